This design comes from an exercise in tuning for small area, a short achievable clock period and few clock cycles per item on the open sky130 flow, not from production work.
The RTL was checked by simulation tests, not by an equivalence proof against the original design.
Runs are listed by start time; runs that overlapped did not see each other's results, and the first one shown may already differ from the original design.
Some runs may be left out. An edit can pass the tests and still lose a function that they never use.
Power figures rest on the tool's default switching activity, not on a simulated workload.

File: design/flow/design.v
module mult_dsp (
    input  wire        CLK,
    input  wire [31:0] A,
    input  wire [31:0] B,
    output reg  [63:0] P
);
    reg [31:0] a_reg, b_reg;
    always @(posedge CLK) begin
        a_reg <= A;
        b_reg <= B;
        P     <= a_reg * b_reg;
    end
endmodule
module priority_encoder_4bits (
    input wire [3:0] data,
    output reg [1:0] result,
    output wire zero
);
    assign zero = (data == 4'b0000);
    always @(*)
        case (data)
            0, 1: result = 2'b00;
            2, 3: result = 2'b01;
            4, 5, 6, 7: result = 2'b10;
            default: result = 2'b11;
        endcase
endmodule
module priority_encoder_16bits (
    input wire [15:0] data,
    output wire [3:0] result,
    output wire zero
);
    wire [3:0] reduction = {(|data[15:12]), (|data[11:8]), (|data[7:4]), (|data[3:0])};
    wire [1:0] level1_result;
    wire level1_zero;
    priority_encoder_4bits level1 (
        .data  (reduction),
        .result(level1_result),
        .zero  (level1_zero)
    );
    wire [1:0] level2_result[3:0];
    wire [3:0] level2_zero;
    genvar i;
    generate
        for (i = 0; i < 4; i = i + 1) begin
            priority_encoder_4bits level2 (
                .data  (data[4*i+:4]),
                .result(level2_result[i]),
                .zero  (level2_zero[i])
            );
        end
    endgenerate
    wire [1:0] level2_result_summary = level2_result[level1_result];
    wire level2_zero_summary = level2_zero[level1_result];
    assign result = {level1_result, level2_result_summary};
    assign zero   = level2_zero_summary;
endmodule
module base4_divider (
    input wire clk,
    input wire rst,
    input wire [31:0] dividend,
    input wire [31:0] divisor,
    input wire input_valid,
    output wire [31:0] quotient,
    output wire [31:0] remainder,
    output wire output_valid
);
    localparam STATE_IDLE = 0;
    localparam STATE_PREPROCESS = 1;
    localparam STATE_SHIFT = 2;
    localparam STATE_DIVIDE = 3;
    localparam STATE_CACHED = 4;
    reg [4:0] cycle_counter;
    reg [2:0] state;
    reg [31:0] dividend_reg, divisor_reg;
    reg [15:0] interleaved_dividend_reg;
    reg [33:0] divisor_1, divisor_2, divisor_3;
    reg [65:0] dividend_shift;
    reg [31:0] quotient_shift;
    reg [31:0] last_dividend, last_divisor, last_quotient, last_remainder;   
    wire [15:0] interleaved_dividend_result = {
        dividend[31] | dividend[30],
        dividend[29] | dividend[28],
        dividend[27] | dividend[26],
        dividend[25] | dividend[24],
        dividend[23] | dividend[22],
        dividend[21] | dividend[20],
        dividend[19] | dividend[18],
        dividend[17] | dividend[16],
        dividend[15] | dividend[14],
        dividend[13] | dividend[12],
        dividend[11] | dividend[10],
        dividend[9] | dividend[8],
        dividend[7] | dividend[6],
        dividend[5] | dividend[4],
        dividend[3] | dividend[2],
        dividend[1] | dividend[0]
    };
    wire [3:0] counter_value;
    wire counter_zero;
    priority_encoder_16bits counter (
        .data  (interleaved_dividend_result),
        .result(counter_value),
        .zero  (counter_zero)
    );
    wire [4:0] counter_init = {!counter_zero, counter_value};
    wire counter_end = !cycle_counter[4];
    wire cache_hit = last_dividend == dividend_reg && last_divisor == divisor_reg;
    wire [33:0] divisor_1_gen = divisor_reg;
    wire [33:0] divisor_2_gen = {divisor_reg, 1'b0};
    wire [33:0] divisor_3_gen = divisor_2_gen + divisor_1_gen;
    wire [33:0] dividend_target = dividend_shift[65:32];
    wire lt1 = dividend_target < divisor_1;   
    wire lt2 = dividend_target < divisor_2;   
    wire lt3 = dividend_target < divisor_3;   
    reg [1:0] gen_res;
    always @(*)
        case ({
            lt1, lt2, lt3
        })
            3'b111, 3'b110, 3'b101, 3'b100: gen_res = 0;   
            3'b011, 3'b010: gen_res = 1;   
            3'b001: gen_res = 2;   
            3'b000: gen_res = 3;   
        endcase
    reg [33:0] sel_sub;
    always @(*)
        case (gen_res)
            0: sel_sub = 0;   
            1: sel_sub = divisor_1_gen;   
            2: sel_sub = divisor_2_gen;   
            3: sel_sub = divisor_3_gen;   
        endcase
    wire [33:0] dividend_sub = dividend_target - sel_sub;
    always @(posedge clk)
        if (rst) begin
            cycle_counter            <= 0;
            state                    <= STATE_IDLE;
            dividend_reg             <= 0;
            divisor_reg              <= 0;
            interleaved_dividend_reg <= 0;
            divisor_1                <= 0;
            divisor_2                <= 0;
            divisor_3                <= 0;
            dividend_shift           <= 0;
            quotient_shift           <= 0;
            last_dividend            <= 0;
            last_divisor             <= 0;
            last_quotient            <= 0;
            last_remainder           <= 0;
        end else
            case (state)
                STATE_IDLE: begin
                    if (input_valid) begin
                        state                    <= STATE_PREPROCESS;
                        dividend_reg             <= dividend;
                        divisor_reg              <= divisor;
                        interleaved_dividend_reg <= interleaved_dividend_result;
                    end
                end
                STATE_PREPROCESS: begin
                    if (cache_hit) state <= STATE_CACHED;
                    else state <= STATE_SHIFT;
                    quotient_shift <= 0;
                    dividend_shift <= {34'b0, dividend_reg};
                    divisor_1      <= divisor_1_gen;
                    divisor_2      <= divisor_2_gen;
                    divisor_3      <= divisor_3_gen;
                    cycle_counter  <= counter_init;
                end
                STATE_SHIFT: begin
                    state <= STATE_DIVIDE;
                    dividend_shift <= dividend_shift << {16 - cycle_counter[3:0], 1'b0};   
                end
                STATE_DIVIDE: begin
                    if (counter_end) begin
                        state          <= STATE_IDLE;
                        last_dividend  <= dividend_reg;
                        last_divisor   <= divisor_reg;
                        last_quotient  <= quotient;
                        last_remainder <= remainder;
                    end else begin
                        cycle_counter  <= cycle_counter - 1;
                        quotient_shift <= {quotient_shift[29:0], gen_res};
                    end
                    if (cycle_counter != 5'b10000)
                        dividend_shift <= {dividend_sub[31:0], dividend_shift[31:0], 2'b00};
                    else dividend_shift <= {2'b00, dividend_sub[31:0], 32'b00};
                end
                STATE_CACHED: state <= STATE_IDLE;
                default: state <= STATE_IDLE;
            endcase
    assign output_valid = state == STATE_DIVIDE && counter_end || state == STATE_CACHED;
    assign quotient     = state == STATE_CACHED ? last_quotient : quotient_shift;
    assign remainder    = state == STATE_CACHED ? last_remainder : dividend_shift[63:32];
endmodule
module alu_integer (
    input  wire [ 3:0] op,
    input  wire [31:0] num1,
    input  wire [31:0] num2,
    output reg  [31:0] result,
    output wire [31:0] add
);
    assign add = num1 + num2;
    always @(*)
        case (op)
            4'b0000:  result = add;
            4'b1000:  result = num1 - num2;
            4'b0001:  result = num1 << num2[4:0];
            4'b0010:  result = $signed(num1) < $signed(num2);
            4'b0011: result = num1 < num2;
            4'b0100:  result = num1 ^ num2;
            4'b0101:  result = num1 >> num2[4:0];
            4'b1101:  result = $signed(num1) >>> num2[4:0];
            4'b0110:   result = num1 | num2;
            4'b0111:  result = num1 & num2;
            default:  result = 0;
        endcase
endmodule
module alu_muldiv (
    input wire clk,
    input wire rst,
    input wire [2:0] op,
    input wire input_valid,
    input wire [31:0] num1,
    input wire [31:0] num2,
    output reg [31:0] result,
    output reg busy
);
    wire [31:0] mul_num1, mul_num2;
    wire [63:0] mul_result;
    mult_dsp mul_module (
        .CLK(clk),
        .A  (mul_num1),
        .B  (mul_num2),
        .P  (mul_result)
    );
    wire [31:0] div_dividend, div_divisor;
    wire [31:0] div_quotient, div_remainder;
    wire div_done;
    wire div_tx_valid;
    base4_divider div_module (
        .clk         (clk),
        .rst         (rst),
        .dividend    (div_dividend),
        .divisor     (div_divisor),
        .input_valid (div_tx_valid),
        .quotient    (div_quotient),
        .remainder   (div_remainder),
        .output_valid(div_done)
    );
    wire num1_sign = num1[31], num2_sign = num2[31];
    reg num1_signed, num2_signed;
    wire result_sign_flip = (num1_sign && num1_signed) ^ (num2_sign && num2_signed);
    wire rem_sign_flip = num1_sign && num1_signed;
    wire divide_by_zero = num2 == 0;
    wire [31:0] abs_num1 = num1_sign && num1_signed ? -num1 : num1, abs_num2 = num2_sign && num2_signed ? -num2 : num2;
    assign mul_num1     = abs_num1;
    assign mul_num2     = abs_num2;
    assign div_dividend = abs_num1;
    assign div_divisor  = abs_num2;
    always @(*) begin
        case (op)
            3'b000, 3'b001, 3'b100, 3'b110: begin
                num1_signed = 1;
                num2_signed = 1;
            end
            3'b010: begin
                num1_signed = 1;
                num2_signed = 0;
            end
            3'b011, 3'b101, 3'b111: begin
                num1_signed = 0;
                num2_signed = 0;
            end
        endcase
    end
    reg [2:0] state;
    reg [63:0] mul_result_signed;
    wire op_is_division = op[2] == 1;
    assign div_tx_valid = input_valid && state != 6 && op_is_division;
    always @(posedge clk)
        if (rst) begin
            state             <= 0;
            mul_result_signed <= 0;
        end else
            case (state)
                0: if (input_valid) state <= op_is_division ? 6 : 1;
                1:   state <= 2;
                2:   state <= 3;
                3:   state <= 4;
                4: begin
                    mul_result_signed <= result_sign_flip ? -mul_result : mul_result;
                    state             <= 5;
                end
                5: state <= 0;
                6: if (div_done) state <= 0;
                default: state <= 0;
            endcase
    always @(*)
        case (state)
            0: busy = input_valid;
            1, 2, 3, 4: busy = 1;
            5: busy = 0;
            6: busy = !div_done;
            default: busy = 0;
        endcase
    reg [31:0] div_result_quotient, div_result_remainder;
    always @(*)
        case ({
            divide_by_zero, result_sign_flip
        })
            2'b00: begin
                div_result_quotient  = div_quotient;
                div_result_remainder = rem_sign_flip ? -div_remainder : div_remainder;
            end
            2'b01: begin
                div_result_quotient  = -div_quotient;
                div_result_remainder = rem_sign_flip ? -div_remainder : div_remainder;
            end
            2'b10, 2'b11: begin
                div_result_quotient  = 32'hFFFFFFFF;
                div_result_remainder = num1;
            end
        endcase
    always @(*)
        case (op)
            3'b000: result = mul_result_signed[31:0];
            3'b001, 3'b011, 3'b010: result = mul_result_signed[63:32];
            3'b100, 3'b101: result = div_result_quotient;
            3'b110, 3'b111: result = div_result_remainder;
        endcase
endmodule
module alu_zicond (
    input wire [31:0] num1,
    input wire [31:0] num2,
    input wire [ 2:0] op,
    output reg [31:0] result
);
    wire num2_eqz = num2 == 0;
    always @(*)
        case (op)
            3'b101: result = num2_eqz ? 0 : num1;
            3'b111: result = num2_eqz ? num1 : 0;
            default: result = 0;
        endcase
endmodule
module alu (
    input wire clk_i,
    input wire rst_i,
    input wire [3:0] alu_op_i,
    input wire [1:0] alu_section_i,
    input wire [31:0] alu_num1_i,
    input wire [31:0] alu_num2_i,
    output reg [31:0] alu_result_o,
    output wire [31:0] alu_add_result_o,
    input wire alu_valid_i,
    output wire alu_busy_o
);
    wire [31:0] integer_result, muldiv_result, zicond_result;
    wire muldiv_busy;
    alu_integer integer_module (
        .op    (alu_op_i),
        .num1  (alu_num1_i),
        .num2  (alu_num2_i),
        .result(integer_result),
        .add   (alu_add_result_o)
    );
    alu_muldiv muldiv_module (
        .clk        (clk_i),
        .rst        (rst_i),
        .op         (alu_op_i[2:0]),
        .input_valid(alu_valid_i && alu_section_i == 2'b01),
        .num1       (alu_num1_i),
        .num2       (alu_num2_i),
        .result     (muldiv_result),
        .busy       (muldiv_busy)
    );
    alu_zicond zicond_module (
        .num1  (alu_num1_i),
        .num2  (alu_num2_i),
        .op    (alu_op_i[2:0]),
        .result(zicond_result)
    );
    assign alu_busy_o = muldiv_busy;
    always @(*)
        case (alu_section_i)
            2'b00: alu_result_o = integer_result;
            2'b01: alu_result_o = muldiv_result;
            2'b10: alu_result_o = zicond_result;
            default: alu_result_o = 0;
        endcase
endmodule
File: design/flow/run.sh
#!/bin/bash
# synth_recipe.tcl (not shown) runs the flow's synth.tcl, then flattens the netlist and writes it again
# the make line also repeats each setting of config.mk as NAME=value (left out here)
make -C /OpenROAD-flow-scripts/flow DESIGN_CONFIG=/design/flow/config.mk WORK_HOME=/design/flow/orfs CLKGATE_MAP_FILE= SYNTH_SCRIPT=/design/flow/synth_recipe.tcl finish
File: design/flow/config.mk
export PLATFORM = sky130hd
export DESIGN_NAME = alu
export DESIGN_NICKNAME = alu
export VERILOG_FILES = /design/flow/design.v
export SDC_FILE = /design/flow/constraint.sdc
export NUM_CORES = 4
export LEC_CHECK = 0
export CAP_MARGIN = 20
export CORE_MARGIN = 2
export CORE_UTILIZATION = 40
export SLEW_MARGIN = 20
File: design/flow/constraint.sdc
create_clock -name core_clock -period 11.0 [get_ports {clk_i}]
set_input_delay 2.2000 -clock core_clock [delete_from_list [all_inputs] [get_ports {clk_i}]]
set_output_delay 2.2000 -clock core_clock [all_outputs]
set_load 0.01 [all_outputs]
==> flow_summary.ini, run 1 <==
[outcome]
status = timing/DRC/antenna clean

[drt]
ant_nets = 0
drc = 0
vias = 69300
wl_per_cell_um = 27.01
drt-total-wl_mm = 320.1
routed_via_density = 5.848
drtPass1Iterations = 6
drt_iter0_markers = 6153

[global_routing]
grt_pass1_vias = 69710
grt.total_usage_pct = 32.25
antenna_found_initial = 26
gr-total-overflow = 0
grt_max_degree = 92
grt_pass1_wl_mm = 471.6

[layout]
area_growth_pct = 8.348
largest_reg_flops = 66
fillers = 19190
top_register = muldiv_module.div_module.dividend_shift
nNetsFinal = 10760
largest_registers = muldiv_module.div_module.dividend_shift x66, muldiv_module.mul_module.P x64, muldiv_module.mul_result_signed x64
final-seq-area_mm2 = 0.01120
drive_above_1_share_pct = 6.229
multi_input_area_mm2 = 0.05969

[floorplanning]
num_io_pins = 138
start_util_pct = 40.16
die_x_um = 443.0
dieArea_mm2 = 0.1963
rows = 161
die_y_um = 443.0
core_mm2 = 0.1920

[synth]
syn_area_mm2 = 0.07710
yosys.cell_types.count = 92
netlist_instances = 9455
ys_ff_latch = 558
synth_ff_type = dfxtp_1
ys_warn_count = 8
ys_seq_area_share_pct = 14.49
synth_edf_count = 0
avgSynthCellArea_um2 = 8.154
ys_async_sr_fraction_pct = 0

[clocking]
clk_root_buffer_cell = clkbuf_16
path_clk_slew_ps = 50
cts_hold_buf = 0
clock_latency_ps = 710
post_cts_buffers = 0
cts_resized = 0
numClockSinks = 558
cts_tree = yes
htree_levels = 3
cts_made_buffers = 66
clk_path_buf_depth = 3

[critical_path]
r2r_start = muldiv_module.mul_module.a_reg[10]$_DFF_P_
arrival_ps = 7820
cp_max_fo = 13
critical_path_class = input port to output pin
startpoint = alu_num1_i[19]
worstPathRequired_ps = 8800
cp-end-kind = output pin
start_kind = input port

[timing]
final.setup_skew_ps = 66.20
rsz0062_at_grt = no
finalCritPeriodShare_pct = 91.12
clock.fmax_mhz = 99.76
timing_worst_slew_pin_value_ps = 1315
maxSlewViolCount = 0
final-hold-violation-count = 0
slew_headroom_pct = 11.95
tns_ps = 0
period_needed_ps = 10020
setup_viol = 0

[worst_hold_path]
min_path_type = flip-flop to flip-flop
hold_start = muldiv_module.div_module.divisor_2[17]$_SDFFE_PP0P_

[placed_design]
gp_congestion = 1.074
portBuffers = 137
hpwl_mm = 253.8

[job]
cap_viol_max_count = 0
==> cell usage after synthesis (56+ instances only) <==
master    count  area [µm²]
nor2_1      599        2248
nand4_1      65       406.6
mux2i_1     228        2282
dfxtp_1     558       11170
clkbuf_1    568        2132
nand3_1     142       710.7
fa_1        900       18020
or3_1        56       350.3
ha_1        526        6581
nor3_1      144       720.7
nand2_1    1273        4778
o21ai_0     346        1732
a221oi_1    101       884.6
a21o_1       90       675.7
a21oi_1     640        3203
xor2_1      118        1033
a31oi_1      63       394.1
xnor2_1     284        2487
mux4_2       84        1892
inv_1      1067        4005
and2_1      627        3923
a211oi_1    156        1171
o211ai_1     98       735.7
==> worst max-delay path: stages <==
cell and delay, ps:
clkdlybuf4s50_1 1080, inv_1 300, ha_1 690, and2_1 250, nand3_1 130, nor3_1 290, nand2_1 110, o31a_1 240
o21ai_0 200, buf_4 240, a31oi_1 170, xnor2_1 300, a221oi_1 180, o21ai_0 720, clkdlybuf4s50_1 690
==> cells by family (layout without fill, tap and decap cells) <==
family                     after synthesis  in the layout  synth area share, %
xor gates and xnor gates               402            402                4.567
adders and majority gates             1426           1426                31.91
DFF                                    558            558                14.49
and+or+nand+nor                       3128           3128                19.11
muxes                                  342            342                5.852
AOI/OAI and AO/OA                     1886           1886                15.68
buffers and inverters                 1713           1569                8.397
other                                    0             13                    0
==> routing by layer <==
| metal | up-vias | GRT usage, % | share of wire (%) |
|---|---|---|---|
| met5 | - | 0 | 0.0075 |
| met4 | 4 | 17.93 | 6.3 |
| met3 | 673 | 5.128 | 6.6 |
| met2 | 2507 | 52.29 | 46 |
| met1 | 35060 | 40.94 | 41 |
| li1 | 31060 | - | - |
==> through the flow <==
step           utilization, %  cells  instance area, µm²  setup WS, ps  hold slack, ps
2_1_floorplan               -   9455               77100          2784           431.9
3_3_place_gp            42.29  11720               81180          1159           442.2
3_5_place_dp            42.30  11720               81210          1163           446.3
4_1_cts                 43.48  11840               83470          1130           454.0
5_1_grt                 43.50  11840               83510         957.5           469.0
6_report                43.51  11850               83530         976.4           451.0
==> layout by cell type (no fill, tap or decap), types with 32 or more instances in the layout <==
master	n
clkbuf_16	70
o21ai_0	342
nor2b_1	32
o31ai_1	42
xor2_1	116
xnor2_1	276
mux4_2	84
a221oi_1	101
nor2_1	593
a31oi_1	63
dfxtp_1	540
and2_1	626
inv_1	1067
a21oi_1	638
nand3_1	140
nand4_1	65
mux2i_1	226
fa_1	900
o211ai_1	98
nor4_1	39
nand2b_1	33
ha_1	525
o21a_1	38
a21o_1	90
a211oi_1	156
nand2_1	1272
buf_4	243
clkdlybuf4s50_1	130
o21bai_1	39
or3_1	56
nor3_1	141
==> worst paths after layout <==
check	slack [ps]	depth (start not counted)	end
worst min-delay path	450	2	muldiv_module.div_module.divisor_2[17]$_SDFFE_PP0P_
worst max register to register	2070	26	muldiv_module.mul_module.P[58]$_DFF_P_
worst min register to register	450	2	muldiv_module.div_module.divisor_2[17]$_SDFFE_PP0P_
worst max-delay path	980	15	alu_result_o[28]
==> cell type report <==
type                    instances  area share [%]
repair buffers                378           3.784
clock inverters                29          0.3819
multi-input cells            7184           71.46
inverters                    1072           4.817
clock buffers                  90           2.331
flip-flops and latches        558           13.40
diodes                         13         0.03894
well taps                    2526           3.784
Testbench counts, summed over its fixed seeds: cycles 94,269, ops 16,000.
Power of run 1 is left out: the tool's default activity adds up to more than one toggle a clock period on the data nets, which glitch-free logic cannot reach.
==> run 2, diff against run 1 <==
==> design/flow/design.v (replaced) <==
module alu_adder (
    input  wire [31:0] a,
    input  wire [31:0] b,
    output wire [31:0] s
);
    assign s = a + b;
endmodule
module alu_integer (
    input  wire [ 1:0] sec,
    input  wire [ 3:0] op,
    input  wire [31:0] a,
    input  wire [31:0] b,
    input  wire [31:0] add,
    input  wire [31:0] md_res,
    input  wire        dz,
    output wire [31:0] result
);
    function [31:0] rev32;
        input [31:0] x;
        integer k;
        for (k = 0; k < 32; k = k + 1) rev32[k] = x[31-k];
    endfunction
    wire [32:0] sub = {1'b0, a} - {1'b0, b};
    wire        ltu = sub[32];
    wire        lt  = (a[31] ^ b[31]) ? a[31] : sub[31];
    wire [31:0] sh_in  = op[2] ? a : rev32(a);
    wire [32:0] sh_ext = $signed({op[3] & a[31], sh_in}) >>> b[4:0];
    wire [31:0] sh_out = sh_ext[31:0];
    wire s_int = sec == 2'd0;
    wire s_md  = sec == 2'd1;
    wire s_zc  = sec == 2'd2;
    wire e_add  = s_int & (op == 4'b0000);
    wire e_sub  = s_int & (op == 4'b1000);
    wire e_sll  = s_int & (op == 4'b0001);
    wire e_slt  = s_int & (op == 4'b0010);
    wire e_sltu = s_int & (op == 4'b0011);
    wire e_xor  = s_int & (op == 4'b0100);
    wire e_sr   = s_int & (op[2:0] == 3'b101);
    wire e_or   = s_int & (op == 4'b0110);
    wire e_and  = s_int & (op == 4'b0111);
    wire e_zc   = s_zc & op[2] & op[0] & (op[1] ? dz : ~dz);
    assign result = ({32{e_add}} & add)
                  | ({32{e_sub}} & sub[31:0])
                  | ({32{e_sll}} & rev32(sh_out))
                  | ({32{e_sr}}  & sh_out)
                  | {31'd0, (e_slt & lt) | (e_sltu & ltu)}
                  | ({32{e_xor}} & (a ^ b))
                  | ({32{e_or}}  & (a | b))
                  | ({32{e_and}} & (a & b))
                  | ({32{e_zc}}  & a)
                  | ({32{s_md}}  & md_res);
endmodule
module alu (
    input wire clk_i,
    input wire rst_i,
    input wire [3:0] alu_op_i,
    input wire [1:0] alu_section_i,
    input wire [31:0] alu_num1_i,
    input wire [31:0] alu_num2_i,
    output wire [31:0] alu_result_o,
    output wire [31:0] alu_add_result_o,
    input wire alu_valid_i,
    output wire alu_busy_o
);
    wire [ 3:0] op = alu_op_i;
    wire [31:0] a  = alu_num1_i;
    wire [31:0] b  = alu_num2_i;
    function [31:0] neg32;
        input [31:0] x;
        reg [31:0] t;
        begin
            t = x;
            t = t | (t << 1);
            t = t | (t << 2);
            t = t | (t << 4);
            t = t | (t << 8);
            t = t | (t << 16);
            neg32 = x ^ {t[30:0], 1'b0};
        end
    endfunction
    alu_adder adder (.a(a), .b(b), .s(alu_add_result_o));
    localparam S_IDLE = 2'd0, S_RUN = 2'd1, S_DONE = 2'd2;
    reg [1:0]  state;
    reg [3:0]  cnt;
    reg [63:0] p;
    reg [31:0] breg;        
    reg        bsgn;        
    reg        neg_res;
    reg        hi;          
    reg        mswap;       
    reg        msgn;        
    reg [2:0]  nbits;       
    wire start  = alu_valid_i && alu_section_i == 2'b01;
    wire is_div = op[2];
    wire idle   = state == S_IDLE;
    wire az     = a == 32'd0;
    wire dz     = b == 32'd0;
    wire sg    = ~op[0];                
    wire neg_n = sg & a[31];
    wire neg_d = sg & b[31];
    wire        qzero, qz_fast;
    wire [3:0]  dch;
    wire [31:0] nabs, rem_init, quo_init;
    wire [2:0]  first_bits;
    integer c;
    function [31:0] ds_smear_lo;
        input [31:0] x;
        reg [31:0] t;
        begin
            t = x;
            t = t | (t << 1);
            t = t | (t << 2);
            t = t | (t << 4);
            t = t | (t << 8);
            t = t | (t << 16);
            ds_smear_lo = t;
        end
    endfunction
    wire [31:0] ds_lo_or = ds_smear_lo(a);
    assign nabs = neg_n ? (a ^ {ds_lo_or[30:0], 1'b0}) : a;
    wire [31:0] ds_xd = neg_d ? ~b : b;
    function [31:0] ds_smear;              
        input [31:0] x;
        reg [31:0] t;
        begin
            t = x;
            t = t | (t >> 1);
            t = t | (t >> 2);
            t = t | (t >> 4);
            t = t | (t >> 8);
            t = t | (t >> 16);
            ds_smear = t;
        end
    endfunction
    wire [31:0] ds_xn = neg_n ? ~a : a;
    wire [31:0] ds_tn = ds_smear(ds_xn);
    wire [31:0] ds_td = ds_smear(ds_xd);
    assign qz_fast = |(ds_td & ~{ds_tn[30:0], 1'b1});
    function [5:0] ds_msb3;                
        input [31:0] x;
        reg [32:0] v;
        reg [10:0] g, t, h;
        reg [2:0]  bits;
        integer j;
        begin
            v = {1'b0, x};
            for (j = 0; j < 11; j = j + 1) g[j] = |v[3*j +: 3];
            t = g;
            t = t | (t >> 1);
            t = t | (t >> 2);
            t = t | (t >> 4);
            t = t | (t >> 8);
            h = t & ~{1'b0, t[10:1]};
            ds_msb3[5:2] = 4'd0;
            bits = 3'd0;
            for (j = 0; j < 11; j = j + 1) begin
                if (h[j]) ds_msb3[5:2] = ds_msb3[5:2] | j;
                bits = bits | ({3{h[j]}} & v[3*j +: 3]);
            end
            ds_msb3[1:0] = bits[2] ? 2'd2 : bits[1] ? 2'd1 : 2'd0;
        end
    endfunction
    wire [5:0] ds_mn = ds_msb3(nabs);
    wire [5:0] ds_md = ds_msb3(ds_xd);
    wire [4:0] ds_dch_s = {1'b0, ds_mn[5:2]} - {1'b0, ds_md[5:2]} - {4'd0, ds_mn[1:0] < ds_md[1:0]};
    assign qzero = ds_dch_s[4] | ~(|nabs);
    assign dch   = ds_dch_s[3:0];
    wire [31:0] ds_sh1 = dch[0] ? {3'd0, nabs[31:3]} : nabs;
    wire [31:0] ds_sh2 = dch[1] ? {6'd0, ds_sh1[31:6]} : ds_sh1;
    wire [31:0] ds_sh3 = dch[2] ? {12'd0, ds_sh2[31:12]} : ds_sh2;
    wire [31:0] ds_sh4 = dch[3] ? {24'd0, ds_sh3[31:24]} : ds_sh3;
    assign rem_init   = {3'd0, ds_sh4[31:3]};
    assign first_bits = ds_sh4[2:0];
    reg [31:0] ds_qmask;
    always @(*)
        for (c = 0; c < 32; c = c + 1) ds_qmask[c] = (c / 3) <= dch;
    assign quo_init = nabs & ds_qmask;
    reg [10:0] chunk_en;
    always @(*)
        for (c = 0; c < 11; c = c + 1) chunk_en[c] = cnt == c;
    wire [32:0] q_pad = {1'b0, p[31:0]};
    reg  [2:0]  nbits_next;             
    always @(*) begin
        nbits_next = 3'd0;
        for (c = 1; c < 11; c = c + 1)
            nbits_next = nbits_next | ({3{chunk_en[c]}} & q_pad[3*(c-1) +: 3]);
    end
    wire [31:0] rem_next;
    wire [2:0]  qbits;
    wire [33:0] dv_dop = {2'b11, breg};
    wire        dv_cin = ~bsgn;
    reg [31:0] dv_r;
    reg [33:0] dv_s;
    reg [3-1:0] dv_q;
    integer dv_j;
    always @(*) begin
        dv_r = p[63:32];
        for (dv_j = 3 - 1; dv_j >= 0; dv_j = dv_j - 1) begin
            dv_s = {1'b0, dv_r, nbits[dv_j]} + dv_dop + dv_cin;
            dv_q[dv_j] = ~dv_s[33];
            dv_r = dv_s[33] ? {dv_r[30:0], nbits[dv_j]} : dv_s[31:0];
        end
    end
    assign rem_next = dv_r;
    assign qbits = dv_q;
    reg [32:0] quo_next;
    always @(*)
        for (c = 0; c < 11; c = c + 1)
            quo_next[3*c +: 3] = chunk_en[c] ? qbits : q_pad[3*c +: 3];
    wire sa = ~(op[1] & op[0]);         
    wire sb = ~op[1];                   
    wire ea = sa & a[31];
    wire eb = sb & b[31];
    function [2:0] mul_groups;
        input [31:0] x;
        input        e;
        reg [33:0] v;
        begin
            v = {e, x, 1'b0};
            if      ((&v[33:0])  | ~(|v[33:0]))  mul_groups = 3'd0;
            else if ((&v[33:8])  | ~(|v[33:8]))  mul_groups = 3'd1;
            else if ((&v[33:16]) | ~(|v[33:16])) mul_groups = 3'd2;
            else if ((&v[33:24]) | ~(|v[33:24])) mul_groups = 3'd3;
            else if ((&v[33:32]) | ~(|v[33:32])) mul_groups = 3'd4;
            else                                  mul_groups = 3'd5;
        end
    endfunction
    wire [2:0] ga = mul_groups(a, ea);
    wire [2:0] gb = mul_groups(b, eb);
    wire swap_now = ga < gb;
    wire [2:0] ngroups = swap_now ? ga : gb;
    wire [41:0] mx = {{9{bsgn}}, breg, 1'b0};
    reg  [8:0]  win;
    always @(*)
        case (cnt[2:0])
            3'd0: win = mx[8:0];
            3'd1: win = mx[16:8];
            3'd2: win = mx[24:16];
            3'd3: win = mx[32:24];
            default: win = mx[40:32];
        endcase
    wire [63:0] mul_next;
    wire [32:0] m_a = {msgn, mswap ? b : a};
    function [34:0] m_booth_pp;   
        input [32:0] aa;
        input [2:0]  bb;
        reg one, two, neg;
        reg [34:0] m;
        begin
            one = bb[1] ^ bb[0];
            two = (bb[2] & ~bb[1] & ~bb[0]) | (~bb[2] & bb[1] & bb[0]);
            neg = bb[2];
            m = one ? {{2{aa[32]}}, aa} : two ? {aa[32], aa, 1'b0} : 35'd0;
            m_booth_pp = neg ? ~m : m;
        end
    endfunction
    wire [34:0] m_pp0 = m_booth_pp(m_a, win[2:0]);
    wire [34:0] m_pp1 = m_booth_pp(m_a, win[4:2]);
    wire [34:0] m_pp2 = m_booth_pp(m_a, win[6:4]);
    wire [34:0] m_pp3 = m_booth_pp(m_a, win[8:6]);
    wire [34:0] m_f0 = {~m_pp0[34], m_pp0[33:0]};
    wire [34:0] m_f1 = {~m_pp1[34], m_pp1[33:0]};
    wire [34:0] m_f2 = {~m_pp2[34], m_pp2[33:0]};
    wire [34:0] m_f3 = {~m_pp3[34], m_pp3[33:0]};
    wire [63:0] m_r0 = {p[55:0], 1'b0, win[8], 6'd0};
    wire [63:0] m_r1 = {29'd0, m_f0};
    wire [63:0] m_r2 = {27'd0, m_f1, 1'b0, win[2]};
    wire [63:0] m_r3 = {25'd0, m_f2, 1'b0, win[4], 2'd0};
    wire [63:0] m_r4 = {23'd0, m_f3, 1'b0, win[6], 4'd0};
    wire [63:0] m_r5 = 64'hfffffeac00000000;
    wire [63:0] m_s1a = m_r0 ^ m_r1 ^ m_r2;
    wire [63:0] m_c1a = {((m_r0 & m_r1) | (m_r0 & m_r2) | (m_r1 & m_r2)), 1'b0};
    wire [63:0] m_s1b = m_r3 ^ m_r4 ^ m_r5;
    wire [63:0] m_c1b = {((m_r3 & m_r4) | (m_r3 & m_r5) | (m_r4 & m_r5)), 1'b0};
    wire [63:0] m_s2  = m_s1a ^ m_c1a ^ m_s1b;
    wire [63:0] m_c2  = {((m_s1a & m_c1a) | (m_s1a & m_s1b) | (m_c1a & m_s1b)), 1'b0};
    wire [63:0] m_s3  = m_s2 ^ m_c2 ^ m_c1b;
    wire [63:0] m_c3  = {((m_s2 & m_c2) | (m_s2 & m_c1b) | (m_c2 & m_c1b)), 1'b0};
    assign mul_next = m_s3 + m_c3;
    reg        cvalid;
    reg        csg;
    reg [31:0] ca;
    wire hit = is_div & cvalid & (csg == sg) & (ca == a) & ((bsgn ? breg : ~breg) == b);
    wire early = is_div ? (dz | qz_fast | hit) : (az | dz);    
    wire fin1  = is_div & qzero;                
    always @(posedge clk_i)
        if (rst_i) begin
            state  <= S_IDLE;
            cvalid <= 1'b0;
        end else case (state)
            S_IDLE: if (start && !hit) begin
                if (!early) state <= fin1 ? S_DONE : S_RUN;
                cvalid <= is_div & ~early;
            end
            S_RUN:  if (cnt == 4'd0) state <= S_DONE;
            default: state <= S_IDLE;
        endcase
    always @(posedge clk_i)
        case (state)
            S_IDLE: if (start && !hit) begin
                if (is_div) begin
                    cnt     <= dch;
                    nbits   <= first_bits;
                    breg    <= neg_d ? b : ~b;    
                    bsgn    <= neg_d;
                    neg_res <= op[1] ? neg_n : (neg_n ^ neg_d);
                    hi      <= op[1];
                    ca      <= a;
                    csg     <= sg;
                    p       <= qzero ? {nabs, 32'd0} : {rem_init, quo_init};
                end else begin
                    cnt     <= {1'b0, ngroups} - 4'd1;
                    breg    <= swap_now ? a : b;
                    bsgn    <= swap_now ? ea : eb;
                    mswap   <= swap_now;
                    msgn    <= swap_now ? eb : ea;
                    neg_res <= 1'b0;
                    hi      <= op[1] | op[0];
                    p       <= 64'd0;
                end
            end
            S_RUN: begin
                cnt <= cnt - 4'd1;
                nbits <= nbits_next;
                p   <= is_div ? {rem_next, quo_next[31:0]} : mul_next;
            end
            default: ;
        endcase
    wire        sel_hi = idle ? op[1] : hi;
    wire        sel_neg = idle ? (op[1] ? neg_n : (neg_n ^ neg_d)) : neg_res;
    wire [31:0] md_raw = sel_hi ? p[63:32] : p[31:0];
    wire [31:0] md_run = sel_neg ? neg32(md_raw) : md_raw;
    wire [31:0] md_early = is_div ? (op[1] ? a : {32{dz}}) : 32'd0;
    wire [31:0] md_res = (idle & ~hit) ? md_early : md_run;
    assign alu_busy_o = idle ? (start & ~early) : (state != S_DONE);
    alu_integer integer_unit (
        .sec   (alu_section_i),
        .op    (op),
        .a     (a),
        .b     (b),
        .add   (alu_add_result_o),
        .md_res(md_res),
        .dz    (dz),
        .result(alu_result_o)
    );
endmodule
==> design/flow/flow/run.sh (new file) <==
#!/bin/bash
# Layout: the standard flow (standard.sh), with two changes:
#  * the buffers that the flow puts on every input and output port are buf_4
#    cells instead of the default choice, the slow delay cell clkdlybuf4s50_1;
#  * the buffers that synthesis (abc) inserted are removed at floorplan
#    (REMOVE_ABC_BUFFERS), so that placement-aware repair buffers the nets.
# The full output of the flow goes to standard_flow.log in the work folder;
# ORFS's own per-step logs are under orfs/logs/.
set -euo pipefail
cd "$(dirname "$0")/.."
export BUFFER_PORTS_ARGS="-buffer_cell sky130_fd_sc_hd__buf_4"
export REMOVE_ABC_BUFFERS=1
bash standard.sh > standard_flow.log 2>&1
==> design/flow/standard.sh (new file) <==
#!/bin/bash
# synth_recipe.tcl (not shown) runs the flow's synth.tcl, then flattens the netlist and writes it again
# the make line also repeats each setting of config.mk as NAME=value (left out here)
make -C /OpenROAD-flow-scripts/flow DESIGN_CONFIG=/design/flow/config.mk WORK_HOME=/design/flow/orfs CLKGATE_MAP_FILE= SYNTH_SCRIPT=/design/flow/synth_recipe.tcl "${@:-finish}"
--- a/design/flow/config.mk
+++ b/design/flow/config.mk
@@ -9,3 +9,5 @@
 export CORE_MARGIN = 2
-export CORE_UTILIZATION = 40
+export CORE_UTILIZATION = 50
+export GPL_TIMING_DRIVEN = 0
+export SETUP_SLACK_MARGIN = 1.2
 export SLEW_MARGIN = 20
removed: design/flow/run.sh
==> run 2 against run 1 <==
Synthesized cell count decreased by 46%. Critical path depth rose by 6. Critical endpoint is now alu_result_o[0]. Utilization up 11 points. Die area is 60% lower. Count of clock-buffer cells in the layout down 73. Still clean.
==> flow_summary.ini, run 2 <==
[clocking]
path_clk_slew_ps = 60
cts_tree = yes
clk_path_buf_depth = 2
htree_levels = 4
cts_made_buffers = 17
cts_hold_buf = 0
numClockSinks = 144
clk_root_buffer_cell = clkbuf_16
clock_latency_ps = 500

[layout]
area_growth_pct = 8.748
nNetsFinal = 5510
multi_input_area_mm2 = 0.03168
final_cells = 5984
final-seq-area_mm2 = 0.004294
largest_registers = p x64, breg x32, ca x32
largest_reg_flops = 64
fillers = 7503
top_register = p
mostFrequentLayoutCells = 445 x a21oi_1, 387 x nor2_1, 379 x nand2_1
layout_commonest_cell = a21oi_1
drive_above_1_share_pct = 11.69

[drt]
drt_iter0_markers = 5123
ant_nets = 0
drtPass1Iterations = 7
drc = 0
drt-total-wl_mm = 193.2
vias = 42580
wl_per_cell_um = 32.28
routed_via_density = 7.115

[outcome]
status = timing/DRC/antenna clean

[timing]
clock.fmax_mhz = 102.6
slew_headroom_pct = 7.939
holdWs_ps = 521.2
setup_viol = 0
rsz0062_at_grt = no
maxSlewViolCount = 0
final.setup_skew_ps = 14.08
finalCritPeriodShare_pct = 88.56
timing_worst_slew_pin_value_ps = 1371
period_needed_ps = 9742
final-hold-violation-count = 0

[power_and_ir_drop]
power_density_mw_per_mm2 = 280.3
p_leak_nw = 17.09
p_total_mw = 11.62
max-vdd-ir-drop_mv = 0.4983

[placed_design]
hpwl_mm = 145.3
portBuffers = 137
gp_congestion = 1.077
dp.cells = 5882

[synth]
synth_edf_count = 141
ys_async_sr_fraction_pct = 0
netlist_top_cells_area = ha_1 11%, edfxtp_1 11%, xnor2_1 7.2%
avgSynthCellArea_um2 = 7.493
yosys.cell_types.count = 107
synth_compound_area_share_pct = 28.99
synth_common_cells = 455 x a21oi_1, 395 x nor2_1, 387 x nand2_1, 357 x inv_1, 339 x ha_1
yosysTopAreaCell = ha_1
ys_warn_count = 2
ys_ff_latch = 144
synth-simple-area-share_pct = 16.60
synthAdderAreaFrac_pct = 16.85
synth_mux_area_share_pct = 7.684
synth_most_common_cell = a21oi_1
synth_ff_type = edfxtp_1
synth_xor_area_share_pct = 11.16
synth_top_area_share_pct = 11.12
syn_area_mm2 = 0.03813
ys_seq_area_share_pct = 11.26
netlist_instances = 5089
synth_top_family_by_area = compound AO/OA/AOI/OAI gates

[floorplanning]
num_io_pins = 138
rows = 101
start_util_pct = 50.38
dieArea_mm2 = 0.07849
die_y_um = 280.2
die_x_um = 280.2
core_mm2 = 0.07570

[critical_path]
critical_path_class = input port to output pin
cp-end-kind = output pin
r2r_slack_ps = 1350
cp_max_fo = 20
worstPathRequired_ps = 8800
start_kind = input port
arrival_ps = 7540

[job]
cap_viol_max_count = 0

[global_routing]
grt.total_usage_pct = 47.64
grt_pass1_vias = 39370
antenna_found_initial = 9
grt_pass1_wl_mm = 273.8
grt_max_degree = 118
gr-total-overflow = 0

[worst_hold_path]
min_path_type = flip-flop to flip-flop
run 2: power by group:
part           switching (mW)  internal (mW)
clock network           0.295          0.318
logic                    6.53           3.74
registers              0.0744          0.661
run 2: layout make-up:
type,instances,area share [%]
flip-flops and latches,144,10.36
repair inverters,2,0.02414
diodes,3,0.01810
clock inverters,15,0.3621
clock buffers,17,1.026
repair buffers,252,5.464
well taps,978,2.951
inverters,366,3.409
multi-input cells,4207,76.39
run 2: worst paths after layout:
check / from / end / cells after the start
worst max register to register: breg[8]$_DFFE_PP_ / p[38]$_DFFE_PP_ / 37
worst min register to register: cvalid$_SDFFE_PP0P_ / cvalid$_SDFFE_PP0P_ / 2
worst max-delay path: alu_num1_i[9] / alu_result_o[0] / 21
worst min-delay path: cvalid$_SDFFE_PP0P_ / cvalid$_SDFFE_PP0P_ / 2
run 2: critical path, stage by stage:
cell       delay [ps]
buf_4             360
inv_1             290
ha_1              530
or3_1             430
o41ai_2           450
or4_1             220
a31o_2            210
a31oi_2           140
o41ai_2           390
nor2_1            100
o41ai_2           310
fa_1              260
mux2i_1            70
a2bb2oi_1         190
nor3b_1            70
a21oi_1           130
nor2_1             60
a221oi_1          220
o211ai_1          180
or3b_2            530
buf_4             160
run 2: cells by family (layout without fill, tap and decap cells):
family	Yosys count	in the layout
AO/OA/AOI/OAI	1696	1696
AND/OR/NAND/NOR	1332	1333
buffers and inverters	739	652
XOR/XNOR	485	485
adder cells (fa/ha/maj)	449	449
multiplexers	244	244
flip-flops	144	144
other	0	3
run 2: metal layers:
metal | vias to the layer above | global-route usage, % | share of wire [%]
met3 | 850 | 12.09 | 12
li1 | 18510 | - | -
met2 | 3040 | 70.39 | 41
met5 | - | 0 | 0.020
met4 | 6 | 39.42 | 10
met1 | 20170 | 58.25 | 37
run 2: repair_timing:
item / 4_1_cts / 5_1_grt
buffers inserted: 30 / 33
pin swaps: 8 / 9
endpoints found under the setup margin: 51 / 46
gates cloned: 2 / 1
gates resized for setup: 48 / 48
run 2: metrics by stage:
stage	worst slack, ps	instance area [µm²]	TNS [ps]	utilization (%)
2_1_floorplan	318.3	36660	0	-
3_3_place_gp	-5072	38910	-262970	51.41
3_5_place_dp	-3324	39910	-124040	52.72
4_1_cts	1212	40940	0	54.08
5_1_grt	1162	41460	0	54.77
6_report	1258	41470	0	54.78
Testbench counts for the RTL of run 2, summed over its fixed seeds: cycles 39,917, ops 16,000.
==> run 3, diff against run 2 <==
--- a/design/flow/config.mk
+++ b/design/flow/config.mk
@@ -11,3 +11,3 @@
 export GPL_TIMING_DRIVEN = 0
-export SETUP_SLACK_MARGIN = 1.2
+export SETUP_SLACK_MARGIN = 1.8
 export SLEW_MARGIN = 20
==> run 3 against run 2 <==
Register-to-register slack improved by 480 ps. Via count increased by 1.1%. Die area is the same. Synthesized area unchanged. Critical endpoint unchanged. Largest cell class unchanged. Still clean on timing, DRC and antenna. Global-route usage is 0.27 points higher. Critical path type unchanged.
==> flow_summary.ini, run 3 <==
[outcome]
status = timing/DRC/antenna clean

[global_routing]
met1_usage_pct = 58.80
grt.total_usage_pct = 47.90
met3_usage_pct = 11.58
grt_util_met2_pct = 70.75
antenna_found_initial = 10
grt_max_degree = 118
grt_pass1_vias = 39700
grt_pass1_wl_mm = 275.1
grt_busiest_layer = met2
gr-total-overflow = 0

[drt]
vias = 43070
drt-total-wl_mm = 195.1
routed_via_density = 7.126
drtPass1Iterations = 8
drt_iter0_markers = 5580
wl_per_cell_um = 32.28
drc = 0
ant_nets = 0

[placed_design]
portBuffers = 137
pre_cts_ws_ps = -3324
gp_congestion = 1.077
dpl-instance-area_mm2 = 0.03991
hpwl_mm = 145.3

[synth]
synth_most_common_cell = a21oi_1
syn_area_mm2 = 0.03813
synth_xor_area_share_pct = 11.16
synth_edf_count = 141
synth_common_cells = 455 x a21oi_1, 395 x nor2_1, 387 x nand2_1, 357 x inv_1, 339 x ha_1
ys_async_sr_fraction_pct = 0
netlist_top_cells_area = ha_1 11%, edfxtp_1 11%, xnor2_1 7.2%
synth_mux_area_share_pct = 7.684
synth_top_area_share_pct = 11.12
ys_seq_area_share_pct = 11.26
yosysTopAreaCell = ha_1
yosys.cell_types.count = 107
synth-simple-area-share_pct = 16.60
netlist_instances = 5089
synth_ff_type = edfxtp_1
ys_ff_latch = 144
synthAdderAreaFrac_pct = 16.85
synth_compound_area_share_pct = 28.99
avgSynthCellArea_um2 = 7.493
synth_top_family_by_area = compound AO/OA/AOI/OAI gates
ys_warn_count = 2

[layout]
largest_registers = p x64, breg x32, ca x32
multi_input_area_mm2 = 0.03220
mostFrequentLayoutCells = 436 x a21oi_1, 387 x nor2_1, 379 x nand2_1
layout_commonest_cell = a21oi_1
nNetsFinal = 5566
stdcell_area_mm2 = 0.04265
area_growth_pct = 11.85
final-seq-area_mm2 = 0.004294
largest_reg_flops = 64
drive_above_1_share_pct = 13.88
top_register = p
fillers = 7397

[worst_hold_path]
min_path_type = flip-flop to flip-flop

[clocking]
numClockSinks = 144
clk_path_buf_depth = 2
clk_root_buffer_cell = clkbuf_16
cts_tree = yes
cts_hold_buf = 0
clock_latency_ps = 510
cts_made_buffers = 17
htree_levels = 4
path_clk_slew_ps = 60

[critical_path]
critical_path_class = input port to output pin
arrival_ps = 7140
crit_chain = buf_6 > inv_1 > ha_2 > or3_1 > o41ai_4 > or4_1 > a31o_2 > a31oi_4 > o41ai_4 > nor2_1 > o41ai_2 > fa_1 > mux2i_1 > a2bb2oi_1 > nor3b_1 > a21oi_1 > nor2_1 > a221oi_1 > o211ai_1 > or3b_2 > buf_4
worst_path_max_delay_cell = or3b_2
cp_max_fo = 20
max_stage_delay_ps = 520
worstPathRequired_ps = 8800
cp-end-kind = output pin
start_kind = input port

[power_and_ir_drop]
p_total_mw = 11.86
p_leak_nw = 17.49
seq_power_share_pct = 6.2
p_sw_share_pct = 58.88
comb_power_share_pct = 88.6
max-vdd-ir-drop_mv = 0.5092
p_int_mw = 4.878
switching_power_mw = 6.983
power_density_mw_per_mm2 = 278.1
p_clk_share_pct = 5.2

[timing]
rsz0062_at_grt = yes
finalCritPeriodShare_pct = 84.87
tns_ps = 0
final.setup_skew_ps = 18.55
layout_setup_ws_ps = 1664
slew_headroom_pct = 11.74
final-hold-violation-count = 0
timing_worst_slew_pin_value_ps = 1313
setup_viol = 0
period_needed_ps = 9336
clock.fmax_mhz = 107.1
maxSlewViolCount = 0

[floorplanning]
die_y_um = 280.2
core_mm2 = 0.07570
start_util_pct = 50.38
rows = 101
dieArea_mm2 = 0.07849
num_io_pins = 138
die_x_um = 280.2

[job]
cap_viol_max_count = 0
## run 3: cell families (layout without fill, tap and decap cells)
group,Yosys count,after routing
compound gates,1696,1696
buf+inv,739,705
simple gates,1332,1336
fa+ha+maj,449,449
mux,244,244
flops,144,144
xor+xnor,485,485
other cells,0,7
## run 3: what timing repair did
item	in CTS	in global routing
setup endpoints to repair	79	55
setup buffers	54	60
gates cloned	3	4
gates resized for setup	138	90
pin swaps	16	20
## run 3: power by group through the flow
| stage | clock network, mW | registers (mW) | logic, mW |
|---|---|---|---|
| floorplan | 0 | 0.700 | 6.75 |
| global placement | 0 | 0.751 | 9.63 |
| detailed placement | 0 | 0.748 | 9.76 |
| CTS | 0.611 | 0.731 | 10.0 |
| global route | 0.629 | 0.730 | 11.3 |
| finish | 0.616 | 0.734 | 10.5 |
## run 3: metal layers
metal | wire, µm | vias to the layer above
met5 | 0 | -
met4 | 20430 | 0
met3 | 22290 | 910
met2 | 80230 | 3121
met1 | 72180 | 20420
li1 | - | 18620
## run 3: through the flow
step,instances,hold WS (ps),utilization [%]
2_1_floorplan,4716,460.0,-
3_3_place_gp,5831,500.1,51.41
3_5_place_dp,5882,511.6,52.72
4_1_cts,5971,527.5,54.90
5_1_grt,6037,536.5,56.32
6_report,6044,524.8,56.34
## run 3: worst max-delay path, delay by kind of cell
family | cells | cell delay (ps)
adder cells (fa/ha/maj) | 2 | 670
buffers and inverters | 3 | 650
AND/OR/NAND/NOR | 6 | 1410
AO/OA/AOI/OAI | 9 | 2100
multiplexers | 1 | 70
## run 3: final timing paths
kind / slack [ps] / cells past startpoint / endpoint / start
setup / recovery: 1660 / 21 / alu_result_o[0] / alu_num1_i[10]
hold / removal: 520 / 2 / cvalid$_SDFFE_PP0P_ / cvalid$_SDFFE_PP0P_
setup reg to reg: 1830 / 36 / p[46]$_DFFE_PP_ / bsgn$_DFFE_PP_
hold reg to reg: 520 / 2 / cvalid$_SDFFE_PP0P_ / cvalid$_SDFFE_PP0P_
## run 3: cell type report
cell class | count | area share [%]
multi-input cells | 4210 | 75.51
flip-flops and latches | 144 | 10.07
repair buffers | 305 | 6.727
inverters | 366 | 3.415
well taps | 978 | 2.869
clock buffers | 17 | 0.9974
clock inverters | 15 | 0.3520
diodes | 7 | 0.04107
repair inverters | 2 | 0.02347
==> run 4, diff against run 3 <==
--- a/design/flow/config.mk
+++ b/design/flow/config.mk
@@ -11,3 +11,3 @@
 export GPL_TIMING_DRIVEN = 0
-export SETUP_SLACK_MARGIN = 1.8
+export SETUP_SLACK_MARGIN = 2.6
 export SLEW_MARGIN = 20
==> run 4 against run 3 <==
Non-clock buffer count grew 166. Routed wire length increased by 5.8%. Die area did not move. Critical path type is now flip-flop to flip-flop. Final cell count increased by 2.7%. Sequential power about the same. Still clean. Count of clock-buffer cells in the layout is the same. Hold slack barely moved. Synthesized cell count did not move. First-iteration DRC count is 24% higher. Global-route usage increased by 2.7 points. Maximum frequency grew 4.5%. Flip-flop and latch count did not move.
==> flow_summary.ini, run 4 <==
[critical_path]
cp_top_family = compound AO/OA/AOI/OAI gates
start_kind = flip-flop
arrival_ps = 9180
max_stage_delay_ps = 440
cp_max_fo = 7
critPathBufInv = 9
worst_path_max_delay_cell = edfxtp_1
critical_path_class = flip-flop to flip-flop
worstPathRequired_ps = 11240
cp-end-kind = flip-flop

[clocking]
clk_root_buffer_cell = clkbuf_16
clk_path_buf_depth = 2
cts_tree = yes
htree_levels = 4
numClockSinks = 144
clock_latency_ps = 500
cts_made_buffers = 17
path_clk_slew_ps = 70

[layout]
layout_commonest_cell = a21oi_1
final_cells = 6210
fillers = 6956
multi_input_area_mm2 = 0.03349
drive_above_1_share_pct = 19.57
top_register = p
stdcell_area_mm2 = 0.04608
mostFrequentLayoutCells = 408 x a21oi_1, 385 x nor2_1, 375 x nand2_1
largest_reg_flops = 64
final-seq-area_mm2 = 0.004294
area_growth_pct = 20.84
nNetsFinal = 5735
largest_registers = p x64, breg x32, ca x32

[power_and_ir_drop]
comb_power_share_pct = 89.5
p_sw_share_pct = 57.98
seq_power_share_pct = 5.7
p_int_mw = 5.365
power_density_mw_per_mm2 = 277.0
switching_power_mw = 7.401
p_clk_share_pct = 4.8
p_leak_nw = 18.78
max-vdd-ir-drop_mv = 0.5188
p_total_mw = 12.77

[timing]
final-hold-violation-count = 0
maxSlewViolCount = 0
clock.fmax_mhz = 111.9
rsz0062_at_grt = yes
setup_viol = 0
timing_worst_slew_pin_value_ps = 1297
final.setup_skew_ps = 15.52
period_needed_ps = 8936
finalCritPeriodShare_pct = 81.23
slew_headroom_pct = 12.92

[synth]
synthAdderAreaFrac_pct = 16.85
synth_top_family_by_area = compound AO/OA/AOI/OAI gates
yosys.cell_types.count = 107
synth_top_area_share_pct = 11.12
ys_ff_latch = 144
synth_common_cells = 455 x a21oi_1, 395 x nor2_1, 387 x nand2_1, 357 x inv_1, 339 x ha_1
avgSynthCellArea_um2 = 7.493
ys_seq_area_share_pct = 11.26
synth_compound_area_share_pct = 28.99
synth_ff_type = edfxtp_1
synth_edf_count = 141
netlist_top_cells_area = ha_1 11%, edfxtp_1 11%, xnor2_1 7.2%
ys_async_sr_fraction_pct = 0
syn_area_mm2 = 0.03813
netlist_instances = 5089
synth_mux_area_share_pct = 7.684
synth_xor_area_share_pct = 11.16
synth_most_common_cell = a21oi_1
synth-simple-area-share_pct = 16.60
ys_warn_count = 2
yosysTopAreaCell = ha_1

[drt]
routed_via_density = 7.199
drt_iter0_markers = 6898
vias = 44700
wl_per_cell_um = 33.25
drt-total-wl_mm = 206.5
drtPass1Iterations = 8
drc = 0
ant_nets = 0

[global_routing]
antenna_found_initial = 7
gr-total-overflow = 0
grt_pass1_vias = 41320
grt_pass1_wl_mm = 289.0
grt_max_degree = 103
grt.total_usage_pct = 50.56

[floorplanning]
num_io_pins = 138
die_y_um = 280.2
start_util_pct = 50.38
dieArea_mm2 = 0.07849
die_x_um = 280.2
rows = 101
core_mm2 = 0.07570

[placed_design]
portBuffers = 137
hpwl_mm = 145.3
dp.cells = 5882
gp_congestion = 1.077
dpl-instance-area_mm2 = 0.03991

[outcome]
status = timing/DRC/antenna clean

[job]
cap_viol_max_count = 0

[worst_hold_path]
min_path_type = flip-flop to flip-flop
-- run 4: cell counts after synthesis --
Identical to the previous run, type by type.
-- run 4: power by group through the flow --
stage	logic, mW	clock network, mW	registers, mW
after global routing	12.2	0.629	0.729
after CTS	10.6	0.611	0.727
after global placement	9.63	0	0.751
after detailed placement	9.76	0	0.748
final	11.4	0.610	0.734
after floorplan	6.75	0	0.700
-- run 4: path summary, 6_finish.rpt --
check	startpoint	end	slack, ps	cells past startpoint
worst max-delay path	bsgn$_DFFE_PP_	p[50]$_DFFE_PP_	2060	40
worst min-delay path	cvalid$_SDFFE_PP0P_	cvalid$_SDFFE_PP0P_	520	2
worst max register to register	bsgn$_DFFE_PP_	p[50]$_DFFE_PP_	2060	40
worst min register to register	cvalid$_SDFFE_PP0P_	cvalid$_SDFFE_PP0P_	520	2
-- run 4: final cells by class --
| type | instances | share of cell area, % |
|---|---|---|
| antenna | 4 | 0.02172 |
| clock buffer | 17 | 0.9232 |
| clock inverter | 15 | 0.3258 |
| inverter | 366 | 3.307 |
| multi-input combinational | 4211 | 72.67 |
| sequential | 144 | 9.319 |
| tap | 978 | 2.656 |
| timing repair buffer | 471 | 10.72 |
| timing repair inverter | 4 | 0.05974 |
-- run 4: per-stage QoR --
step	setup slack (ps)	util [%]	hold slack [ps]	TNS (ps)
detailed placement	-3324	52.72	511.6	-124040
CTS	2265	58.82	527.5	0
finish	2064	60.87	524.8	0
global route	1935	60.86	536.5	0
global placement	-5072	51.41	500.1	-262970
floorplan	318.3	-	460.0	0
-- run 4: what timing repair did --
action                     4_1_cts  5_1_grt
cloned                          20        1
gates resized for setup        434      158
pin swaps                       72       65
setup endpoints to repair      108       64
hold endpoints to repair         0        0
setup buffers                  173       96
hold buffers                     0        0
-- run 4: cell families after synthesis --
family / after synthesis
AOI/OAI and AO/OA: 1696
and+or+nand+nor: 1332
buffers and inverters: 739
xor gates and xnor gates: 485
adders and majority gates: 449
muxes: 244
DFF: 144
-- run 4: worst reg2reg max path: cells and delay by family (launching register included) --
family | cells | cell delay, ps
fa+ha+maj | 3 | 990
simple gates | 10 | 1530
mux | 2 | 710
flops | 1 | 440
buf+inv | 9 | 1500
compound gates | 16 | 3520
-- run 4: routing by layer --
| layer | GRT usage (%) | vias up | wire length (µm) |
|---|---|---|---|
| met4 | 45.00 | 2 | 22840 |
| met5 | 0 | - | 20 |
| met2 | 73.53 | 3446 | 83640 |
| met3 | 13.71 | 1051 | 26180 |
| li1 | - | 18980 | - |
| met1 | 61.04 | 21230 | 73810 |
==> run 5, diff against run 4 <==
--- a/design/flow/config.mk
+++ b/design/flow/config.mk
@@ -9,5 +9,5 @@
 export CORE_MARGIN = 2
-export CORE_UTILIZATION = 50
+export CORE_UTILIZATION = 60
 export GPL_TIMING_DRIVEN = 0
-export SETUP_SLACK_MARGIN = 2.6
+export SETUP_SLACK_MARGIN = 2.0
 export SLEW_MARGIN = 20
==> run 5 against run 4 <==
Maximum frequency down 4.1%. Global-route usage up 7.6 points. Routed wire length down 4.0%. Critical endpoint is now p[49]$_DFFE_PP_. Setup slack worse by 380 ps. Synthesized area unchanged. Still clean on timing, DRC and antenna.
==> flow_summary.ini, run 5 <==
[outcome]
status = timing/DRC/antenna clean

[job]
cap_viol_max_count = 0

[timing]
layout_setup_ws_ps = 1680
finalCritPeriodShare_pct = 84.73
rsz0062_at_grt = yes
setup_viol = 0
tns_ps = 0
timing_worst_slew_pin_value_ps = 1391
clock.fmax_mhz = 107.3
slew_headroom_pct = 7.082
maxSlewViolCount = 0
period_needed_ps = 9320
final.setup_skew_ps = 26.30
final-hold-violation-count = 0

[clocking]
cts_hold_buf = 0
clock_latency_ps = 530
clk_path_buf_depth = 2
numClockSinks = 144
path_clk_slew_ps = 90
clk_root_buffer_cell = clkbuf_16
cts_tree = yes
htree_levels = 4
cts_made_buffers = 17

[power_and_ir_drop]
p_sw_share_pct = 58.71
comb_power_share_pct = 88.8
max-vdd-ir-drop_mv = 0.4478
p_total_mw = 12.15
p_leak_nw = 17.69
p_int_mw = 5.016
seq_power_share_pct = 6.0
power_density_mw_per_mm2 = 279.8
switching_power_mw = 7.131
p_clk_share_pct = 5.2

[layout]
area_growth_pct = 13.87
stdcell_area_mm2 = 0.04342
largest_reg_flops = 64
largest_registers = p x64, breg x32, ca x32
fillers = 5175
drive_above_1_share_pct = 15.17
top_register = p
nNetsFinal = 5591
final_util_pct = 68.96
mostFrequentLayoutCells = 437 x a21oi_1, 387 x nor2_1, 378 x nand2_1
layout_commonest_cell = a21oi_1

[critical_path]
startpoint = breg[3]$_DFFE_PP_
arrival_ps = 9550
cp-end-kind = flip-flop
worst_path_max_delay_cell = mux2i_1
critical_path_class = flip-flop to flip-flop
worstPathRequired_ps = 11230
max_stage_delay_ps = 700
crit_path_frequent_cell = buf_4
cp_max_fo = 12
r2r_start = breg[3]$_DFFE_PP_
start_kind = flip-flop

[drt]
routed_via_density = 7.643
wl_met2_mm = 78.02
drc = 0
drt_iter0_markers = 9015
wl_met1_mm = 63.37
wl_per_cell_um = 33.36
drtPass1Iterations = 12
routed-wl-met3_mm = 32.25
drt-total-wl_mm = 198.3
highest_layer = met5
vias = 45420
ant_nets = 0

[synth]
yosysTopAreaCell = ha_1
synth_mux_area_share_pct = 7.684
avgSynthCellArea_um2 = 7.493
synth-simple-area-share_pct = 16.60
ys_seq_area_share_pct = 11.26
synth_top_area_share_pct = 11.12
synthAdderAreaFrac_pct = 16.85
ys_warn_count = 2
synth_most_common_cell = a21oi_1
ys_ff_latch = 144
ys_async_sr_fraction_pct = 0
syn_area_mm2 = 0.03813
netlist_top_cells_area = ha_1 11%, edfxtp_1 11%, xnor2_1 7.2%
netlist_instances = 5089
synth_xor_area_share_pct = 11.16
synth_edf_count = 141
synth_common_cells = 455 x a21oi_1, 395 x nor2_1, 387 x nand2_1, 357 x inv_1, 339 x ha_1
yosys.cell_types.count = 107
synth_top_family_by_area = compound AO/OA/AOI/OAI gates
synth_ff_type = edfxtp_1
synth_compound_area_share_pct = 28.99

[global_routing]
antenna_found_initial = 12
gr-total-overflow = 0
grt_pass1_wl_mm = 283.1
grt_pass1_vias = 42000
grt_max_degree = 118
grt.total_usage_pct = 58.15

[placed_design]
hpwl_mm = 139.6
dpl-instance-area_mm2 = 0.03972
gp_congestion = 1.108
portBuffers = 137
pre_cts_ws_ps = -3171

[floorplanning]
die_y_um = 256.1
die_x_um = 256.1
core_mm2 = 0.06297
num_io_pins = 138
rows = 92
dieArea_mm2 = 0.06559
start_util_pct = 60.56

[worst_hold_path]
hold_start = cvalid$_SDFFE_PP0P_
min_path_type = flip-flop to flip-flop
-- run 5: power by group through the flow --
stage          Clock [mW]  Sequential (mW)  Combinational, mW
2_1_floorplan           0            0.700               6.75
3_3_place_gp            0            0.745               9.31
3_5_place_dp            0            0.742               9.56
4_1_cts             0.618            0.724               9.98
5_1_grt             0.640            0.728               11.4
6_report            0.631            0.734               10.8
-- run 5: layout make-up --
| cell class | instances | area, µm² | share of cell area, % |
|---|---|---|---|
| Antenna cell | 13 | 32.53 | 0.07492 |
| Clock buffer | 17 | 425.4 | 0.9797 |
| Clock inverter | 15 | 157.7 | 0.3631 |
| Inverter | 366 | 1509 | 3.475 |
| Multi-Input combinational cell | 4210 | 32600 | 75.07 |
| Sequential cell | 144 | 4294 | 9.890 |
| Tap cell | 846 | 1059 | 2.438 |
| Timing Repair Buffer | 329 | 3328 | 7.665 |
| Timing Repair inverter | 3 | 18.77 | 0.04322 |
-- run 5: routing by layer --
metal  global-route usage, %  up-vias
met4                   51.43       10
met5                  0.5117        -
met1                   65.63    20810
li1                        -    18690
met2                   82.76     4363
met3                   25.74     1545
-- run 5: timing repair --
| action | 4_1_cts | 5_1_grt |
|---|---|---|
| endpoints found under the setup margin | 83 | 78 |
| pin swaps | 36 | 36 |
| cloned | 11 | 0 |
| resized for setup | 231 | 102 |
| buffers inserted | 91 | 47 |
-- run 5: stage by stage --
stage	instances	hold slack, ps
after floorplan	4716	460.0
after global placement	5699	580.7
after detailed placement	5745	596.7
after CTS	5879	615.9
after global routing	5932	662.1
final	5943	632.7
-- run 5: worst max-delay path: cells and delay by family (launching register included) --
kind            cells  cell delay, ps
compound gates     13            2480
fa+ha+maj           3            1100
buf+inv             8            1340
flops               1             550
mux                 3            1420
simple gates       11            2060
-- run 5: cell families after synthesis --
logic type	after synthesis
flops	144
xor+xnor	485
mux	244
buf+inv	739
fa+ha+maj	449
simple gates	1332
compound gates	1696
-- run 5: path summary, 6_finish.rpt --
check	end	slack, ps	cells after the start
setup / recovery	p[49]$_DFFE_PP_	1680	38
hold / removal	cvalid$_SDFFE_PP0P_	630	2
setup reg to reg	p[49]$_DFFE_PP_	1680	38
hold reg to reg	cvalid$_SDFFE_PP0P_	630	2
==> run 6, diff against run 5 <==
--- a/design/flow/design.v
+++ b/design/flow/design.v
@@ -279,17 +279,8 @@
     assign mul_next = m_s3 + m_c3;
-    reg        cvalid;
-    reg        csg;
-    reg [31:0] ca;
-    wire hit = is_div & cvalid & (csg == sg) & (ca == a) & ((bsgn ? breg : ~breg) == b);
-    wire early = is_div ? (dz | qz_fast | hit) : (az | dz);    
+    wire early = is_div ? (dz | qz_fast) : (az | dz);    
     wire fin1  = is_div & qzero;                
     always @(posedge clk_i)
-        if (rst_i) begin
-            state  <= S_IDLE;
-            cvalid <= 1'b0;
-        end else case (state)
-            S_IDLE: if (start && !hit) begin
-                if (!early) state <= fin1 ? S_DONE : S_RUN;
-                cvalid <= is_div & ~early;
-            end
+        if (rst_i) state <= S_IDLE;
+        else case (state)
+            S_IDLE: if (start && !early) state <= fin1 ? S_DONE : S_RUN;
             S_RUN:  if (cnt == 4'd0) state <= S_DONE;
@@ -299,3 +290,3 @@
         case (state)
-            S_IDLE: if (start && !hit) begin
+            S_IDLE: if (start) begin
                 if (is_div) begin
@@ -307,4 +298,2 @@
                     hi      <= op[1];
-                    ca      <= a;
-                    csg     <= sg;
                     p       <= qzero ? {nabs, 32'd0} : {rem_init, quo_init};
@@ -328,8 +317,6 @@
         endcase
-    wire        sel_hi = idle ? op[1] : hi;
-    wire        sel_neg = idle ? (op[1] ? neg_n : (neg_n ^ neg_d)) : neg_res;
-    wire [31:0] md_raw = sel_hi ? p[63:32] : p[31:0];
-    wire [31:0] md_run = sel_neg ? neg32(md_raw) : md_raw;
+    wire [31:0] md_raw = hi ? p[63:32] : p[31:0];
+    wire [31:0] md_run = neg_res ? neg32(md_raw) : md_raw;
     wire [31:0] md_early = is_div ? (op[1] ? a : {32{dz}}) : 32'd0;
-    wire [31:0] md_res = (idle & ~hit) ? md_early : md_run;
+    wire [31:0] md_res = idle ? md_early : md_run;
     assign alu_busy_o = idle ? (start & ~early) : (state != S_DONE);
--- a/design/flow/config.mk
+++ b/design/flow/config.mk
@@ -9,5 +9,5 @@
 export CORE_MARGIN = 2
-export CORE_UTILIZATION = 60
+export CORE_UTILIZATION = 50
 export GPL_TIMING_DRIVEN = 0
-export SETUP_SLACK_MARGIN = 2.0
+export SETUP_SLACK_MARGIN = 1.8
 export SLEW_MARGIN = 20
==> run 6 against run 5 <==
Synthesized area down 5.8%. Critical path depth down 17. Sequential share of layout area down 1.7 points. Synthesized cell count down 0.92%. Flip-flop and latch count down 34. Still clean on timing, DRC and antenna.
==> flow_summary.ini, run 6 <==
[clocking]
clock_latency_ps = 400
cts_made_buffers = 9
cts_tree = yes
numClockSinks = 110
htree_levels = 3
clk_root_buffer_cell = clkbuf_16
clk_path_buf_depth = 2
cts_hold_buf = 0
path_clk_slew_ps = 90

[critical_path]
crit_path_frequent_cell = nor2_1
worst_path_max_delay_cell = o41ai_4
cp_max_fo = 14
worstPathRequired_ps = 8800
critPathBufInv = 3
arrival_ps = 7050
critical_path_class = input port to output pin
max_stage_delay_ps = 410
cp_top_family = compound AO/OA/AOI/OAI gates
crit_chain = buf_8 > clkinvlp_4 > ha_4 > or3_1 > o21ai_2 > o22ai_2 > o21a_2 > o221a_4 > o41ai_4 > a221oi_2 > o31a_1 > nor2_1 > nor2_1 > o21ai_1 > fa_2 > o22a_1 > o22ai_1 > a221o_1 > a211oi_4 > o41ai_2 > buf_4
cp-end-kind = output pin
start_kind = input port

[worst_hold_path]
min_path_type = flip-flop to flip-flop

[synth]
ys_ff_latch = 110
yosysTopAreaCell = ha_1
synth_most_common_cell = nand2_1
yosys.cell_types.count = 104
synth_common_cells = 502 x nand2_1, 420 x a21oi_1, 406 x nor2_1, 384 x o21ai_0, 354 x inv_1
ys_seq_area_share_pct = 9.140
synth_edf_count = 108
synth-simple-area-share_pct = 18.26
netlist_top_cells_area = ha_1 12%, edfxtp_1 9.0%, xnor2_1 8.1%
synth_compound_area_share_pct = 32.15
netlist_instances = 5042
synthAdderAreaFrac_pct = 17.86
synth_mux_area_share_pct = 4.911
synth_top_family_by_area = compound AO/OA/AOI/OAI gates
avgSynthCellArea_um2 = 7.124
ys_warn_count = 2
synth_ff_type = edfxtp_1
synth_top_area_share_pct = 11.81
synth_xor_area_share_pct = 9.990
ys_async_sr_fraction_pct = 0
syn_area_mm2 = 0.03592

[drt]
wl_met1_mm = 65.17
wl_met2_mm = 75.52
highest_layer = met5
routed_via_density = 6.999
wl_per_cell_um = 30.51
drt-total-wl_mm = 182.0
routed-wl-met3_mm = 23.90
drc = 0
drt_iter0_markers = 5654
drtPass1Iterations = 7
vias = 41750
ant_nets = 0

[power_and_ir_drop]
p_leak_nw = 16.28
seq_power_share_pct = 5.7
p_int_mw = 4.213
p_clk_share_pct = 3.5
p_sw_share_pct = 59.40
max-vdd-ir-drop_mv = 0.3971
switching_power_mw = 6.164
comb_power_share_pct = 90.9
power_density_mw_per_mm2 = 257.7

[layout]
stdcell_area_mm2 = 0.04026
mostFrequentLayoutCells = 496 x nand2_1, 405 x a21oi_1, 394 x nor2_1
area_growth_pct = 12.09
drive_above_1_share_pct = 12.61
largest_registers = p x64, breg x32, cnt x4
top_register = p
largest_reg_flops = 64
layout_commonest_cell = nand2_1
nNetsFinal = 5525

[floorplanning]
die_y_um = 272.0
start_util_pct = 50.33
rows = 98
num_io_pins = 138
dieArea_mm2 = 0.07400
core_mm2 = 0.07136
die_x_um = 272.0

[timing]
finalCritPeriodShare_pct = 84.06
setup_viol = 0
maxSlewViolCount = 0
holdWs_ps = 676.6
timing_worst_slew_pin_value_ps = 1290
tns_ps = 0
slew_headroom_pct = 13.39
period_needed_ps = 9247
clock.fmax_mhz = 108.1
rsz0062_at_grt = yes
final-hold-violation-count = 0
final.setup_skew_ps = 17.22

[placed_design]
gp_congestion = 1.114
portBuffers = 137
dpl-instance-area_mm2 = 0.03803
hpwl_mm = 138.6

[global_routing]
grt_pass1_vias = 38010
grt_max_degree = 138
gr-total-overflow = 0
grt.total_usage_pct = 46.88
antenna_found_initial = 12
grt_pass1_wl_mm = 257.0

[job]
cap_viol_max_count = 0

[outcome]
status = timing/DRC/antenna clean
run 6: cell types whose count changed after synthesis, sizes merged, moves of 27 or more:
cell / change
a21oi: -33
a22oi: +127
nand2: +114
a31oi: +34
xor2: -96
o21ai: +93
o221a: -32
mux2i: -76
nand3: +31
edfxtp: -33
a211oi: +27
o22ai: -121
run 6: cells by family (layout without fill, tap and decap cells):
logic type      after synthesis  after routing
simple gates               1435           1441
mux                         140            140
xor+xnor                    408            409
fa+ha+maj                   448            448
other cells                   0              5
flops                       110            110
buf+inv                     718            679
compound gates             1783           1783
run 6: worst register-to-register path: cells and delay by family, from the launching register on:
kind / cells / cell delay, ps
buffers and inverters: 4 / 440
AOI/OAI and AO/OA: 14 / 4150
DFF: 1 / 470
and+or+nand+nor: 3 / 850
adders and majority gates: 6 / 2670
xor gates and xnor gates: 2 / 270
run 6: layout make-up:
cell class,instances,area (µm²)
multi-input combinational,4221,31110
fill,7065,31100
sequential,110,3283
timing repair buffer,292,2903
inverter,369,1456
tap,950,1189
clock buffer,9,225.2
clock inverter,7,77.57
antenna,5,12.51
timing repair inverter,2,10.01
run 6: routing by layer:
metal / up-vias / GRT usage [%]
met5: - / 0
met4: 18 / 36.12
met3: 806 / 15.77
met2: 2937 / 69.64
met1: 19600 / 55.69
li1: 18390 / -
run 6: what timing repair did:
action                                 4_1_cts  5_1_grt
setup buffers                               35       65
pin swaps                                   16       40
gates cloned                                 7        3
setup endpoints to repair                   81       51
endpoints found under the hold margin        0        0
gates resized for setup                    100      114
run 6: per-stage QoR:
stage / cells / worst slack, ps / util (%) / power (mW)
finish: 5965 / 1753 / 56.42 / 10.38
global route: 5960 / 1570 / 56.40 / 11.03
CTS: 5889 / 1814 / 54.79 / 9.900
detailed placement: 5831 / -1804 / 53.29 / 9.338
global placement: 5780 / -4224 / 51.51 / 9.244
floorplan: 4693 / 444.7 / - / 6.703
run 6: power groups by stage:
stage	combinational, mW	clock (mW)	sequential, mW
final	9.43	0.359	0.587
after global routing	10.1	0.367	0.586
after CTS	8.96	0.354	0.587
after detailed placement	8.74	0	0.599
after global placement	8.64	0	0.604
after floorplan	6.14	0	0.560
run 6: worst paths after layout:
path | startpoint | end | slack [ps] | cells after the start
setup reg to reg | cnt[0]$_DFFE_PP_ | p[49]$_DFFE_PP_ | 1890 | 29
hold reg to reg | state[1]$_SDFFE_PP0P_ | state[1]$_SDFFE_PP0P_ | 680 | 1
setup / recovery | alu_num1_i[5] | alu_result_o[0] | 1750 | 21
hold / removal | state[1]$_SDFFE_PP0P_ | state[1]$_SDFFE_PP0P_ | 680 | 1
Testbench counts for the RTL of run 6, summed over its fixed seeds: cycles 42,835, ops 16,000.
==> run 7, diff against run 6 <==
--- a/design/flow/design.v
+++ b/design/flow/design.v
@@ -279,8 +279,17 @@
     assign mul_next = m_s3 + m_c3;
-    wire early = is_div ? (dz | qz_fast) : (az | dz);    
+    reg        cvalid;
+    reg        csg;
+    reg [31:0] ca;
+    wire hit = is_div & cvalid & (csg == sg) & (ca == a) & ((bsgn ? breg : ~breg) == b);
+    wire early = is_div ? (dz | qz_fast | hit) : (az | dz);    
     wire fin1  = is_div & qzero;                
     always @(posedge clk_i)
-        if (rst_i) state <= S_IDLE;
-        else case (state)
-            S_IDLE: if (start && !early) state <= fin1 ? S_DONE : S_RUN;
+        if (rst_i) begin
+            state  <= S_IDLE;
+            cvalid <= 1'b0;
+        end else case (state)
+            S_IDLE: if (start && !hit) begin
+                if (!early) state <= fin1 ? S_DONE : S_RUN;
+                cvalid <= is_div & ~early;
+            end
             S_RUN:  if (cnt == 4'd0) state <= S_DONE;
@@ -290,3 +299,3 @@
         case (state)
-            S_IDLE: if (start) begin
+            S_IDLE: if (start && !hit) begin
                 if (is_div) begin
@@ -298,2 +307,4 @@
                     hi      <= op[1];
+                    ca      <= a;
+                    csg     <= sg;
                     p       <= qzero ? {nabs, 32'd0} : {rem_init, quo_init};
@@ -317,6 +328,8 @@
         endcase
-    wire [31:0] md_raw = hi ? p[63:32] : p[31:0];
-    wire [31:0] md_run = neg_res ? neg32(md_raw) : md_raw;
+    wire        sel_hi = idle ? op[1] : hi;
+    wire        sel_neg = idle ? (op[1] ? neg_n : (neg_n ^ neg_d)) : neg_res;
+    wire [31:0] md_raw = sel_hi ? p[63:32] : p[31:0];
+    wire [31:0] md_run = sel_neg ? neg32(md_raw) : md_raw;
     wire [31:0] md_early = is_div ? (op[1] ? a : {32{dz}}) : 32'd0;
-    wire [31:0] md_res = idle ? md_early : md_run;
+    wire [31:0] md_res = (idle & ~hit) ? md_early : md_run;
     assign alu_busy_o = idle ? (start & ~early) : (state != S_DONE);
--- a/design/flow/config.mk
+++ b/design/flow/config.mk
@@ -9,5 +9,5 @@
 export CORE_MARGIN = 2
-export CORE_UTILIZATION = 50
+export CORE_UTILIZATION = 55
 export GPL_TIMING_DRIVEN = 0
-export SETUP_SLACK_MARGIN = 1.8
+export SETUP_SLACK_MARGIN = 1.6
 export SLEW_MARGIN = 20
==> run 7 against run 6 <==
Largest cell class unchanged. Still clean. Maximum frequency decreased by 1.3%. Die area fell by 3.4%. Utilization increased by 5.4 points. Highest routed layer unchanged. Global-route usage up 5.5 points. Critical path depth unchanged.
==> flow_summary.ini, run 7 <==
[outcome]
status = timing/DRC/antenna clean

[floorplanning]
num_io_pins = 138
die_x_um = 267.3
die_y_um = 267.3
dieArea_mm2 = 0.07145
core_mm2 = 0.06859
rows = 96
start_util_pct = 55.60

[layout]
top_register = p
final-seq-area_mm2 = 0.004294
stdcell_area_mm2 = 0.04238
mostFrequentLayoutCells = 442 x a21oi_1, 388 x nor2_1, 378 x nand2_1
largest_registers = p x64, breg x32, ca x32
multi_input_area_mm2 = 0.03214
drive_above_1_share_pct = 13.41
area_growth_pct = 11.13
layout_commonest_cell = a21oi_1
fillers = 6343
nNetsFinal = 5548
final_cells = 5979
largest_reg_flops = 64

[drt]
ant_nets = 0
drc = 0
drtPass1Iterations = 8
vias = 43920
drt_iter0_markers = 6565
routed_via_density = 7.345
wl_per_cell_um = 32.39
drt-total-wl_mm = 193.7

[synth]
synth_common_cells = 455 x a21oi_1, 395 x nor2_1, 387 x nand2_1, 357 x inv_1, 339 x ha_1
avgSynthCellArea_um2 = 7.493
netlist_top_cells_area = ha_1 11%, edfxtp_1 11%, xnor2_1 7.2%
ys_seq_area_share_pct = 11.26
syn_area_mm2 = 0.03813
ys_async_sr_fraction_pct = 0
yosys.cell_types.count = 107
synth_ff_type = edfxtp_1
yosysTopAreaCell = ha_1
ys_warn_count = 2
netlist_instances = 5089
synth_most_common_cell = a21oi_1
synth_top_area_share_pct = 11.12
ys_ff_latch = 144
synth_edf_count = 141

[critical_path]
reg2reg_to = p[44]$_DFFE_PP_
r2r_cells = 37
worstPathRequired_ps = 11230
crit_chain = buf_4 > or4_1 > o22ai_2 > o21a_1 > inv_1 > a2111oi_2 > nand2_1 > o221ai_1 > a211oi_1 > mux2i_1 > o221ai_1 > a21oi_1 > fa_2 > inv_1 > fa_2 > clkinv_4 > mux4_2 > a21oi_1 > o21ai_0 > a31oi_1 > o21ai_0
r2r_start = breg[6]$_DFFE_PP_
critical_path_class = input port to flip-flop
cp-end-kind = flip-flop
r2r_slack_ps = 1790
cp_max_fo = 24
arrival_ps = 9590
start_kind = input port
max_stage_delay_ps = 970
worst_path_max_delay_cell = fa_2

[global_routing]
antenna_found_initial = 8
grt_pass1_wl_mm = 273.0
grt.total_usage_pct = 52.39
gr-total-overflow = 0
grt_pass1_vias = 40260
grt_max_degree = 118

[worst_hold_path]
hold_start = cvalid$_SDFFE_PP0P_
min_to = cvalid$_SDFFE_PP0P_
whs_path_depth = 2
min_path_type = flip-flop to flip-flop

[timing]
final.setup_skew_ps = 19.34
final-hold-violation-count = 0
rsz0062_at_grt = yes
setup_viol = 0
timing_worst_slew_pin_value_ps = 1307
period_needed_ps = 9366
maxSlewViolCount = 0
holdWs_ps = 620.1
layout_setup_ws_ps = 1634
clock.fmax_mhz = 106.8
finalCritPeriodShare_pct = 85.15
slew_headroom_pct = 11.94

[placed_design]
portBuffers = 137
gp_congestion = 1.096
pre_cts_ws_ps = -3474
dp.cells = 5831
dpl-instance-area_mm2 = 0.03981
hpwl_mm = 140.8

[clocking]
clk_path_buf_depth = 2
cts_made_buffers = 17
cts_tree = yes
cts_hold_buf = 0
clk_root_buffer_cell = clkbuf_16
htree_levels = 4
clock_latency_ps = 510
path_clk_slew_ps = 80
numClockSinks = 144

[power_and_ir_drop]
power_density_mw_per_mm2 = 279.8
max-vdd-ir-drop_mv = 0.5029
p_leak_nw = 17.32
p_total_mw = 11.86

[job]
cap_viol_max_count = 0
## run 7: cell type report
cell class | instances | share of cell area [%]
Sequential cell | 144 | 10.13
Timing Repair inverter | 3 | 0.05019
Clock buffer | 17 | 1.004
Tap cell | 931 | 2.749
Clock inverter | 15 | 0.3779
Inverter | 366 | 3.484
Antenna cell | 7 | 0.04134
Multi-Input combinational cell | 4209 | 75.84
Timing Repair Buffer | 287 | 6.316
## run 7: where the power goes
part           internal [mW]  switching (mW)
Sequential             0.660          0.0683
Combinational           3.87            6.62
Clock                  0.322           0.313
## run 7: cell families (layout without fill, tap and decap cells)
| family | count (synthesis) | after routing | share of synthesized area (%) |
|---|---|---|---|
| simple gates | 1332 | 1335 | 16.60 |
| other cells | 0 | 7 | 0 |
| compound gates | 1696 | 1696 | 28.99 |
| xor+xnor | 485 | 485 | 11.16 |
| fa+ha+maj | 449 | 449 | 16.85 |
| mux | 244 | 244 | 7.684 |
| buf+inv | 739 | 688 | 7.465 |
| flops | 144 | 144 | 11.26 |
## run 7: repair_timing
| item | CTS | global route |
|---|---|---|
| buffers inserted | 58 | 40 |
| pin swaps | 17 | 24 |
| endpoints found under the setup margin | 67 | 59 |
| gates cloned | 3 | 4 |
| gates resized for setup | 122 | 96 |
## run 7: worst max-delay path: cells and delay by family
kind            cells  cell delay [ps]
compound gates     11             3420
fa+ha+maj           2             1200
simple gates        2              950
mux                 2              910
buf+inv             4              870
## run 7: metrics by stage
stage	TNS (ps)	util, %
2_1_floorplan	0	-
3_3_place_gp	-236000	56.65
3_5_place_dp	-134380	58.04
6_report	0	61.78
4_1_cts	0	60.43
5_1_grt	0	61.76
## run 7: worst max path at each step
| stage | depth (start not counted) | end | from |
|---|---|---|---|
| after floorplan | 31 | p[40]$_DFFE_PP_ | bsgn$_DFFE_PP_ |
| after global routing | 24 | alu_result_o[0] | alu_num2_i[1] |
| after global placement | 32 | p[27]$_DFFE_PP_ | bsgn$_DFFE_PP_ |
| final | 21 | p[47]$_DFFE_PP_ | alu_num2_i[31] |
| after detailed placement | 32 | p[27]$_DFFE_PP_ | bsgn$_DFFE_PP_ |
| after CTS | 24 | alu_result_o[0] | alu_num1_i[2] |
## run 7: routing by layer
metal | share of wire (%) | track usage, % | vias up
met2 | 40 | 76.87 | 3727
met4 | 11 | 44.82 | 4
met1 | 34 | 61.77 | 20470
met5 | 0.014 | 0 | -
li1 | - | - | 18590
met3 | 14 | 16.86 | 1131
Testbench counts for the RTL of run 7, summed over its fixed seeds: cycles 39,917, ops 16,000.
==> run 8, diff against run 7 <==
--- a/design/flow/config.mk
+++ b/design/flow/config.mk
@@ -9,5 +9,5 @@
 export CORE_MARGIN = 2
-export CORE_UTILIZATION = 55
+export CORE_UTILIZATION = 45
 export GPL_TIMING_DRIVEN = 0
-export SETUP_SLACK_MARGIN = 1.6
+export SETUP_SLACK_MARGIN = 2.0
 export SLEW_MARGIN = 20
==> run 8 against run 7 <==
Die area up 22%. Still clean. Count of clock-buffer cells in the layout up 2. Critical path type is now input port to output pin. Critical path depth down 1. Largest cell class unchanged.
==> flow_summary.ini, run 8 <==
[clocking]
clock_latency_ps = 500
clk_root_buffer_cell = clkbuf_16
cts_made_buffers = 17
clk_path_buf_depth = 2
cts_hold_buf = 0
numClockSinks = 144
htree_levels = 4
path_clk_slew_ps = 70
cts_tree = yes

[layout]
nNetsFinal = 5621
final_cells = 6253
drive_above_1_share_pct = 15.77
top_register = p
layout_commonest_cell = a21oi_1
area_growth_pct = 15.97
mostFrequentLayoutCells = 432 x a21oi_1, 385 x nor2_1, 378 x nand2_1
largest_registers = p x64, breg x32, ca x32
stdcell_area_mm2 = 0.04422
largest_reg_flops = 64

[critical_path]
critical_path_class = input port to output pin
worst_path_max_delay_cell = or3b_4
worstPathRequired_ps = 8800
arrival_ps = 7110
cp-end-kind = output pin
critPathBufInv = 3
crit_chain = buf_4 > inv_1 > ha_2 > o41ai_4 > or4_4 > a31o_4 > a31oi_4 > o41ai_4 > nor2_1 > o41ai_2 > fa_2 > mux2i_1 > a2bb2oi_2 > nor3b_1 > a21oi_1 > nor2_1 > a221oi_2 > o211ai_1 > or3b_4 > buf_6
start_kind = input port
max_stage_delay_ps = 530
cp_max_fo = 19
cp_top_family = compound AO/OA/AOI/OAI gates

[synth]
ys_warn_count = 2
syn_area_mm2 = 0.03813
synth_most_common_cell = a21oi_1
avgSynthCellArea_um2 = 7.493
synth_edf_count = 141
netlist_top_cells_area = ha_1 11%, edfxtp_1 11%, xnor2_1 7.2%
synth_ff_type = edfxtp_1
synth_common_cells = 455 x a21oi_1, 395 x nor2_1, 387 x nand2_1, 357 x inv_1, 339 x ha_1
netlist_instances = 5089
synth_top_area_share_pct = 11.12
yosysTopAreaCell = ha_1
yosys.cell_types.count = 107
ys_async_sr_fraction_pct = 0
ys_ff_latch = 144
ys_seq_area_share_pct = 11.26

[global_routing]
grt_max_degree = 118
antenna_found_initial = 11
grt.total_usage_pct = 44.60
grt_pass1_vias = 40230
grt_pass1_wl_mm = 283.3
gr-total-overflow = 0

[placed_design]
portBuffers = 137
dpl-instance-area_mm2 = 0.04029
pre_cts_ws_ps = -2910
gp_congestion = 1.069
dp.cells = 6047
hpwl_mm = 145.4

[timing]
period_needed_ps = 9310
setup_viol = 0
maxSlewViolCount = 0
final.setup_skew_ps = 18.07
layout_setup_ws_ps = 1690
slew_headroom_pct = 16.27
clock.fmax_mhz = 107.4
finalCritPeriodShare_pct = 84.64
holdWs_ps = 573.6
timing_worst_slew_pin_value_ps = 1247
rsz0062_at_grt = yes
final-hold-violation-count = 0

[power_and_ir_drop]
p_leak_nw = 18.01
max-vdd-ir-drop_mv = 0.3409
power_density_mw_per_mm2 = 268.3

[floorplanning]
die_x_um = 295.1
rows = 106
die_y_um = 295.1
num_io_pins = 138
start_util_pct = 45.49
dieArea_mm2 = 0.08708
core_mm2 = 0.08382

[drt]
ant_nets = 0
drt-total-wl_mm = 200.0
drtPass1Iterations = 10
drt_iter0_markers = 5816
drc = 0
wl_per_cell_um = 31.98
routed_via_density = 6.909
vias = 43200

[job]
cap_viol_max_count = 0

[worst_hold_path]
min_path_type = flip-flop to flip-flop

[outcome]
status = timing/DRC/antenna clean
## run 8: cell types whose count changed in the layout (fill, tap and decap cells not counted), moves of 10 or more
cell,change
ha_1,-20
buf_12,+15
buf_4,+32
inv_1,-12
a21oi_1,-10
ha_4,+22
mux2i_1,+11
## run 8: per-stage QoR
step | total power, mW | setup TNS, ps | utilization [%]
CTS | 11.40 | 0 | 51.25
floorplan | 7.448 | 0 | -
global placement | 10.29 | -287540 | 46.66
detailed placement | 10.40 | -103150 | 48.06
finish | 11.87 | 0 | 52.76
global route | 12.70 | 0 | 52.74
## run 8: repair_timing
action,in CTS,in global routing
gates cloned,15,0
setup endpoints to repair,84,55
endpoints found under the hold margin,0,0
pin swaps,45,53
resized for setup,222,139
setup buffers,88,65
## run 8: tightest hold or removal path, delay by kind of cell (launching register included)
family           cells  cell delay [ps]
multiplexers         1              130
AND/OR/NAND/NOR      1               50
flip-flops           1              350
## run 8: path summary, 6_finish.rpt
kind	startpoint	cells after the start	slack, ps	end
worst max-delay path	alu_num1_i[7]	20	1690	alu_result_o[0]
worst min-delay path	cvalid$_SDFFE_PP0P_	2	570	cvalid$_SDFFE_PP0P_
worst max register to register	breg[6]$_DFFE_PP_	33	2150	p[57]$_DFFE_PP_
worst min register to register	cvalid$_SDFFE_PP0P_	2	570	cvalid$_SDFFE_PP0P_
## run 8: logic make-up (layout without fill, tap and decap cells)
kind of cell | after synthesis | count (layout) | share of synthesized area, %
AO/OA/AOI/OAI | 1696 | 1696 | 28.99
buffers and inverters | 739 | 758 | 7.465
multiplexers | 244 | 244 | 7.684
other | 0 | 7 | 0
XOR/XNOR | 485 | 485 | 11.16
adder cells (fa/ha/maj) | 449 | 449 | 16.85
AND/OR/NAND/NOR | 1332 | 1336 | 16.60
flip-flops | 144 | 144 | 11.26
## run 8: final cells by class
class | instances | area, µm²
fillers | 8165 | 39600
diodes | 7 | 17.52
repair inverters | 4 | 27.53
inverters | 366 | 1499
clock inverters | 11 | 142.6
multi-input cells | 4210 | 32610
clock buffers | 19 | 432.9
repair buffers | 358 | 3782
well taps | 1134 | 1419
flip-flops and latches | 144 | 4294
## run 8: power breakdown
| part | internal (mW) | switching, mW |
|---|---|---|
| registers | 0.661 | 0.0738 |
| logic | 4.00 | 6.50 |
| clock network | 0.352 | 0.273 |
## run 8: layer usage
metal  global-route usage [%]  up-vias  part of all wire [%]
met5                        0        -                 0.069
met4                    36.37       16                   9.8
met3                    10.34      816                    11
met2                    66.66     3007                    42
met1                    54.81    20610                    37
li1                         -    18760                     -
==> run 9, diff against run 8 <==
--- a/design/flow/config.mk
+++ b/design/flow/config.mk
@@ -7,7 +7,7 @@
 export LEC_CHECK = 0
-export CAP_MARGIN = 20
+export CAP_MARGIN = 10
 export CORE_MARGIN = 2
-export CORE_UTILIZATION = 45
+export CORE_UTILIZATION = 50
 export GPL_TIMING_DRIVEN = 0
-export SETUP_SLACK_MARGIN = 2.0
-export SLEW_MARGIN = 20
+export SETUP_SLACK_MARGIN = 1.8
+export SLEW_MARGIN = 10
==> run 9 against run 8 <==
Maximum frequency is 1.8% higher. Count of clock-buffer cells in the layout shrank 2. Flip-flop and latch count unchanged. Setup slack better by 160 ps. Hold slack worse by 66 ps. Critical path type unchanged.
==> flow_summary.ini, run 9 <==
[critical_path]
arrival_ps = 6950
r2r_slack_ps = 1860
worst_path_max_delay_cell = or4_1
r2r_cells = 35
worstPathRequired_ps = 8800
critical_path_class = input port to output pin
cp_top_family = simple AND/OR/NAND/NOR gates
critPathBufInv = 2
reg2reg_to = p[44]$_DFFE_PP_
r2r_start = bsgn$_DFFE_PP_
start_kind = input port
startpoint = alu_op_i[1]
crit_chain = buf_8 > nor3b_4 > nor2_4 > mux2i_1 > ha_1 > nand4_1 > nor4_4 > a41oi_1 > xnor2_1 > nor2_1 > or4_1 > a21oi_1 > o21ai_0 > buf_4
cp-end-kind = output pin
cp_max_fo = 117
max_stage_delay_ps = 610

[timing]
final-hold-violation-count = 0
maxSlewViolCount = 0
clock.fmax_mhz = 109.3
timing_worst_slew_pin_value_ps = 1316
period_needed_ps = 9149
layout_setup_ws_ps = 1851
slew_headroom_pct = 11.34
finalCritPeriodShare_pct = 83.18
final.setup_skew_ps = 24.71
setup_viol = 0
rsz0062_at_grt = no

[synth]
synth-simple-area-share_pct = 16.60
yosys.cell_types.count = 107
synth_compound_area_share_pct = 28.99
synth_edf_count = 141
synth_common_cells = 455 x a21oi_1, 395 x nor2_1, 387 x nand2_1, 357 x inv_1, 339 x ha_1
synth_mux_area_share_pct = 7.684
yosysTopAreaCell = ha_1
ys_ff_latch = 144
synthAdderAreaFrac_pct = 16.85
netlist_top_cells_area = ha_1 11%, edfxtp_1 11%, xnor2_1 7.2%
synth_xor_area_share_pct = 11.16
synth_top_family_by_area = compound AO/OA/AOI/OAI gates
ys_async_sr_fraction_pct = 0
avgSynthCellArea_um2 = 7.493
syn_area_mm2 = 0.03813
netlist_instances = 5089
synth_most_common_cell = a21oi_1
synth_ff_type = edfxtp_1
ys_warn_count = 2
ys_seq_area_share_pct = 11.26
synth_top_area_share_pct = 11.12

[floorplanning]
rows = 101
die_x_um = 280.2
dieArea_mm2 = 0.07849
die_y_um = 280.2
start_util_pct = 50.38
core_mm2 = 0.07570
num_io_pins = 138

[placed_design]
pre_cts_ws_ps = -3886
portBuffers = 137
hpwl_mm = 144.9
dp.cells = 5882
gp_congestion = 1.077

[drt]
drt-total-wl_mm = 196.6
drt_iter0_markers = 6005
vias = 43150
drtPass1Iterations = 9
routed_via_density = 7.154
drc = 0
ant_nets = 0
wl_per_cell_um = 32.59

[clocking]
numClockSinks = 144
clock_latency_ps = 500
cts_tree = yes
htree_levels = 4
path_clk_slew_ps = 70
clk_path_buf_depth = 2
cts_made_buffers = 17
clk_root_buffer_cell = clkbuf_16

[layout]
largest_reg_flops = 64
fillers = 7298
top_register = p
nNetsFinal = 5556
drive_above_1_share_pct = 13.27
largest_registers = p x64, breg x32, ca x32
mostFrequentLayoutCells = 440 x a21oi_1, 389 x nor2_1, 380 x nand2_1
final_cells = 6031
area_growth_pct = 11.58
layout_commonest_cell = a21oi_1

[worst_hold_path]
hold_start = cvalid$_SDFFE_PP0P_
whs_path_depth = 2
min_to = cvalid$_SDFFE_PP0P_
min_path_type = flip-flop to flip-flop

[outcome]
status = timing/DRC/antenna clean

[global_routing]
grt.total_usage_pct = 48.32
grt_pass1_vias = 39650
grt_pass1_wl_mm = 277.0
antenna_found_initial = 3
grt_max_degree = 118
gr-total-overflow = 0

[power_and_ir_drop]
max-vdd-ir-drop_mv = 0.5201
power_density_mw_per_mm2 = 277.1
p_leak_nw = 17.45

[job]
cap_viol_max_count = 0
[run 9: cell counts after synthesis]
No cell type changed its count.
[run 9: logic make-up after synthesis]
family / Yosys count
AND/OR/NAND/NOR: 1332
adder cells (fa/ha/maj): 449
multiplexers: 244
flip-flops: 144
XOR/XNOR: 485
buffers and inverters: 739
AO/OA/AOI/OAI: 1696
[run 9: per-layer routing]
| layer | GRT usage, % | routed length [µm] | vias up |
|---|---|---|---|
| met4 | 39.91 | 20730 | 0 |
| met3 | 10.53 | 22780 | 840 |
| met2 | 71.62 | 80740 | 3164 |
| met1 | 60.02 | 72320 | 20530 |
| li1 | - | - | 18610 |
| met5 | 0 | 0 | - |
[run 9: worst min-delay path: stages (launching register included)]
cell and delay, ps:
dfxtp_1 330, mux2i_1 70, nor2_1 80
[run 9: through the flow]
| step | power, mW | setup TNS (ps) | utilization (%) | instance area (µm²) | hold WS [ps] |
|---|---|---|---|---|---|
| finish | 11.79 | 0 | 56.21 | 42550 | 507.3 |
| global route | 12.59 | 0 | 56.19 | 42540 | 553.4 |
| CTS | 11.39 | 0 | 55.23 | 41810 | 514.5 |
| detailed placement | 10.49 | -148550 | 52.70 | 39890 | 498.6 |
| global placement | 10.38 | -262970 | 51.41 | 38910 | 500.1 |
| floorplan | 7.448 | 0 | - | 36660 | 460.0 |
[run 9: cell type report]
cell class	instances	area, µm²	share of cell area (%)
Antenna cell	4	10.01	0.02353
Clock buffer	17	425.4	0.9999
Clock inverter	15	150.1	0.3529
Inverter	366	1466	3.447
Multi-Input combinational cell	4210	32060	75.34
Sequential cell	144	4294	10.09
Tap cell	978	1224	2.876
Timing Repair Buffer	294	2903	6.823
Timing Repair inverter	3	18.77	0.04411
[run 9: power breakdown]
group	leakage [nW]	switching (mW)	internal, mW
clock	0.283	0.296	0.319
sequential	1.33	0.0756	0.661
combinational	15.8	6.59	3.85
total	17.5	6.96	4.83
[run 9: timing repair]
action	4_1_cts	5_1_grt
cloned	7	3
hold buffers	0	0
resized for setup	156	74
endpoints found under the setup margin	87	71
pin swaps	23	22
setup buffers	64	37
[run 9: worst max path at each step]
| stage | slack [ps] | to | depth (start not counted) |
|---|---|---|---|
| floorplan | 320 | p[40]$_DFFE_PP_ | 31 |
| global placement | -5070 | p[0]$_DFFE_PP_ | 31 |
| detailed placement | -3890 | p[27]$_DFFE_PP_ | 32 |
| CTS | 1760 | p[47]$_DFFE_PP_ | 24 |
| global route | 1760 | p[62]$_DFFE_PP_ | 35 |
| finish | 1850 | alu_result_o[22] | 14 |
==> run 10, diff against run 9 <==
--- a/design/flow/config.mk
+++ b/design/flow/config.mk
@@ -7,3 +7,3 @@
 export LEC_CHECK = 0
-export CAP_MARGIN = 10
+export CAP_MARGIN = 5
 export CORE_MARGIN = 2
@@ -12,2 +12,2 @@
 export SETUP_SLACK_MARGIN = 1.8
-export SLEW_MARGIN = 10
+export SLEW_MARGIN = 5
==> run 10 against run 9 <==
Critical path depth is 4 higher. Global-route usage increased by 0.16 points. Largest power group unchanged. Non-clock buffer count is 2 higher. Hold slack better by 22 ps. First-iteration DRC count shrank 1.4%. Sequential power hardly changed. Count of clock-buffer cells in the layout unchanged. Setup slack improved by 13 ps. Register-to-register slack improved by 40 ps. Synthesized area did not move.
==> flow_summary.ini, run 10 <==
[outcome]
status = timing/DRC/antenna clean

[clocking]
clk_path_buf_depth = 2
cts_made_buffers = 17
cts_tree = yes
path_clk_slew_ps = 70
numClockSinks = 144
clock_latency_ps = 510
clk_root_buffer_cell = clkbuf_16
htree_levels = 4

[synth]
synthAdderAreaFrac_pct = 16.85
syn_area_mm2 = 0.03813
synth_edf_count = 141
synth_top_family_by_area = compound AO/OA/AOI/OAI gates
synth-simple-area-share_pct = 16.60
ys_seq_area_share_pct = 11.26
ys_warn_count = 2
synth_common_cells = 455 x a21oi_1, 395 x nor2_1, 387 x nand2_1, 357 x inv_1, 339 x ha_1
synth_compound_area_share_pct = 28.99
synth_xor_area_share_pct = 11.16
yosys.cell_types.count = 107
netlist_top_cells_area = ha_1 11%, edfxtp_1 11%, xnor2_1 7.2%
synth_mux_area_share_pct = 7.684
ys_async_sr_fraction_pct = 0
netlist_instances = 5089
synth_top_area_share_pct = 11.12
ys_ff_latch = 144
synth_ff_type = edfxtp_1
yosysTopAreaCell = ha_1
synth_most_common_cell = a21oi_1
avgSynthCellArea_um2 = 7.493

[critical_path]
cp_top_family = compound AO/OA/AOI/OAI gates
critical_path_class = input port to output pin
cp_num_cells = 18
cp_max_fo = 20
r2r_cells = 34
cp-end-kind = output pin
start_kind = input port
max_stage_delay_ps = 560
arrival_ps = 6940
crit_chain = buf_4 > inv_1 > ha_2 > nor2b_1 > o21ai_0 > o41ai_4 > or4_4 > a31o_4 > a31oi_4 > o41ai_4 > nor2_1 > o41ai_2 > fa_2 > a221o_1 > a211oi_1 > o221ai_1 > o21bai_1 > buf_4
critPathBufInv = 3
worstPathRequired_ps = 8800
worst_path_max_delay_cell = or4_4

[layout]
area_growth_pct = 12.15
largest_reg_flops = 64
drive_above_1_share_pct = 13.70
stdcell_area_mm2 = 0.04277
top_register = p
layout_commonest_cell = a21oi_1
mostFrequentLayoutCells = 438 x a21oi_1, 386 x nor2_1, 379 x nand2_1
largest_registers = p x64, breg x32, ca x32
nNetsFinal = 5558

[placed_design]
dpl-instance-area_mm2 = 0.03984
gp_congestion = 1.077
hpwl_mm = 144.5
portBuffers = 137

[timing]
rsz0062_at_grt = no
clock.fmax_mhz = 109.5
slew_headroom_pct = 11.10
timing_worst_slew_pin_value_ps = 1320
setup_viol = 0
holdWs_ps = 529.0
maxSlewViolCount = 0
finalCritPeriodShare_pct = 83.06
period_needed_ps = 9137
final.setup_skew_ps = 15.90
final-hold-violation-count = 0

[global_routing]
grt.total_usage_pct = 48.47
grt_max_degree = 118
grt_pass1_wl_mm = 277.5
gr-total-overflow = 0
antenna_found_initial = 6
grt_pass1_vias = 39550

[floorplanning]
num_io_pins = 138
die_x_um = 280.2
core_mm2 = 0.07570
dieArea_mm2 = 0.07849
start_util_pct = 50.38
die_y_um = 280.2
rows = 101

[worst_hold_path]
whs_path_depth = 2
min_path_type = flip-flop to flip-flop

[drt]
drc = 0
drt-total-wl_mm = 196.8
drt_iter0_markers = 5920
drtPass1Iterations = 9
vias = 43100
wl_per_cell_um = 32.62
routed_via_density = 7.142
ant_nets = 0

[power_and_ir_drop]
p_leak_nw = 17.46
max-vdd-ir-drop_mv = 0.5700
power_density_mw_per_mm2 = 277.9

[job]
cap_viol_max_count = 0
==> run 10: cell counts after synthesis <==
Identical to the previous run, type by type.
==> run 10: timing repair <==
item	4_1_cts	5_1_grt
endpoints found under the setup margin	86	50
cloned	6	3
hold buffers	0	0
resized for setup	166	83
buffers inserted	74	40
pin swaps	26	26
==> run 10: kinds of logic (layout without fill, tap and decap cells) <==
logic type	count (synthesis)	in the layout
other	0	5
DFF	144	144
and+or+nand+nor	1332	1336
buffers and inverters	739	697
muxes	244	244
adders and majority gates	449	449
AOI/OAI and AO/OA	1696	1696
xor gates and xnor gates	485	485
==> run 10: final cells by class <==
cell class / count / area, µm²
multi-input cells: 4210 / 32150
fillers: 7263 / 32930
inverters: 366 / 1479
repair buffers: 296 / 2958
flip-flops and latches: 144 / 4294
clock buffers: 17 / 425.4
clock inverters: 15 / 203.9
repair inverters: 3 / 18.77
diodes: 5 / 12.51
well taps: 978 / 1224
==> run 10: routing by layer <==
metal | global-route usage, % | vias to the layer above | part of all wire (%)
met5 | 0 | - | 0.028
met3 | 11.08 | 828 | 11
met4 | 40.01 | 8 | 11
li1 | - | 18610 | -
met2 | 71.53 | 3064 | 41
met1 | 60.16 | 20590 | 37
==> run 10: tightest hold or removal path: stages, from the launching register on <==
cell and delay [ps]:
dfxtp_1 340, mux2i_1 70, nor2_1 90
==> run 10: final timing paths <==
| path | from | endpoint | slack [ps] |
|---|---|---|---|
| worst min register to register | cvalid$_SDFFE_PP0P_ | cvalid$_SDFFE_PP0P_ | 530 |
| worst max-delay path | alu_num1_i[8] | alu_result_o[31] | 1860 |
| worst max register to register | bsgn$_DFFE_PP_ | p[50]$_DFFE_PP_ | 1900 |
| worst min-delay path | cvalid$_SDFFE_PP0P_ | cvalid$_SDFFE_PP0P_ | 530 |
==> run 10: through the flow <==
stage                     util, %  cells  total power, mW  setup slack, ps  TNS (ps)
after detailed placement    52.64   5873            10.49            -3745   -142130
after CTS                   55.40   5985            11.46             1802         0
final                       56.50   6034            11.89             1863         0
after global placement      51.41   5831            10.38            -5072   -262970
after global routing        56.48   6029            12.64             1757         0
after floorplan                 -   4716            7.448            318.3         0
==> run 10: report_power, final <==
part	total, mW	internal (mW)	switching, mW	leakage (nW)
Clock	0.669	0.381	0.288	0.301
Combinational	10.5	3.86	6.62	15.8
Sequential	0.735	0.661	0.0745	1.33
Total	11.9	4.91	6.98	17.5
==> run 11, diff against run 10 <==
--- a/design/flow/config.mk
+++ b/design/flow/config.mk
@@ -7,3 +7,3 @@
 export LEC_CHECK = 0
-export CAP_MARGIN = 5
+export CAP_MARGIN = 10
 export CORE_MARGIN = 2
@@ -11,3 +11,3 @@
 export GPL_TIMING_DRIVEN = 0
-export SETUP_SLACK_MARGIN = 1.8
-export SLEW_MARGIN = 5
+export SETUP_SLACK_MARGIN = 2.2
+export SLEW_MARGIN = 10
==> run 11 against run 10 <==
Sequential share of layout area down 0.43 points. Synthesized cell count unchanged. Clock power down 8.2%. Synthesized area unchanged. Routed wire length up 3.1%. Combinational power about the same. Final cell count up 1.6%. Count of clock-buffer cells in the layout unchanged. Setup slack better by 240 ps. Utilization up 2.5 points. Design area up 4.4%. First-iteration DRC count up 14%.
==> flow_summary.ini, run 11 <==
[clocking]
cts_tree = yes
clk_root_buffer_cell = clkbuf_16
path_clk_slew_ps = 70
cts_made_buffers = 17
clock_latency_ps = 510
htree_levels = 4
numClockSinks = 144
clk_path_buf_depth = 2

[synth]
netlist_instances = 5089
netlist_top_cells_area = ha_1 11%, edfxtp_1 11%, xnor2_1 7.2%
synth_most_common_cell = a21oi_1
ys_async_sr_fraction_pct = 0
ys_warn_count = 2
synth_edf_count = 141
yosys.cell_types.count = 107
synth_ff_type = edfxtp_1
ys_ff_latch = 144
synth_common_cells = 455 x a21oi_1, 395 x nor2_1, 387 x nand2_1, 357 x inv_1, 339 x ha_1
yosysTopAreaCell = ha_1
ys_seq_area_share_pct = 11.26
syn_area_mm2 = 0.03813
avgSynthCellArea_um2 = 7.493
synth_top_area_share_pct = 11.12

[power_and_ir_drop]
max-vdd-ir-drop_mv = 0.5169
power_density_mw_per_mm2 = 273.0
p_sw_share_pct = 58.56
seq_power_share_pct = 6.0
comb_power_share_pct = 88.9
p_int_mw = 5.053
p_total_mw = 12.19
p_clk_share_pct = 5.0
switching_power_mw = 7.139
p_leak_nw = 18.16

[placed_design]
hpwl_mm = 144.9
gp_congestion = 1.077
pre_cts_ws_ps = -3886
dp.cells = 5882
portBuffers = 137

[floorplanning]
die_y_um = 280.2
rows = 101
num_io_pins = 138
start_util_pct = 50.38
die_x_um = 280.2
core_mm2 = 0.07570
dieArea_mm2 = 0.07849

[timing]
maxSlewViolCount = 0
slew_headroom_pct = 11.95
timing_worst_slew_pin_value_ps = 1311
setup_viol = 0
layout_setup_ws_ps = 2104
rsz0062_at_grt = yes
final.setup_skew_ps = 22.48
finalCritPeriodShare_pct = 80.87
clock.fmax_mhz = 112.4
period_needed_ps = 8896
final-hold-violation-count = 0

[drt]
vias = 44030
drt_iter0_markers = 6778
drc = 0
drt-total-wl_mm = 202.9
routed_via_density = 7.183
ant_nets = 0
wl_per_cell_um = 33.11
drtPass1Iterations = 9

[critical_path]
startpoint = bsgn$_DFFE_PP_
critical_path_class = flip-flop to flip-flop
worst_path_max_delay_cell = edfxtp_1
arrival_ps = 9100
cp_max_fo = 12
r2r_cells = 37
max_stage_delay_ps = 460
start_kind = flip-flop
cp_top_family = compound AO/OA/AOI/OAI gates
worstPathRequired_ps = 11200
critPathBufInv = 8
cp_num_cells = 37
cp-end-kind = flip-flop
reg2reg_to = p[59]$_DFFE_PP_
r2r_slack_ps = 2100
r2r_start = bsgn$_DFFE_PP_

[global_routing]
grt_max_degree = 118
antenna_found_initial = 7
grt_pass1_wl_mm = 283.2
grt.total_usage_pct = 49.54
grt_pass1_vias = 40310
gr-total-overflow = 0

[layout]
mostFrequentLayoutCells = 427 x a21oi_1, 386 x nor2_1, 377 x nand2_1
drive_above_1_share_pct = 17.00
largest_reg_flops = 64
largest_registers = p x64, breg x32, ca x32
nNetsFinal = 5655
top_register = p
area_growth_pct = 17.12
layout_commonest_cell = a21oi_1
final_cells = 6129

[job]
cap_viol_max_count = 0

[outcome]
status = timing/DRC/antenna clean

[worst_hold_path]
min_to = cvalid$_SDFFE_PP0P_
whs_path_depth = 2
hold_start = cvalid$_SDFFE_PP0P_
min_path_type = flip-flop to flip-flop
run 11: cells by family after synthesis:
kind of cell / synth area share, %
and+or+nand+nor: 16.60
buffers and inverters: 7.465
muxes: 7.684
DFF: 11.26
adders and majority gates: 16.85
xor gates and xnor gates: 11.16
AOI/OAI and AO/OA: 28.99
run 11: power groups by stage:
stage	registers, mW	clock network [mW]	logic (mW)
2_1_floorplan	0.700	0	6.75
3_3_place_gp	0.751	0	9.63
3_5_place_dp	0.749	0	9.74
4_1_cts	0.726	0.610	10.2
5_1_grt	0.730	0.629	11.6
6_report	0.735	0.614	10.8
run 11: per-stage QoR:
step	hold slack (ps)	instance area (µm²)	setup TNS, ps	util, %
detailed placement	498.6	39890	-148550	52.70
CTS	514.5	42990	0	56.79
finish	514.1	44660	0	59.00
global placement	500.1	38910	-262970	51.41
floorplan	460.0	36660	0	-
global route	553.4	44660	0	58.99
run 11: worst max-delay path by stage:
stage,end
floorplan,p[40]$_DFFE_PP_
global placement,p[0]$_DFFE_PP_
detailed placement,p[27]$_DFFE_PP_
CTS,alu_result_o[0]
global route,p[59]$_DFFE_PP_
finish,p[59]$_DFFE_PP_
run 11: worst register-to-register path: cells and delay by family, from the launching register on:
| kind | cells | cell delay, ps |
|---|---|---|
| AND/OR/NAND/NOR | 9 | 1800 |
| AO/OA/AOI/OAI | 15 | 3270 |
| multiplexers | 2 | 680 |
| flip-flops | 1 | 460 |
| adder cells (fa/ha/maj) | 3 | 990 |
| buffers and inverters | 8 | 1390 |
run 11: cell type report:
cell class                      count  area, µm²
Clock buffer                       17      425.4
Antenna cell                        3      7.507
Tap cell                          978       1224
Inverter                          366       1515
Fill cell                        7027      31030
Sequential cell                   144       4294
Timing Repair Buffer              390       4055
Timing Repair inverter              4      27.53
Clock inverter                     15      150.1
Multi-Input combinational cell   4212      32960
run 11: layer usage:
metal	GRT usage [%]	wire, µm	vias to the layer above
met5	0	42	-
met4	42.07	21880	6
met3	13.06	26280	981
met2	72.81	82750	3307
met1	60.20	71950	20940
li1	-	-	18790
run 11: timing repair:
| item | 4_1_cts | 5_1_grt |
|---|---|---|
| cloned | 14 | 5 |
| hold buffers | 0 | 0 |
| buffers inserted | 109 | 83 |
| endpoints found under the setup margin | 101 | 52 |
| gates resized for setup | 280 | 168 |
| pin swaps | 48 | 47 |

## separate check: timing with driven ports
No port has a modelled driver above. Below, the same layouts with a new extraction and two added sets of constraints.
Step 1 sets driving cells, clkbuf_16 on the clock port and buf_2 on the other inputs (assumed; they add their load-dependent delay and slew).
Step 2, shift: input delay + t, output delay - t, t = (earliest + latest rising clock arrival at the registers) / 2. This alone moves slack from input paths to output paths.
Slacks: ideal / step 1 / step 2; pairs: ideal / step 1.
| run | t (ns) | setup slack, ns | worst hold slack (ns) | cell pins on the clock port's net |
|---|---|---|---|---|
| run 1 | 0.750 | 0.976 / 0.948 / 0.948 | 0.451 / 0.451 / 0.451 | 1 |
| run 2 | 0.566 | 1.258 / 1.234 / 0.838 | 0.521 / 0.521 / 0.521 | 1 |
| run 3 | 0.566 | 1.664 / 1.627 / 1.365 | 0.525 / 0.525 / 0.525 | 1 |
| run 4 | 0.558 | 2.064 / 1.994 / 1.811 | 0.525 / 0.525 / 0.525 | 1 |
| run 5 | 0.588 | 1.680 / 1.680 / 1.318 | 0.633 / 0.633 / 0.633 | 1 |
| run 6 | 0.446 | 1.753 / 1.699 / 1.354 | 0.677 / 0.677 / 0.677 | 1 |
| run 7 | 0.573 | 1.634 / 1.446 / 1.055 | 0.620 / 0.620 / 0.620 | 1 |
| run 8 | 0.565 | 1.690 / 1.502 / 1.502 | 0.574 / 0.574 / 0.574 | 1 |
| run 9 | 0.555 | 1.851 / 1.790 / 1.424 | 0.507 / 0.507 / 0.507 | 1 |
| run 10 | 0.568 | 1.863 / 1.837 / 1.332 | 0.529 / 0.529 / 0.529 | 1 |
| run 11 | 0.561 | 2.104 / 2.052 / 1.749 | 0.514 / 0.514 / 0.514 | 1 |
After both steps setup and hold are still met in every run listed. For run 7, which loses most, drivers alone change the setup slack by -0.188 ns; drivers and shift together by -0.579 ns.
